This is an optimization exercise on Yosys and OpenROAD, whose aim is small area, not a production implementation.
RTL that was checked went through simulation tests only; none was proved equivalent to the original.
Runs are listed by start time; runs that overlapped did not see each other's results, and the first one shown may already differ from the original design.
Not every run is shown, and edits may drop behaviour that the tests do not exercise.
The RTL of runs 3 to 5 was laid out without a check of its function.
The clock port is modelled as an ideal driver; clocking choices that lean on that would not hold on a real chip.

<file path="flow/design.v">
`timescale 1ns / 1ps
`timescale 1ns / 1ps 
module top(
    input clk,
    input rst,
    input start,
    output reg tx, 
    input rx,
    output reg [7:0] rxdata,
    output reg rdone
    );
 parameter clk_value = 100_000_000;
 parameter baud = 9600;
 parameter wait_count = clk_value / baud;
 reg bitDone;
 integer count;
 parameter idle = 0, send = 1, check = 2;
 reg [1:0] state;
 always@(posedge clk)
 begin
  if(rst)
    begin
    count   <= 0;
    bitDone <= 1'b0;
    end
  else if(state == idle)
    begin 
    count <= 0;
    end
  else begin
    if(count == wait_count)
       begin
        bitDone <= 1'b1;
        count   <= 0;  
       end
    else
       begin
       count   <= count + 1;
       bitDone <= 1'b0;  
      end    
  end
 end
 reg [9:0] txData;
 integer bitIndex;  
 always@(posedge clk)
 begin
 if(rst)
   begin
   state    <= idle;
   tx       <= 1'b1;
   bitIndex <= 0;
   end
 else
 case(state)
 idle : 
     begin
           tx       <= 1'b1;
           txData   <= 8'h00;
           bitIndex <= 0;
            if(start == 1'b1)
              begin
                txData <= {1'b1,8'h41,1'b0};
                state  <= send;
              end
            else
              begin           
               state <= idle;
              end
     end
  send: begin
           tx       <= txData[bitIndex];
           bitIndex <= bitIndex + 1;
           state    <= check;
  end 
  check: 
  begin
        if(bitDone == 1'b1)
            begin
               if(bitIndex == 10)
                begin
                 state <= idle;
                end
                else
                begin
                state <= send;
                end
            end
  end
 default: state <= idle;
 endcase
 end
 integer rcount;
 integer rindex;
 parameter ridle = 0, rwait = 1, recv = 2, rcheck = 3;
 reg [1:0] rstate;
 always@(posedge clk)
 begin
 if(rst)
   begin
   rstate <= ridle;
   rcount <= 0;
   rindex <= 0;
   rdone  <= 1'b0;
   rxdata <= 8'h00;
   end
 else
 case(rstate)
 ridle : 
     begin
      rdone  <= 1'b0;
      rindex <= 0;
         if(rx == 1'b0)
          begin
           rstate <= recv;
          end
         else
           begin
           rstate <= ridle;
           end
     end
rwait : 
begin
      if(rcount < wait_count / 2)
         begin
          rcount <= rcount + 1;
          rstate <= rwait;
         end
     else
       begin
          rcount <= 0;
          rstate <= recv;
          rxdata <= {rx,rxdata[7:1]}; 
       end
end
recv : 
begin
   if(bitDone == 1'b1)
      begin
       rstate <= rcheck;
      end
  else
     begin
      rstate <= recv;
     end
end
rcheck: 
begin
   if(rindex < 8)
      begin
      rindex <= rindex + 1;
      rstate <= rwait;
      end
    else
      begin
      rstate <= ridle;
      rindex <= 0;
      rdone  <= 1'b1; 
      end
end
default : rstate <= ridle;
 endcase
 end
 endmodule
</file>
<file path="flow/run.sh">
#!/bin/bash
# synth_recipe.tcl (not shown) runs the flow's synth.tcl, then flattens the netlist and writes it again
# the make line also repeats each setting of config.mk as NAME=value (left out here)
make -C /OpenROAD-flow-scripts/flow DESIGN_CONFIG=/design/flow/config.mk WORK_HOME=/design/flow/orfs CLKGATE_MAP_FILE= SYNTH_SCRIPT=/design/flow/synth_recipe.tcl finish
</file>
<file path="flow/config.mk">
export PLATFORM = sky130hd
export DESIGN_NAME = top
export DESIGN_NICKNAME = top
export VERILOG_FILES = /design/flow/design.v
export SDC_FILE = /design/flow/constraint.sdc
export NUM_CORES = 4
export LEC_CHECK = 0
export CAP_MARGIN = 20
export CORE_MARGIN = 2
export CORE_UTILIZATION = 40
export SLEW_MARGIN = 20
</file>
<file path="flow/constraint.sdc">
create_clock -name core_clock -period 10.0 [get_ports {clk}]
set_input_delay 2.0000 -clock core_clock [delete_from_list [all_inputs] [get_ports {clk}]]
set_output_delay 2.0000 -clock core_clock [all_outputs]
set_load 0.01 [all_outputs]
</file>
==> metrics.log, run 1 <==
INFO  metric die_width = 133 um
INFO  metric max_cap_violations = 0
INFO  metric critical_path_arrival = 3.83 ns
INFO  metric inserted_diodes = 0
INFO  metric min_to = count[0]$_SDFF_PP0_
INFO  metric grt_pass1_wl = 23500 um
INFO  metric tot_gr_track_use = 0.162
INFO  metric drt_iter0_markers = 268
INFO  metric postCtsSetupRepairBufs = 0
INFO  metric finalWorstPathRequiredPeriod = 3.52 ns
INFO  metric h-tree-depth = 4
INFO  metric std_cell_rows = 47
INFO  metric detail_route.first_pass.iterations = 4
INFO  metric clock_tree.buffer_depth = 2
INFO  metric cpMaxStageDelayCell = sky130_fd_sc_hd__clkdlybuf4s50_1
INFO  metric cp_slowest_stage_delay = 0.74 ns
INFO  metric timing_hold_violations_final = 0
INFO  metric worst_hold_slack = 0.466 ns
INFO  metric grt_overflow = 0
INFO  metric antenna_found_initial = 0
INFO  metric synth_compound_gate_area_share = 0.0277
INFO  metric synth_most_common_cell = sky130_fd_sc_hd__nor2_1
INFO  metric crit-reg2reg-capture = bitIndex[18]$_SDFFE_PP0P_
INFO  metric worst-path-max-fanout = 17
INFO  metric detailed_place_hpwl = 9080 um
INFO  metric commonest_register_cell_after_synthesis = sky130_fd_sc_hd__dfxtp_1
INFO  metric critical_path_class = input pin to flop
INFO  metric floorplan.core_area = 16400 um2
INFO  metric crit_buf_inv = 3
INFO  metric worst_slew_pin_slew = 0.673 ns
INFO  metric timing.final.setup_violations = 0
INFO  metric dieArea = 17600 um2
INFO  metric synth_enable_flop_cells = 1
INFO  metric fin_setup_tns = 0 ns
INFO  metric wire_per_inst = 13.4 um
INFO  metric synth.avg_cell_area = 8.77 um2
INFO  metric clk-insertion-delay-late = 0.42 ns
INFO  metric dp_cells = 968
INFO  metric synth-xor-area-share = 0.158
INFO  metric cts_hold_repair.buffers = 0
INFO  metric ys_seq_elements = 144
INFO  metric synth_largest_area_cell = sky130_fd_sc_hd__dfxtp_1
INFO  metric worst_slew_margin_rel = 0.548
INFO  metric min_period_over_period = 0.352
INFO  metric via_count_of_the_first_global_routing_pass = 5190
INFO  metric layout.cells.non_filler = 1000
INFO  metric maxClockFrequency = 0.284 GHz
INFO  metric ys_async_sr_fraction = 0
INFO  metric clockRootBuffer = sky130_fd_sc_hd__clkbuf_16
INFO  metric cp-start-kind = input pin
INFO  metric critPathRequiredTime = 10.31 ns
INFO  metric wl = 13400 um
INFO  metric cp_top_family = buffers and inverters
INFO  metric worstSetupEndpointType = flop
INFO  metric synth.net_count = 771
INFO  metric top_cell_types_by_occurrence_after_synthesis = sky130_fd_sc_hd__nor2_1, sky130_fd_sc_hd__dfxtp_1, sky130_fd_sc_hd__xor2_1, sky130_fd_sc_hd__nand2_1, sky130_fd_sc_hd__nand4_1
INFO  metric dpl_worst_slack = 5.99 ns
INFO  metric remaining_drc_errors = 0
INFO  metric synth_sequential_area_ratio = 0.436
INFO  metric drive_above_1_share = 0.0718
INFO  metric holdPathStages = 1
INFO  metric skew = 0.00729 ns
INFO  metric synth_top_area_cells = sky130_fd_sc_hd__dfxtp_1, sky130_fd_sc_hd__xor2_1, sky130_fd_sc_hd__nor2_1
INFO  metric holdCritStartpoint = count[0]$_SDFF_PP0_
INFO  metric netlist-cell-type-count = 51
INFO  metric worstHoldPathType = flop to flop
INFO  metric rsz0062_at_grt = no
INFO  metric timing.rr.start = bitIndex[0]$_SDFFE_PP0P_
INFO  metric cts.sinks = 144
INFO  metric die_height = 133 um
INFO  metric ys_warn_count = 1
INFO  metric place.port_buffers = 13
INFO  metric route.antenna.remaining_nets = 0
INFO  metric nNetsFinal = 781
INFO  metric post_drt_via_cell_ratio = 5.22
INFO  metric smallest_setup_slack_after_layout = 6.48 ns
INFO  metric synthSimpleGateAreaFrac = 0.316
INFO  metric clkTransAtPathRegs = 0.06 ns
INFO  metric regToRegSetupSlack = 7.93 ns
INFO  metric syn_area = 6640 um2
INFO  metric synth_fa_ha_area_frac = 0.0188
INFO  metric gp_congestion = 0.780
INFO  metric cts_tree = yes
INFO  metric grt_max_degree = 33
INFO  metric count_of_cells_along_the_worst_register_to_register_path = 6
INFO  metric crit_path_cell_trace = clkdlybuf4s50_1 -> inv_1 -> o21ai_2 -> buf_4 -> nor2_1
INFO  metric pin_count = 14
INFO  metric initial_utilization = 0.405
INFO  metric maxSlewViolCount = 0
INFO  metric yosys.area.top_type_share = 0.431
INFO  metric tritoncts.num_buffers = 17
INFO  metric vias = 5224
INFO  metric synth_mux_area_frac = 0.0106
INFO  metric layout-area-overhead-vs-synth = 15.3%
INFO  metric outcome = complete, no violations
INFO  metric synth_top_family_by_area = simple AND/OR/NAND/NOR gates
INFO  metric syn-instance-count = 757
INFO  metric cts_repair_resize_count = 0
-- routing by layer --
metal  global-route usage  vias to the layer above  wire length [um]
met2                0.271                       63              6430
met3               0.0421                       16               368
met4               0.0603                        0               165
met5                    0                        -                 0
li1                     -                     2644                 -
met1                0.201                     2501              6390
-- worst register-to-register path, delay by kind of cell, from the launching register on --
family        cells  cell delay [ns]
fa+ha+maj         1             0.18
xor+xnor          1             0.14
simple gates      4             1.22
flops             1             0.43
-- metrics by stage --
step	instance area [um2]	utilization
2_1_floorplan	6640	-
3_3_place_gp	6950	0.424
3_5_place_dp	6960	0.424
4_1_cts	7650	0.466
5_1_grt	7650	0.466
6_report	7650	0.466
-- final cells by class --
| type | count | area [um2] |
|---|---|---|
| repair buffers | 21 | 190 |
| clock buffers | 19 | 464 |
| multi-input cells | 568 | 3540 |
| clock inverters | 13 | 230 |
| well taps | 220 | 275 |
| inverters | 15 | 56.3 |
| flip-flops and latches | 144 | 2890 |
| fillers | 1534 | 8750 |
-- flip-flops by register name, summed over array words and instances, names as in the netlist --
signal,flops
bitDone,1
bitIndex,32
count,32
rcount,32
rdone,1
rindex,32
rstate,2
rxdata,8
state,2
tx,1
txData,1
-- cell usage in the layout, fill, tap and decap left out, types with 2 or more instances in the layout --
cell type,n
sky130_fd_sc_hd__ha_1,10
sky130_fd_sc_hd__clkdlybuf4s50_1,13
sky130_fd_sc_hd__nand3_1,48
sky130_fd_sc_hd__nor4_1,25
sky130_fd_sc_hd__clkbuf_16,18
sky130_fd_sc_hd__bufinv_16,6
sky130_fd_sc_hd__and3b_1,3
sky130_fd_sc_hd__o21ai_2,3
sky130_fd_sc_hd__nor4_4,3
sky130_fd_sc_hd__xor2_1,90
sky130_fd_sc_hd__nor4b_1,5
sky130_fd_sc_hd__and4_1,17
sky130_fd_sc_hd__clkinv_2,2
sky130_fd_sc_hd__mux2i_1,7
sky130_fd_sc_hd__nor2b_1,5
sky130_fd_sc_hd__xnor2_1,30
sky130_fd_sc_hd__o21bai_1,2
sky130_fd_sc_hd__inv_1,15
sky130_fd_sc_hd__nor2_1,146
sky130_fd_sc_hd__buf_4,8
sky130_fd_sc_hd__nand4_1,49
sky130_fd_sc_hd__dfxtp_1,143
sky130_fd_sc_hd__nand2_1,51
sky130_fd_sc_hd__and3_1,19
sky130_fd_sc_hd__o21ai_0,5
sky130_fd_sc_hd__nand4b_1,2
sky130_fd_sc_hd__nand3b_1,2
sky130_fd_sc_hd__and2_1,3
sky130_fd_sc_hd__a211oi_1,2
sky130_fd_sc_hd__clkinvlp_4,3
sky130_fd_sc_hd__nand2b_1,3
sky130_fd_sc_hd__a21oi_1,6
sky130_fd_sc_hd__nor3_1,15
-- worst max-delay path by stage --
stage	from	to	slack [ns]	cells after the start
after floorplan	rst	bitIndex[21]$_SDFFE_PP0P_	7.05	5
after global placement	rst	rcount[8]$_SDFFE_PP0N_	6.09	5
after detailed placement	rst	rcount[21]$_SDFFE_PP0N_	5.99	5
after CTS	rst	rcount[7]$_SDFFE_PP0N_	6.43	5
after global routing	rst	rcount[9]$_SDFFE_PP0N_	6.23	5
final	rst	rcount[7]$_SDFFE_PP0N_	6.48	5
-- cells by family after synthesis --
kind of cell / Yosys count
adder cells (fa/ha/maj): 10
multiplexers: 7
buffers and inverters: 45
AND/OR/NAND/NOR: 404
XOR/XNOR: 120
AO/OA/AOI/OAI: 27
flip-flops: 144
Power of run 1 is not shown: the default activity estimate is doubtful for this run.
==> run 2: changes to the inputs <==
==> flow/design.v (replaced) <==
module top(
    input clk,
    input rst,
    input start,
    output reg tx,
    input rx,
    output [7:0] rxdata,
    output rdone
    );
 localparam [13:0] CI = 14'b01010101010101;    
 localparam [13:0] CR = 14'b01110001000000;    
 localparam [13:0] CT = 14'b10001010000000;    
 localparam [13:0] CM = 14'b01010101111111;    
 reg [13:0] cp;
 wire [13:0] cs = cp ^ CI;
 wire ctc = ((cs & CM) == (CT & CM));
 reg bitDone;
 reg [3:0] b;
 wire idle = (b[3] & b[1] & b[0]);
 reg F;
 always @(*) begin
  case (b)
   4'd1, 4'd7, 4'd9, 4'd11: F = 1'b1;
   default: F = 1'b0;
  endcase
 end
 always @(posedge clk) begin
  if (rst | idle | ctc) cp <= CR ^ CI;
  else cp <= {cs[12:0], cs[13] ^ cs[0]} ^ CI;
  bitDone <= ~rst & ctc;
  if (rst) b <= 4'd11;
  else if (idle) b <= start ? 4'd0 : 4'd11;
  else if (ctc | (b == 4'd10)) b <= b + 1'b1;
  if (rst) tx <= 1'b1;
  else if (!bitDone) tx <= F;
 end
 localparam [12:0] RI = 13'b1010101010101;
 localparam [12:0] RR = 13'b0111001010011;
 localparam [12:0] RT = 13'b0100100000000;
 localparam [12:0] RM = 13'b0111001110111;
 reg [12:0] rp;
 wire [12:0] rs = rp ^ RI;
 wire rtc = ((rs & RM) == (RT & RM));
 reg [3:0] ri;
 reg ph;
 reg [7:0] rxd;
 assign rxdata = rxd;
 wire ridle = (ri == 4'd0) | (ri == 4'd11);
 wire last = (ri == 4'd10);
 assign rdone = (ri == 4'd11);
 wire stay = ph & ~rtc & ~last;
 always @(posedge clk) begin
  if (rst | ~stay) rp <= RR ^ RI;
  else rp <= {rs[11:0], rs[12] ^ rs[0]} ^ RI;
  if (rst) begin ri <= 4'd0; ph <= 1'b0; end
  else if (ridle) begin ri <= rx ? 4'd0 : 4'd1; ph <= 1'b0; end
  else if (~ph) begin if (bitDone) begin ri <= ri + 1'b1; ph <= 1'b1; end end
  else if (last) begin ri <= 4'd11; ph <= 1'b0; end
  else if (rtc) ph <= 1'b0;
  if (rst) rxd <= 8'h00;
  else if (ph & rtc & ~last) rxd <= {rx, rxd[7:1]};
 end
endmodule
==> run 2 against run 1 <==
  * Still clean on timing, DRC and antenna
  * Setup slack lost 0.077 ns
  * Global-route usage shrank 2.0 points
  * Flip-flop and latch count shrank 98
  * Cell count shrank 76%
  * Utilization grew 0.23 points
  * Clock skew shrank 0.0016 ns
  * Die area shrank 72%
  * Critical endpoint is now rdone
==> metrics.log, run 2 <==
INFO  metric min_period_over_period = 0.360 (+0.00769)
INFO  metric critPathLaunch = ri[1]$_SDFFE_PP0P_
INFO  metric top_register = cp
INFO  metric postCtsSetupRepairBufs = 0 (unchanged)
INFO  metric ys_warn_count = 1 (unchanged)
INFO  metric die_width = 70.1 um (-47%)
INFO  metric via_count_of_the_first_global_routing_pass = 1200 (-77%)
INFO  metric finalWorstPathRequiredPeriod = 3.60 ns (+0.0769 ns)
INFO  metric detailed_place_hpwl = 2330 um (-74%)
INFO  metric dieArea = 4910 um2 (-72%)
INFO  metric initial_utilization = 0.407 (+0.00205)
INFO  metric clkTransAtPathRegs = 0.07 ns (about the same)
INFO  metric cts_repair_resize_count = 0 (unchanged)
INFO  metric cp-start-kind = flop
INFO  metric synth_sequential_area_ratio = 0.527 (+0.0916)
INFO  metric yosys.area.top_type_share = 0.527 (+0.0961)
INFO  metric cpMaxStageDelayCell = sky130_fd_sc_hd__clkdlybuf4s50_1
INFO  metric clockRootBuffer = sky130_fd_sc_hd__clkbuf_8
INFO  metric wl = 3190 um (-76%)
INFO  metric ys_seq_elements = 46 (-68%)
INFO  metric worst_slew_margin_rel = 0.487 (-0.0613)
INFO  metric worst-path-max-fanout = 5 (-12)
INFO  metric cts.sinks = 46 (-68%)
INFO  metric cp_slowest_stage_delay = 0.52 ns (-0.22 ns)
INFO  metric netlist-cell-type-count = 37 (-27%)
INFO  metric worst_slew_pin_slew = 0.768 ns (+0.0947 ns)
INFO  metric worstSetupEndpointType = output port
INFO  metric vias = 1255 (-76%)
INFO  metric clock_tree.buffer_depth = 2 (unchanged)
INFO  metric crit_path_cell_trace = ha_1 -> and3b_1 -> clkdlybuf4s50_1
INFO  metric route.antenna.remaining_nets = 0 (unchanged)
INFO  metric nNetsFinal = 203 (-74%)
INFO  metric fin_setup_tns = 0 ns (unchanged)
INFO  metric syn_area = 1750 um2 (-74%)
INFO  metric antenna_found_initial = 0 (unchanged)
INFO  metric detail_route.first_pass.iterations = 4 (unchanged)
INFO  metric largest_register_ffs = 14
INFO  metric grt_max_degree = 26 (-21%)
INFO  metric holdCritStartpoint = rp[7]$_SDFF_PP0_
INFO  metric top_cell_types_by_occurrence_after_synthesis = sky130_fd_sc_hd__dfxtp_1, sky130_fd_sc_hd__nor2_1, sky130_fd_sc_hd__nand2_1, sky130_fd_sc_hd__nand2b_1, sky130_fd_sc_hd__mux2i_1
INFO  metric layout_top_registers = cp x14, rp x13, rxd x8
INFO  metric synth_most_common_cell = sky130_fd_sc_hd__dfxtp_1
INFO  metric tot_gr_track_use = 0.141 (-0.0205)
INFO  metric maxClockFrequency = 0.278 GHz (-2.1%)
INFO  metric synth_top_area_cells = sky130_fd_sc_hd__dfxtp_1, sky130_fd_sc_hd__nor2_1, sky130_fd_sc_hd__mux2i_1
INFO  metric cts_hold_repair.buffers = 0 (unchanged)
INFO  metric min_to = rp[8]$_SDFF_PP1_
INFO  metric critical_path_arrival = 1.60 ns (-2.23 ns)
INFO  metric timing_hold_violations_final = 0 (unchanged)
INFO  metric remaining_drc_errors = 0 (unchanged)
INFO  metric place.port_buffers = 13 (unchanged)
INFO  metric pin_count = 14 (unchanged)
INFO  metric grt_util_met1 = 0.184 (-0.0170)
INFO  metric syn-instance-count = 176 (-77%)
INFO  metric maxSlewViolCount = 0 (unchanged)
INFO  metric drive_above_1_share = 0.0677 (-0.00409)
INFO  metric floorplan.core_area = 4290 um2 (-74%)
INFO  metric synth_largest_area_cell = sky130_fd_sc_hd__dfxtp_1
INFO  metric grt_overflow = 0 (unchanged)
INFO  metric synth.net_count = 186 (-76%)
INFO  metric rsz0062_at_grt = no
INFO  metric drt_iter0_markers = 73 (-73%)
INFO  metric timing.final.setup_violations = 0 (unchanged)
INFO  metric die_height = 70.1 um (-47%)
INFO  metric holdPathStages = 1 (unchanged)
INFO  metric regToRegSetupSlack = 8.39 ns (+0.46 ns)
INFO  metric grt.busiest_layer = met2
INFO  metric std_cell_rows = 24 (-49%)
INFO  metric synth_enable_flop_cells = 0 (-1)
INFO  metric met3_usage = 0.0491 (+0.00692)
INFO  metric ys_async_sr_fraction = 0 (unchanged)
INFO  metric final_cell_mix = sky130_fd_sc_hd__dfxtp_1, sky130_fd_sc_hd__nor2_1, sky130_fd_sc_hd__nand2_1
INFO  metric grtUsageMet2 = 0.215 (-0.0563)
INFO  metric crit_buf_inv = 1 (-2)
INFO  metric wire_per_inst = 13.1 um (-2.2%)
INFO  metric worstHoldPathType = flop to flop
INFO  metric tritoncts.num_buffers = 5 (-12)
INFO  metric detailed_place.area = 1930 um2 (-72%)
INFO  metric crit-reg2reg-capture = rp[9]$_SDFF_PP1_
INFO  metric outcome = complete, no violations
INFO  metric h-tree-depth = 2 (-2)
INFO  metric grt_pass1_wl = 5500 um (-77%)
INFO  metric cp_top_family = buffers and inverters
INFO  metric final_cell_area = 2010 um2 (-74%)
INFO  metric leading_cell_type_in_the_layout_fill_and_taps_excluded = sky130_fd_sc_hd__dfxtp_1
INFO  metric max_cap_violations = 0 (unchanged)
INFO  metric layout-area-overhead-vs-synth = 15.3% (about the same)
INFO  metric inserted_diodes = 0 (unchanged)
INFO  metric timing.rr.start = ri[0]$_SDFFE_PP0P_
INFO  metric count_of_cells_along_the_worst_register_to_register_path = 6 (unchanged)
INFO  metric post_drt_via_cell_ratio = 5.14 (-1.5%)
INFO  metric cts_tree = yes
INFO  metric skew = 0.00573 ns (-0.00156 ns)
INFO  metric critical_path_class = flop to output port
INFO  metric commonest_register_cell_after_synthesis = sky130_fd_sc_hd__dfxtp_1
INFO  metric gp_congestion = 0.756 (-3.2%)
INFO  metric critPathRequiredTime = 8.00 ns (-2.31 ns)
INFO  metric clk-insertion-delay-late = 0.29 ns (-0.13 ns)
INFO  metric synth.avg_cell_area = 9.92 um2 (+13%)
## run 2: cell count changes after synthesis, sizes merged, moves of 21 or more
cell	before	now
nand4	51	4
nand3	48	3
nor4	28	2
dfxtp	143	46
nand2	52	19
xnor2	30	1
buf	21	0
xor2	90	3
nor2	147	26
## run 2: routing by layer
metal,wire (um),part of all wire,vias to the layer above
li1,-,-,636
met3,129,0.040,5
met1,1550,0.49,596
met2,1450,0.46,18
met5,0,0,-
met4,57,0.018,0
## run 2: kinds of logic after synthesis
logic type	Yosys count	share of synthesized area
and+or+nand+nor	80	0.241
adders and majority gates	6	0.0430
xor gates and xnor gates	4	0.0201
muxes	8	0.0458
buffers and inverters	10	0.0215
DFF	46	0.527
AOI/OAI and AO/OA	22	0.101
## run 2: worst max path at each step
stage,to,slack (ns),depth (start not counted)
finish,rdone,6.40,3
floorplan,rdone,7.25,2
CTS,rdone,6.38,3
detailed placement,rp[9]$_SDFF_PP1_,6.22,4
global route,rdone,6.30,3
global placement,rp[12]$_SDFF_PP1_,6.34,4
## run 2: per-stage QoR
| stage | setup WS [ns] | cells | util | hold slack (ns) |
|---|---|---|---|---|
| detailed placement | 6.22 | 238 | 0.450 | 0.359 |
| finish | 6.40 | 244 | 0.469 | 0.375 |
| global placement | 6.34 | 238 | 0.450 | 0.349 |
| floorplan | 7.25 | 176 | - | 0.343 |
| CTS | 6.38 | 244 | 0.469 | 0.380 |
| global route | 6.30 | 244 | 0.469 | 0.398 |
## run 2: worst reg2reg max path, cell delays in order, from the launching register on
cell,delay (ns)
sky130_fd_sc_hd__dfxtp_1,0.40
sky130_fd_sc_hd__inv_1,0.09
sky130_fd_sc_hd__ha_1,0.21
sky130_fd_sc_hd__nand3b_1,0.21
sky130_fd_sc_hd__nand3b_1,0.18
sky130_fd_sc_hd__nor2_1,0.30
sky130_fd_sc_hd__nand2_1,0.10
## run 2: layout make-up
cell class / count / area (um2)
clock buffers: 6 / 82.6
fillers: 412 / 2280
repair buffers: 13 / 130
well taps: 52 / 65.1
flip-flops and latches: 46 / 921
inverters: 7 / 26.3
multi-input cells: 120 / 788
Power of run 2 is not shown: the default activity estimate is doubtful for this run.
==> run 3: changes to the inputs <==
==> flow/design.v (replaced) <==
module top(
    input clk,
    input rst,
    input start,
    output reg tx,
    input rx,
    output [7:0] rxdata,
    output rdone
    );
 localparam [13:0] CI = 14'b01010101010101;    
 localparam [13:0] CT = 14'd5349;
 localparam [13:0] CM = 14'b11111101111101;
 reg [13:0] cp;
 wire [13:0] cs = cp ^ CI;
 wire bitDone = ((cs & CM) == (CT & CM));
 reg [3:0] b;
 wire idle = b[3] & b[1];
 reg F;
 always @(*) begin
  case (b)
   4'd1, 4'd7, 4'd9, 4'd10: F = 1'b1;
   default: F = 1'b0;
  endcase
 end
 always @(posedge clk) begin
  if (rst | idle) cp <= 14'd0 ^ CI;
  else if (bitDone) cp <= 14'd1 ^ CI;
  else cp <= {cs[12:0], ~(cs[13] ^ cs[0])} ^ CI;
  if (rst) b <= 4'd10;
  else if (idle) b <= start ? 4'd0 : 4'd10;
  else if (bitDone) b <= b + 1'b1;
  tx <= rst | F;
 end
 localparam [12:0] RI = 13'b1010101010101;
 localparam [12:0] RR = 13'b0111001010011;
 localparam [12:0] RT = 13'b0100100000000;
 localparam [12:0] RM = 13'b0111001110111;
 reg [12:0] rp;
 wire [12:0] rs = rp ^ RI;
 wire rtc = ((rs & RM) == (RT & RM));
 reg [3:0] ri;
 reg ph;
 reg [7:0] rxd;
 assign rxdata = rxd;
 wire ridle = (ri == 4'd0) | (ri == 4'd11);
 wire last = (ri == 4'd10);
 assign rdone = (ri == 4'd11);
 always @(posedge clk) begin
  if (rst | ~ph) rp <= RR ^ RI;
  else rp <= {rs[11:0], rs[12] ^ rs[0]} ^ RI;
  if (rst) begin ri <= 4'd0; ph <= 1'b0; end
  else if (ridle) begin ri <= rx ? 4'd0 : 4'd1; ph <= 1'b0; end
  else if (~ph) begin if (bitDone) begin ri <= ri + 1'b1; ph <= 1'b1; end end
  else if (last) begin ri <= 4'd11; ph <= 1'b0; end
  else if (rtc) ph <= 1'b0;
  if (rst) rxd <= 8'h00;
  else if (ph & rtc) rxd <= {rx, rxd[7:1]};
 end
endmodule
==> flow/flow/run.sh (new file) <==
#!/bin/bash
# Standard synthesis, then an area re-mapping of its combinational logic
# (flip-flops untouched), then the standard layout with small port buffers
# and a one-level clock tree.
set -euo pipefail
HERE=$PWD
R=$HERE/orfs/results/$FLOW_PLATFORM/top/base
LIB=$FLOW_HOME/platforms/sky130hd/lib/sky130_fd_sc_hd__tt_025C_1v80.lib
bash standard.sh $R/1_2_yosys.v > synth.log 2>&1
cp $R/1_2_yosys.v $HERE/standard_synth.v
DONTUSE=""
for c in $(grep -o "sky130_fd_sc_hd__lpflow_[a-z0-9_]*\|sky130_fd_sc_hd__probe[a-z0-9_]*" $FLOW_HOME/platforms/sky130hd/config.mk); do DONTUSE="$DONTUSE -dont_use $c"; done
LIB=$LIB IN_V=$HERE/standard_synth.v OUT_V=$R/1_2_yosys.v DONTUSE="$DONTUSE" ABC_SCRIPT=$HERE/flow/area.abc \
  yosys -c $HERE/flow/remap.tcl > remap.log 2>&1
export BUFFER_PORTS_ARGS="-buffer_cell sky130_fd_sc_hd__buf_1"
export CTS_ARGS="${CTS_ARGS_OVERRIDE:--sink_clustering_enable -sink_clustering_size 50 -sink_clustering_max_diameter 500 -root_buf sky130_fd_sc_hd__clkbuf_8 -buf_list sky130_fd_sc_hd__clkbuf_8 -dont_use_dummy_load -repair_clock_nets}"
bash standard.sh finish > layout.log 2>&1
==> flow/flow/area.abc (new file) <==
&get -n
&st
&syn2
&dch -f
&nf -R 1000
&put
==> flow/flow/remap.tcl (new file) <==
# Re-map the combinational logic of the standard synthesis netlist for area.
# The flip-flops keep their instances, names and cell types.
yosys -import
set lib $::env(LIB)
set in $::env(IN_V)
set out $::env(OUT_V)
read_liberty -ignore_miss_func $lib
read_verilog $in
hierarchy -top top
# keep every sequential cell as it is
setattr -mod -set keep_hierarchy 1 sky130_fd_sc_hd__df* sky130_fd_sc_hd__edf* sky130_fd_sc_hd__sdf* sky130_fd_sc_hd__dl* sky130_fd_sc_hd__conb_1
flatten
opt_clean
techmap
opt -fast
abc -liberty $lib {*}$::env(DONTUSE) -script $::env(ABC_SCRIPT)
opt_clean -purge
hilomap -singleton -hicell sky130_fd_sc_hd__conb_1 HI -locell sky130_fd_sc_hd__conb_1 LO
splitnets
opt_clean -purge
stat -liberty $lib
select -module top
write_verilog -noattr -nohex -nodec -selected $out
==> flow/standard.sh (new file) <==
#!/bin/bash
# synth_recipe.tcl (not shown) runs the flow's synth.tcl, then flattens the netlist and writes it again
# the make line also repeats each setting of config.mk as NAME=value (left out here)
make -C /OpenROAD-flow-scripts/flow DESIGN_CONFIG=/design/flow/config.mk WORK_HOME=/design/flow/orfs CLKGATE_MAP_FILE= SYNTH_SCRIPT=/design/flow/synth_recipe.tcl "${@:-finish}"
removed: flow/run.sh
==> run 3 against run 2 <==
  * Still clean
  * Design area decreased by 17%
  * First-iteration DRC count is 37% lower
  * Routed wire length decreased by 21%
  * Synthesized cell count decreased by 13%
  * Fmax is 9.0% higher
  * Critical path type unchanged
==> metrics.log, run 3 <==
INFO  metric outcome = complete, no violations
INFO  metric top_register = cp
INFO  metric critPathRequiredTime = 8.00 ns (about the same)
INFO  metric maxClockFrequency = 0.303 GHz (+9.0%)
INFO  metric vias = 1086 (-13%)
INFO  metric worstHoldPathType = flop to flop
INFO  metric detailed_place_hpwl = 1780 um (-24%)
INFO  metric pin_count = 14 (unchanged)
INFO  metric syn-instance-count = 154 (-13%)
INFO  metric place.port_buffers = 13 (unchanged)
INFO  metric clkTransAtPathRegs = 0.08 ns (about the same)
INFO  metric h-tree-depth = 2 (unchanged)
INFO  metric wl = 2520 um (-21%)
INFO  metric dp_cells = 215 (-9.7%)
INFO  metric grt_max_degree = 20 (-23%)
INFO  metric final_core_utilization = 0.462 (-0.00699)
INFO  metric grt_overflow = 0 (unchanged)
INFO  metric postCtsSetupRepairBufs = 0 (unchanged)
INFO  metric initial_utilization = 0.413 (+0.00580)
INFO  metric leading_cell_type_in_the_layout_fill_and_taps_excluded = sky130_fd_sc_hd__dfxtp_1
INFO  metric cpMaxStageDelayCell = sky130_fd_sc_hd__dfxtp_1
INFO  metric layout.cells.non_filler = 220 (-9.8%)
INFO  metric route.antenna.remaining_nets = 0 (unchanged)
INFO  metric critPathLaunch = ri[1]$_SDFFE_PP0P_
INFO  metric die_height = 65.0 um (-7.3%)
INFO  metric via_count_of_the_first_global_routing_pass = 1041 (-13%)
INFO  metric tot_gr_track_use = 0.143 (+0.00191)
INFO  metric worst_hold_slack = 0.362 ns (-0.0131 ns)
INFO  metric cts_repair_resize_count = 0 (unchanged)
INFO  metric clk-insertion-delay-late = 0.29 ns (about the same)
INFO  metric finalWorstPathRequiredPeriod = 3.30 ns (-0.298 ns)
INFO  metric holdCritStartpoint = cp[7]$_SDFF_PP0_
INFO  metric min_period_over_period = 0.330 (-0.0298)
INFO  metric max_cap_violations = 0 (unchanged)
INFO  metric inserted_diodes = 0 (unchanged)
INFO  metric dieArea = 4220 um2 (-14%)
INFO  metric final.fill_count = 349 (-15%)
INFO  metric clockRootBuffer = sky130_fd_sc_hd__clkbuf_8
INFO  metric nNetsFinal = 178 (-12%)
INFO  metric rsz0062_at_grt = no
INFO  metric cts.sinks = 45 (-2.2%)
INFO  metric met2_wirelength = 1220 um (-16%)
INFO  metric syn_area = 1490 um2 (-15%)
INFO  metric cp-start-kind = flop
INFO  metric timing.final.setup_violations = 0 (unchanged)
INFO  metric worst-path-max-fanout = 5 (unchanged)
INFO  metric cts_tree = yes
INFO  metric drt_iter0_markers = 46 (-37%)
INFO  metric final_cell_mix = sky130_fd_sc_hd__dfxtp_1, sky130_fd_sc_hd__nor2_1, sky130_fd_sc_hd__nand2_1
INFO  metric crit_buf_inv = 1 (unchanged)
INFO  metric met3_length = 119 um (-7.8%)
INFO  metric grt_pass1_wl = 4440 um (-19%)
INFO  metric synth.net_count = 158 (-15%)
INFO  metric worst_slew_margin_rel = 0.506 (+0.0197)
INFO  metric skew = 0.0138 ns (+0.00809 ns)
INFO  metric critical_path_class = flop to output port
INFO  metric cp_top_family = simple AND/OR/NAND/NOR gates
INFO  metric fin_setup_tns = 0 ns (unchanged)
INFO  metric maxSlewViolCount = 0 (unchanged)
INFO  metric drive_above_1_share = 0.0291 (-0.0386)
INFO  metric post_drt_via_cell_ratio = 4.94 (-4.0%)
INFO  metric ys_warn_count = 1 (unchanged)
INFO  metric floorplan.core_area = 3610 um2 (-16%)
INFO  metric die_width = 65.0 um (-7.3%)
INFO  metric worst_slew_pin_slew = 0.741 ns (-0.0271 ns)
INFO  metric timing_hold_violations_final = 0 (unchanged)
INFO  metric clock_tree.buffer_depth = 2 (unchanged)
INFO  metric tritoncts.num_buffers = 5 (unchanged)
INFO  metric antenna_found_initial = 0 (unchanged)
INFO  metric routed.top_layer = met4
INFO  metric std_cell_rows = 22 (-8.3%)
INFO  metric crit_path_cell_trace = and3b_1 -> and2_0 -> buf_1
INFO  metric synth.avg_cell_area = 9.66 um2 (-2.7%)
INFO  metric critical_path_arrival = 1.30 ns (-0.30 ns)
INFO  metric layout_top_registers = cp x14, rp x13, rxd x8
INFO  metric cp_slowest_stage_delay = 0.41 ns (-0.11 ns)
INFO  metric largest_register_ffs = 14 (unchanged)
INFO  metric worstSetupEndpointType = output port
INFO  metric gp_congestion = 0.762 (+0.83%)
INFO  metric cts_hold_repair.buffers = 0 (unchanged)
INFO  metric wl_met1 = 1120 um (-28%)
INFO  metric remaining_drc_errors = 0 (unchanged)
INFO  metric detail_route.first_pass.iterations = 4 (unchanged)
INFO  metric layout-area-overhead-vs-synth = 11.9%
INFO  metric timing.rr.start = rp[0]$_SDFF_PP0_
INFO  metric wire_per_inst = 11.5 um (-12%)
## run 3: area by class of cell
class                           count  area [um2]  share of cell area
Sequential cell                    45         901               0.541
Multi-Input combinational cell    106         576               0.346
Clock buffer                        5        68.8              0.0413
Tap cell                           48        60.1              0.0361
Timing Repair Buffer               13        48.8              0.0293
Inverter                            3        11.3             0.00676
## run 3: through the flow
step	cell area [um2]	setup slack (ns)
floorplan	1490	7.19
global placement	1600	6.81
detailed placement	1600	6.70
CTS	1670	6.69
global route	1670	6.59
finish	1670	6.70
## run 3: final timing paths
path / endpoint / depth (start not counted) / slack [ns]
setup / recovery: rdone / 3 / 6.70
hold / removal: cp[8]$_SDFF_PP1_ / 1 / 0.36
setup reg to reg: rxd[1]$_SDFFE_PP0P_ / 5 / 8.21
hold reg to reg: cp[8]$_SDFF_PP1_ / 1 / 0.36
## run 3: routing by layer
metal | vias up | track usage
met3 | 6 | 0.0642
li1 | 556 | -
met5 | - | 0
met1 | 502 | 0.149
met2 | 22 | 0.240
met4 | 0 | 0.0798
## run 3: worst reg2reg max path, stage by stage, from the launching register on
cell and delay, ns:
sky130_fd_sc_hd__dfxtp_1 0.37, sky130_fd_sc_hd__nor4bb_1 0.21, sky130_fd_sc_hd__and4b_1 0.25, sky130_fd_sc_hd__nand4_1 0.46
sky130_fd_sc_hd__mux2i_1 0.31, sky130_fd_sc_hd__nor2_1 0.06
Power of run 3 is not shown: the default activity estimate is doubtful for this run.
==> run 4: changes to the inputs <==
--- a/flow/flow/run.sh
+++ b/flow/flow/run.sh
@@ -1,5 +1,10 @@
 #!/bin/bash
-# Standard synthesis, then an area re-mapping of its combinational logic
-# (flip-flops untouched), then the standard layout with small port buffers
-# and a one-level clock tree.
+# Own layout flow:
+#  1. the standard synthesis (standard.sh, unchanged);
+#  2. an area re-mapping of its combinational logic with ABC (flip-flops keep
+#     their instances, names and cell types);
+#  3. the standard layout, with buf_1 port buffers and a small clock
+#     distribution (port -> one root buffer -> K leaf buffers) instead of
+#     the H-tree; CTS is then left with nothing to do.
+# Each tool's output goes to its own log file here.
 set -euo pipefail
@@ -15,3 +20,7 @@
 export BUFFER_PORTS_ARGS="-buffer_cell sky130_fd_sc_hd__buf_1"
-export CTS_ARGS="${CTS_ARGS_OVERRIDE:--sink_clustering_enable -sink_clustering_size 50 -sink_clustering_max_diameter 500 -root_buf sky130_fd_sc_hd__clkbuf_8 -buf_list sky130_fd_sc_hd__clkbuf_8 -dont_use_dummy_load -repair_clock_nets}"
+export KBUF_ROOT=sky130_fd_sc_hd__clkbuf_2
+export KBUF_CELL=${KBUF_CELL:-sky130_fd_sc_hd__clkbuf_8}
+export KBUF_N=${KBUF_N:-3}
+export PRE_CTS_TCL=$HERE/flow/clock_buffers.tcl
+export CTS_ARGS="-clk_nets clk"
 bash standard.sh finish > layout.log 2>&1
==> flow/flow/clock_buffers.tcl (new file) <==
# Clock distribution: the clock port drives one root clock buffer, which
# drives K leaf clock buffers, each placed at the centre of a cluster of
# flip-flops and driving that cluster.
set block [ord::get_db_block]
set master [[ord::get_db] findMaster $::env(KBUF_CELL)]
set K $::env(KBUF_N)
set rmaster [[ord::get_db] findMaster $::env(KBUF_ROOT)]
set clk [$block findNet clk]
set sinks {}
foreach it [$clk getITerms] {
  if {[$it getIoType] == "INPUT"} {
    set bb [[$it getInst] getBBox]
    lappend sinks [list $it [expr {([$bb xMin] + [$bb xMax]) / 2.0}] [expr {([$bb yMin] + [$bb yMax]) / 2.0}]]
  }
}
# k-means on sink locations, seeded along the x axis
set sorted [lsort -real -index 1 $sinks]
set n [llength $sorted]
set cent {}
for {set k 0} {$k < $K} {incr k} {
  set s [lindex $sorted [expr {int(($k + 0.5) * $n / $K)}]]
  lappend cent [list [lindex $s 1] [lindex $s 2]]
}
for {set iter 0} {$iter < 50} {incr iter} {
  set assign {}
  foreach s $sinks {
    set best 0; set bd 1e30
    for {set k 0} {$k < $K} {incr k} {
      set c [lindex $cent $k]
      set d [expr {abs([lindex $s 1] - [lindex $c 0]) + abs([lindex $s 2] - [lindex $c 1])}]
      if {$d < $bd} {set bd $d; set best $k}
    }
    lappend assign $best
  }
  set new {}
  for {set k 0} {$k < $K} {incr k} {
    set sx 0; set sy 0; set m 0
    foreach s $sinks a $assign { if {$a == $k} { set sx [expr {$sx + [lindex $s 1]}]; set sy [expr {$sy + [lindex $s 2]}]; incr m } }
    if {$m > 0} { lappend new [list [expr {$sx / $m}] [expr {$sy / $m}]] } else { lappend new [lindex $cent $k] }
  }
  set cent $new
}
set root [odb::dbInst_create $block $rmaster clkbuf_root]
set rnet [odb::dbNet_create $block clknet_root]
$rnet setSigType CLOCK
[$root findITerm A] connect $clk
[$root findITerm X] connect $rnet
set rx 0; set ry 0
foreach c $cent { set rx [expr {$rx + [lindex $c 0] / $K}]; set ry [expr {$ry + [lindex $c 1] / $K}] }
$root setLocation [expr {int($rx)}] [expr {int($ry)}]
$root setPlacementStatus PLACED
for {set k 0} {$k < $K} {incr k} {
  set buf [odb::dbInst_create $block $master clkbuf_leaf_$k]
  set net [odb::dbNet_create $block clknet_leaf_$k]
  $net setSigType CLOCK
  set m 0
  foreach s $sinks a $assign {
    if {$a == $k} { set it [lindex $s 0]; $it disconnect; $it connect $net; incr m }
  }
  [$buf findITerm A] connect $rnet
  [$buf findITerm X] connect $net
  set c [lindex $cent $k]
  $buf setLocation [expr {int([lindex $c 0])}] [expr {int([lindex $c 1])}]
  $buf setPlacementStatus PLACED
  puts "clock buffer $k ($::env(KBUF_CELL)) drives $m sinks"
}
==> run 4 against run 3 <==
  * Design area shrank 1.4%
  * Routed wire length shrank 3.4%
  * Still clean on timing, DRC and antenna
  * Clock skew grew 0.0079 ns
  * Sequential share of layout area grew 0.74 points
  * Global-route usage shrank 2.0 points
  * Setup slack lost 0.090 ns
  * Largest cell class unchanged
  * Flip-flop and latch count is the same
  * Highest routed layer unchanged
==> metrics.log, run 4 <==
INFO  metric leading_cell_type_in_the_layout_fill_and_taps_excluded = sky130_fd_sc_hd__dfxtp_1
INFO  metric ys_warn_count = 1 (unchanged)
INFO  metric synth.avg_cell_area = 9.66 um2 (unchanged)
INFO  metric outcome = complete, no violations
INFO  metric dieArea = 4220 um2 (unchanged)
INFO  metric antenna_found_initial = 0 (unchanged)
INFO  metric smallest_setup_slack_after_layout = 6.61 ns (-0.0902 ns)
INFO  metric crit_path_cell_trace = and3b_1 -> and2_0 -> buf_1
INFO  metric timing_hold_violations_final = 0 (unchanged)
INFO  metric remaining_drc_errors = 0 (unchanged)
INFO  metric die_width = 65.0 um (unchanged)
INFO  metric worst_slew_pin_slew = 0.714 ns (-0.0270 ns)
INFO  metric final_core_utilization = 0.456 (-0.00625)
INFO  metric initial_utilization = 0.413 (unchanged)
INFO  metric critPathRequiredTime = 8.00 ns (about the same)
INFO  metric tot_gr_track_use = 0.123 (-0.0199)
INFO  metric worst_slew_margin_rel = 0.524 (+0.0180)
INFO  metric layout-area-overhead-vs-synth = 10.4%
INFO  metric grt_overflow = 0 (unchanged)
INFO  metric largest_register_ffs = 14 (unchanged)
INFO  metric syn_area = 1490 um2 (unchanged)
INFO  metric maxSlewViolCount = 0 (unchanged)
INFO  metric cp-start-kind = flop
INFO  metric skew = 0.0218 ns (+0.00794 ns)
INFO  metric wire_per_inst = 11.1 um (-3.0%)
INFO  metric critical_path_arrival = 1.39 ns (+0.09 ns)
INFO  metric min_period_over_period = 0.339 (+0.00902)
INFO  metric rsz0062_at_grt = no
INFO  metric grt_pass1_wl = 4330 um (-2.5%)
INFO  metric detailed_place_hpwl = 1780 um (unchanged)
INFO  metric critical_path_class = flop to output port
INFO  metric post_drt_via_cell_ratio = 4.90 (-0.75%)
INFO  metric cpMaxStageDelayCell = sky130_fd_sc_hd__dfxtp_1
INFO  metric nNetsFinal = 177 (-0.56%)
INFO  metric worstSetupEndpointType = output port
INFO  metric final_cell_mix = sky130_fd_sc_hd__dfxtp_1, sky130_fd_sc_hd__nor2_1, sky130_fd_sc_hd__nand2_1
INFO  metric timing.final.setup_violations = 0 (unchanged)
INFO  metric detail_route.first_pass.iterations = 4 (unchanged)
INFO  metric gp_congestion = 0.762 (unchanged)
INFO  metric layout.cells.non_filler = 219 (-0.45%)
INFO  metric crit_buf_inv = 1 (unchanged)
INFO  metric route.antenna.remaining_nets = 0 (unchanged)
INFO  metric cp_slowest_stage_delay = 0.42 ns (about the same)
INFO  metric pin_count = 14 (unchanged)
INFO  metric via_count_of_the_first_global_routing_pass = 1007 (-3.3%)
INFO  metric worstHoldPathType = flop to flop
INFO  metric drt_iter0_markers = 54 (+17%)
INFO  metric fin_setup_tns = 0 ns (unchanged)
INFO  metric syn-instance-count = 154 (unchanged)
INFO  metric wl = 2440 um (-3.4%)
INFO  metric drive_above_1_share = 0.0234 (-0.00568)
INFO  metric clk-insertion-delay-late = 0.37 ns (+0.08 ns)
INFO  metric dpl_worst_slack = 6.70 ns (unchanged)
INFO  metric die_height = 65.0 um (unchanged)
INFO  metric vias = 1073 (-1.2%)
INFO  metric clkTransAtPathRegs = 0.10 ns (+0.02 ns)
INFO  metric cts_repair_resize_count = 0 (unchanged)
INFO  metric postCtsSetupRepairBufs = 0 (unchanged)
INFO  metric layout_top_registers = cp x14, rp x13, rxd x8
INFO  metric grt_max_degree = 20 (unchanged)
INFO  metric place.port_buffers = 13 (unchanged)
INFO  metric top_register = cp
INFO  metric synth.net_count = 158 (unchanged)
INFO  metric max_cap_violations = 0 (unchanged)
INFO  metric cts_hold_repair.buffers = 0 (unchanged)
INFO  metric finalWorstPathRequiredPeriod = 3.39 ns (+0.0902 ns)
INFO  metric floorplan.core_area = 3610 um2 (unchanged)
INFO  metric dp_cells = 215 (unchanged)
INFO  metric wl_met1 = 1120 um (about the same)
INFO  metric maxClockFrequency = 0.295 GHz (-2.7%)
INFO  metric inserted_diodes = 0 (unchanged)
INFO  metric worst-path-max-fanout = 5 (unchanged)
INFO  metric routed.top_layer = met4
INFO  metric met2_wirelength = 1150 um (-6.1%)
INFO  metric std_cell_rows = 22 (unchanged)
INFO  metric met3_length = 105 um (-12%)
INFO  metric cp_top_family = simple AND/OR/NAND/NOR gates
==> run 4: changes by cell type in the layout (fill, tap and decap cells not counted), sizes merged <==
cell,previous run,this run
clkbuf,5,4
==> run 4: routing by layer <==
layer / global-route usage / vias up
met5: 0 / -
met4: 0.0266 / 0
met3: 0.0174 / 7
met2: 0.227 / 18
met1: 0.152 / 494
li1: - / 554
==> run 4: worst register-to-register path, stage by stage, from the launching register on <==
cell and delay, ns:
sky130_fd_sc_hd__dfxtp_1 0.37, sky130_fd_sc_hd__nor4bb_1 0.21, sky130_fd_sc_hd__and4b_1 0.25, sky130_fd_sc_hd__nand4_1 0.46
sky130_fd_sc_hd__mux2i_1 0.30, sky130_fd_sc_hd__nor2_1 0.06
==> run 4: layout make-up <==
class	instances	area (um2)
fillers	354	1960
plain buffers	4	46.3
well taps	48	60.1
flip-flops and latches	45	901
inverters	3	11.3
repair buffers	13	48.8
multi-input cells	106	576
==> run 4: final timing paths <==
kind,start,to,slack [ns],depth (start not counted)
min reg2reg,rp[7]$_SDFF_PP0_,rp[8]$_SDFF_PP1_,0.37,1
max reg2reg,rp[0]$_SDFF_PP0_,rxd[7]$_SDFFE_PP0P_,8.21,5
min,rp[7]$_SDFF_PP0_,rp[8]$_SDFF_PP1_,0.37,1
max,ri[1]$_SDFFE_PP0P_,rdone,6.61,3
==> run 4: metrics by stage <==
stage / cell area (um2) / hold WS, ns
after global routing: 1640 / 0.386
final: 1640 / 0.369
after CTS: 1640 / 0.349
after floorplan: 1490 / 0.343
after detailed placement: 1600 / 0.349
after global placement: 1600 / 0.348
Power of run 4 is not shown: the default activity estimate is doubtful for this run.
==> run 5: changes to the inputs <==
--- a/flow/config.mk
+++ b/flow/config.mk
@@ -9,3 +9,4 @@
 export CORE_MARGIN = 2
-export CORE_UTILIZATION = 40
+export CORE_UTILIZATION = 70
+export PLACE_DENSITY = 0.8
 export SLEW_MARGIN = 20
==> run 5 against run 4 <==
  * Hold slack got worse by 0.037 ns
  * Clock skew increased by 0.023 ns
  * Via count increased by 3.3%
  * Critical path depth unchanged
  * Global-route usage increased by 11 points
  * Cell count decreased by 9.6%
  * Sequential share of layout area increased by 0.89 points
  * Flip-flop and latch count unchanged
  * Synthesized area unchanged
  * Die area decreased by 41%
  * Synthesized cell count unchanged
  * Largest cell class unchanged
==> metrics.log, run 5 <==
INFO  metric drive_above_1_share = 0.0234 (unchanged)
INFO  metric multi_input_area = 576 um2 (unchanged)
INFO  metric count_of_cells_along_the_worst_register_to_register_path = 5 (unchanged)
INFO  metric grt_overflow = 0 (unchanged)
INFO  metric gp_congestion = 0.747 (-2.0%)
INFO  metric drt_iter0_markers = 20 (-63%)
INFO  metric detailed_place.area = 1570 um2 (-1.6%)
INFO  metric worst-path-max-fanout = 5 (unchanged)
INFO  metric ys_warn_count = 1 (unchanged)
INFO  metric syn_area = 1490 um2 (unchanged)
INFO  metric largest_register_ffs = 14 (unchanged)
INFO  metric cp_top_family = simple AND/OR/NAND/NOR gates
INFO  metric route.antenna.remaining_nets = 0 (unchanged)
INFO  metric nNetsFinal = 177 (unchanged)
INFO  metric dieArea = 2510 um2 (-41%)
INFO  metric wl = 2660 um (+9.2%)
INFO  metric outcome = complete, no violations
INFO  metric crit-reg2reg-capture = rxd[3]$_SDFFE_PP0P_
INFO  metric skew = 0.0444 ns (+0.0227 ns)
INFO  metric layout-area-overhead-vs-synth = 8.66%
INFO  metric std_cell_rows = 16 (-27%)
INFO  metric cts_repair_resize_count = 0 (unchanged)
INFO  metric critical_path_class = flop to output port
INFO  metric max_cap_violations = 0 (unchanged)
INFO  metric tot_gr_track_use = 0.235 (+0.111)
INFO  metric regArea = 901 um2 (unchanged)
INFO  metric inserted_diodes = 0 (unchanged)
INFO  metric clkTransAtPathRegs = 0.12 ns (+0.02 ns)
INFO  metric detailed_place_hpwl = 1840 um (+3.4%)
INFO  metric via_count_of_the_first_global_routing_pass = 1110 (+10%)
INFO  metric post_drt_via_cell_ratio = 5.60 (+14%)
INFO  metric die_width = 50.1 um (-23%)
INFO  metric final.fill_count = 138 (-61%)
INFO  metric pin_count = 14 (unchanged)
INFO  metric place.port_buffers = 13 (unchanged)
INFO  metric synth.net_count = 158 (unchanged)
INFO  metric initial_utilization = 0.751 (+0.338)
INFO  metric cp_slowest_stage_delay = 0.42 ns (about the same)
INFO  metric worstHoldPathType = flop to flop
INFO  metric top_register = cp
INFO  metric clk-insertion-delay-late = 0.38 ns (about the same)
INFO  metric worst_slew_pin_slew = 0.763 ns (+0.0491 ns)
INFO  metric cp-start-kind = flop
INFO  metric crit_path_cell_trace = and3b_1 -> and2_0 -> buf_1
INFO  metric smallest_setup_slack_after_layout = 6.60 ns (-0.00928 ns)
INFO  metric fin_setup_tns = 0 ns (unchanged)
INFO  metric maxSlewViolCount = 0 (unchanged)
INFO  metric final_cell_area = 1620 um2 (-1.6%)
INFO  metric rsz0062_at_grt = no
INFO  metric antenna_found_initial = 0 (unchanged)
INFO  metric dpl_worst_slack = 6.75 ns (+0.0473 ns)
INFO  metric die_height = 50.1 um (-23%)
INFO  metric worst_slew_margin_rel = 0.492 (-0.0328)
INFO  metric floorplan.core_area = 1980 um2 (-45%)
INFO  metric maxClockFrequency = 0.294 GHz (-0.27%)
INFO  metric holdPathStages = 1 (unchanged)
INFO  metric regToRegSetupSlack = 8.13 ns (-0.08 ns)
INFO  metric crit_buf_inv = 1 (unchanged)
INFO  metric cts_hold_repair.buffers = 0 (unchanged)
INFO  metric critPathLaunch = ri[1]$_SDFFE_PP0P_
INFO  metric min_period_over_period = 0.340 (+0.000928)
INFO  metric wire_per_inst = 13.4 um (+21%)
INFO  metric synth.avg_cell_area = 9.66 um2 (unchanged)
INFO  metric syn-instance-count = 154 (unchanged)
INFO  metric cpMaxStageDelayCell = sky130_fd_sc_hd__dfxtp_1
INFO  metric timing.rr.start = rp[11]$_SDFF_PP1_
INFO  metric detail_route.first_pass.iterations = 4 (unchanged)
INFO  metric timing.critical_path.depth = 3 (unchanged)
INFO  metric critPathRequiredTime = 8.00 ns (about the same)
INFO  metric grt_max_degree = 23 (+15%)
INFO  metric final_cell_mix = sky130_fd_sc_hd__dfxtp_1, sky130_fd_sc_hd__nor2_1, sky130_fd_sc_hd__nand2_1
INFO  metric worstSetupEndpointType = output port
INFO  metric timing.final.setup_violations = 0 (unchanged)
INFO  metric finalWorstPathRequiredPeriod = 3.40 ns (+0.00928 ns)
INFO  metric remaining_drc_errors = 0 (unchanged)
INFO  metric vias = 1108 (+3.3%)
INFO  metric grt_pass1_wl = 4710 um (+8.6%)
INFO  metric holdCritStartpoint = cp[11]$_SDFF_PP0_
INFO  metric critical_path_arrival = 1.40 ns (about the same)
INFO  metric min_to = cp[12]$_SDFF_PP1_
INFO  metric layout_top_registers = cp x14, rp x13, rxd x8
INFO  metric leading_cell_type_in_the_layout_fill_and_taps_excluded = sky130_fd_sc_hd__dfxtp_1
INFO  metric postCtsSetupRepairBufs = 0 (unchanged)
INFO  metric timing_hold_violations_final = 0 (unchanged)
## run 5: area by class of cell
class / count / area share
inverter: 3 / 0.00697
buffer: 4 / 0.0286
tap: 27 / 0.0209
sequential: 45 / 0.557
timing repair buffer: 13 / 0.0302
multi-input combinational: 106 / 0.356
## run 5: per-stage QoR
stage	std cells	utilization	hold WS [ns]
after floorplan	154	-	0.343
after global routing	198	0.816	0.337
after global placement	194	0.792	0.347
after detailed placement	194	0.792	0.348
final	198	0.816	0.331
after CTS	198	0.816	0.349
## run 5: metal layers
| layer | routed length (um) | global-route usage |
|---|---|---|
| met2 | 1320 | 0.412 |
| met4 | 122 | 0.106 |
| met3 | 90 | 0.0273 |
| met5 | 0 | 0 |
| met1 | 1120 | 0.284 |
## run 5: worst max-delay path by stage
| stage | slack (ns) | endpoint |
|---|---|---|
| floorplan | 7.19 | rdone |
| finish | 6.60 | rdone |
| global placement | 6.84 | ri[0]$_SDFFE_PP0P_ |
| global route | 6.47 | rdone |
| CTS | 6.75 | ri[0]$_SDFFE_PP0P_ |
| detailed placement | 6.75 | ri[0]$_SDFFE_PP0P_ |
Power of run 5 is not shown: the default activity estimate is doubtful for this run.
==> run 6: changes to the inputs <==
--- a/flow/design.v
+++ b/flow/design.v
@@ -44,5 +44,5 @@
  assign rxdata = rxd;
- wire ridle = (ri == 4'd0) | (ri == 4'd11);
- wire last = (ri == 4'd10);
- assign rdone = (ri == 4'd11);
+ wire ridle = ri[3] & ri[0];
+ assign rdone = ri[3] & ~ri[1] & ri[0];
+ wire step = ph & (rtc | ri[3]);    
  always @(posedge clk) begin
@@ -50,7 +50,6 @@
   else rp <= {rs[11:0], rs[12] ^ rs[0]} ^ RI;
-  if (rst) begin ri <= 4'd0; ph <= 1'b0; end
-  else if (ridle) begin ri <= rx ? 4'd0 : 4'd1; ph <= 1'b0; end
-  else if (~ph) begin if (bitDone) begin ri <= ri + 1'b1; ph <= 1'b1; end end
-  else if (last) begin ri <= 4'd11; ph <= 1'b0; end
-  else if (rtc) ph <= 1'b0;
+  if (rst) begin ri <= 4'd11; ph <= 1'b0; end
+  else if (ridle) begin ri <= rx ? 4'd11 : 4'd0; ph <= 1'b0; end
+  else if (~ph) ph <= bitDone;
+  else if (step) begin ri <= ri + 1'b1; ph <= 1'b0; end
   if (rst) rxd <= 8'h00;
--- a/flow/config.mk
+++ b/flow/config.mk
@@ -9,4 +9,3 @@
 export CORE_MARGIN = 2
-export CORE_UTILIZATION = 70
-export PLACE_DENSITY = 0.8
+export CORE_UTILIZATION = 40
 export SLEW_MARGIN = 20
==> run 6 against run 5 <==
  * Synthesized cell count down 5.2%
  * Synthesized area shrank 4.1%
  * Global-route usage down 12 points
  * Via count shrank 11%
  * First-iteration DRC count grew 80%
  * Critical endpoint unchanged
==> metrics.log, run 6 <==
INFO  metric outcome = complete, no violations
INFO  metric floorplan.core_area = 3390 um2 (+71%)
INFO  metric die_width = 63.7 um (+27%)
INFO  metric vias = 990 (-11%)
INFO  metric drive_above_1_share = 0.0305 (+0.00710)
INFO  metric die_height = 63.7 um (+27%)
INFO  metric multi_input_area = 514 um2 (-11%)
INFO  metric regToRegSetupSlack = 8.03 ns (-0.10 ns)
INFO  metric syn_area = 1430 um2 (-4.1%)
INFO  metric critical_path_class = flop to output port
INFO  metric gp_congestion = 0.788 (+5.5%)
INFO  metric crit-reg2reg-capture = ri[1]$_SDFFE_PP1P_
INFO  metric critical_path_arrival = 1.23 ns (-0.17 ns)
INFO  metric ys_warn_count = 1 (unchanged)
INFO  metric fin_setup_tns = 0 ns (unchanged)
INFO  metric skew = 0.0387 ns (-0.00569 ns)
INFO  metric grt_pass1_wl = 4050 um (-14%)
INFO  metric clkTransAtPathRegs = 0.11 ns (about the same)
INFO  metric synth.net_count = 150 (-5.1%)
INFO  metric timing.critical_path.to = rdone
INFO  metric initial_utilization = 0.421 (-0.330)
INFO  metric critPathRequiredTime = 8.00 ns (about the same)
INFO  metric place.port_buffers = 13 (unchanged)
INFO  metric layout_top_registers = cp x14, rp x13, rxd x8
INFO  metric worstHoldPathType = flop to flop
INFO  metric final_core_utilization = 0.468 (-0.348)
INFO  metric leading_cell_type_in_the_layout_fill_and_taps_excluded = sky130_fd_sc_hd__dfxtp_1
INFO  metric dieArea = 4060 um2 (+62%)
INFO  metric inserted_diodes = 0 (unchanged)
INFO  metric rsz0062_at_grt = no
INFO  metric cp-start-kind = flop
INFO  metric regArea = 901 um2 (unchanged)
INFO  metric grt_util_met1 = 0.168 (-0.116)
INFO  metric count_of_cells_along_the_worst_register_to_register_path = 8 (+3)
INFO  metric final_cell_mix = sky130_fd_sc_hd__dfxtp_1, sky130_fd_sc_hd__nor2_1, sky130_fd_sc_hd__nand2_1
INFO  metric worst-path-max-fanout = 8 (+3)
INFO  metric synth.avg_cell_area = 9.77 um2 (+1.1%)
INFO  metric post_drt_via_cell_ratio = 4.71 (-16%)
INFO  metric min_period_over_period = 0.323 (-0.0174)
INFO  metric grt.busiest_layer = met2
INFO  metric route.antenna.remaining_nets = 0 (unchanged)
INFO  metric maxSlewViolCount = 0 (unchanged)
INFO  metric clk-insertion-delay-late = 0.35 ns (-0.03 ns)
INFO  metric remaining_drc_errors = 0 (unchanged)
INFO  metric tot_gr_track_use = 0.116 (-0.119)
INFO  metric layout-area-overhead-vs-synth = 11.2%
INFO  metric critPathLaunch = ri[0]$_SDFFE_PP1P_
INFO  metric maxClockFrequency = 0.310 GHz (+5.4%)
INFO  metric grtUsageMet2 = 0.186 (-0.227)
INFO  metric grt_max_degree = 20 (-13%)
INFO  metric drt_iter0_markers = 36 (+80%)
INFO  metric wire_per_inst = 10.7 um (-21%)
INFO  metric cts_repair_resize_count = 0 (unchanged)
INFO  metric nNetsFinal = 170 (-4.0%)
INFO  metric final.fill_count = 339 (+150%)
INFO  metric timing.rr.start = rp[6]$_SDFF_PP0_
INFO  metric largest_register_ffs = 14 (unchanged)
INFO  metric worst_slew_pin_slew = 0.552 ns (-0.211 ns)
INFO  metric worst_slew_margin_rel = 0.632 (+0.141)
INFO  metric antenna_found_initial = 0 (unchanged)
INFO  metric detailed_place_hpwl = 1700 um (-7.7%)
INFO  metric max_cap_violations = 0 (unchanged)
INFO  metric grt_overflow = 0 (unchanged)
INFO  metric cts_hold_repair.buffers = 0 (unchanged)
INFO  metric wl = 2240 um (-16%)
INFO  metric syn-instance-count = 146 (-5.2%)
INFO  metric top_register = cp
INFO  metric via_count_of_the_first_global_routing_pass = 919 (-17%)
INFO  metric finalWorstPathRequiredPeriod = 3.23 ns (-0.174 ns)
INFO  metric timing.final.setup_violations = 0 (unchanged)
INFO  metric worstSetupEndpointType = output port
INFO  metric detail_route.first_pass.iterations = 4 (unchanged)
INFO  metric timing_hold_violations_final = 0 (unchanged)
INFO  metric std_cell_rows = 21 (+5)
INFO  metric postCtsSetupRepairBufs = 0 (unchanged)
INFO  metric met3_usage = 0.0179 (-0.00942)
INFO  metric pin_count = 14 (unchanged)
==> run 6: final cells by class <==
cell class	count	share of cell area
Sequential cell	45	0.568
Multi-Input combinational cell	98	0.324
Tap cell	46	0.0363
Buffer	4	0.0292
Inverter	3	0.00710
Timing Repair Buffer	14	0.0355
==> run 6: how the worst min path moves through the flow <==
stage,from,to,slack (ns),depth (start not counted)
floorplan,cp[1]$_SDFF_PP0_,cp[2]$_SDFF_PP1_,0.34,1
global placement,cp[1]$_SDFF_PP0_,cp[2]$_SDFF_PP1_,0.35,1
detailed placement,cp[1]$_SDFF_PP0_,cp[2]$_SDFF_PP1_,0.35,1
CTS,cp[1]$_SDFF_PP0_,cp[2]$_SDFF_PP1_,0.36,1
global route,rp[8]$_SDFF_PP1_,rp[9]$_SDFF_PP1_,0.40,1
finish,cp[1]$_SDFF_PP0_,cp[2]$_SDFF_PP1_,0.38,1
==> run 6: critical path, stage by stage (launching register included) <==
cell and delay, ns:
sky130_fd_sc_hd__dfxtp_1 0.46, sky130_fd_sc_hd__nand2_1 0.14, sky130_fd_sc_hd__nor2_1 0.12, sky130_fd_sc_hd__buf_1 0.16
==> run 6: stage by stage <==
stage,std cells,hold slack [ns],setup slack (ns),instance area (um2)
floorplan,146,0.343,7.33,1430
global placement,206,0.349,6.82,1540
detailed placement,206,0.349,6.74,1540
CTS,210,0.357,6.74,1590
global route,210,0.400,6.64,1590
finish,210,0.377,6.77,1590
==> run 6: per-layer routing <==
metal / share of wire / vias to the layer above
met5: 0 / -
met4: 0.014 / 0
met3: 0.031 / 4
met2: 0.45 / 7
met1: 0.51 / 446
li1: - / 533
Power of run 6 is not shown: the default activity estimate is doubtful for this run.
==> run 7: changes to the inputs <==
==> flow/flow/area.abc (replaced) <==
&get -n
&st
&deepsyn -T 20
&nf -R 1000
&put
==> run 7 against run 6 <==
  * Synthesized area down 3.9%
  * Critical path depth increased by 5
  * First-iteration DRC count decreased by 47%
  * Largest cell class unchanged
  * Routed wire length is 3.6% lower
  * Critical path type is now input pin to flop
  * Critical endpoint is now ri[2]$_SDFFE_PP0P_
==> metrics.log, run 7 <==
INFO  metric outcome = complete, no violations
INFO  metric worst_slew_margin_rel = 0.367 (-0.265)
INFO  metric crit_buf_inv = 1 (unchanged)
INFO  metric maxClockFrequency = 0.252 GHz (-19%)
INFO  metric crit-reg2reg-capture = ri[2]$_SDFFE_PP0P_
INFO  metric drt_iter0_markers = 19 (-47%)
INFO  metric clkTransAtPathRegs = 0.09 ns (-0.02 ns)
INFO  metric max_cap_violations = 0 (unchanged)
INFO  metric fin_setup_tns = 0 ns (unchanged)
INFO  metric final_cell_mix = sky130_fd_sc_hd__dfxtp_1, sky130_fd_sc_hd__nor2_1, sky130_fd_sc_hd__nand2_1
INFO  metric timing.final.setup_violations = 0 (unchanged)
INFO  metric grt_max_degree = 19 (-5.0%)
INFO  metric via_count_of_the_first_global_routing_pass = 903 (-1.7%)
INFO  metric rsz0062_at_grt = no
INFO  metric critical_path_arrival = 4.21 ns (+2.98 ns)
INFO  metric count_of_cells_along_the_worst_register_to_register_path = 7 (-1)
INFO  metric tot_gr_track_use = 0.116 (about the same)
INFO  metric timing.critical_path.depth = 8 (+5)
INFO  metric grt_overflow = 0 (unchanged)
INFO  metric post_drt_via_cell_ratio = 4.86 (+3.1%)
INFO  metric die_width = 62.5 um (-1.9%)
INFO  metric grt_pass1_wl = 3920 um (-3.2%)
INFO  metric cts_repair_resize_count = 0 (unchanged)
INFO  metric min_period_over_period = 0.397 (+0.0749)
INFO  metric crit_path_cell_trace = buf_1 -> nor2b_1 -> nand2_1 -> nor3_1 -> and3_1 -> and2_0 -> a221oi_1 -> o21a_1
INFO  metric leading_cell_type_in_the_layout_fill_and_taps_excluded = sky130_fd_sc_hd__dfxtp_1
INFO  metric cp-start-kind = input pin
INFO  metric timing_hold_violations_final = 0 (unchanged)
INFO  metric place.port_buffers = 13 (unchanged)
INFO  metric syn_area = 1370 um2 (-3.9%)
INFO  metric postCtsSetupRepairBufs = 0 (unchanged)
INFO  metric worstSetupEndpointType = flop
INFO  metric wire_per_inst = 11.0 um (+3.3%)
INFO  metric pin_count = 14 (unchanged)
INFO  metric die_height = 62.5 um (-1.9%)
INFO  metric detailed_place_hpwl = 1600 um (-5.8%)
INFO  metric worstHoldPathType = flop to flop
INFO  metric final.fill_count = 343 (+1.2%)
INFO  metric nNetsFinal = 156 (-8.2%)
INFO  metric holdCritStartpoint = rp[8]$_SDFF_PP1_
INFO  metric floorplan.core_area = 3310 um2 (-2.3%)
INFO  metric critical_path_class = input pin to flop
INFO  metric cp_top_family = simple AND/OR/NAND/NOR gates
INFO  metric layout_top_registers = cp x14, rp x13, rxd x8
INFO  metric critPathLaunch = rst
INFO  metric largest_register_ffs = 14 (unchanged)
INFO  metric regToRegSetupSlack = 7.52 ns (-0.51 ns)
INFO  metric maxSlewViolCount = 0 (unchanged)
INFO  metric dieArea = 3910 um2 (-3.7%)
INFO  metric remaining_drc_errors = 0 (unchanged)
INFO  metric finalWorstPathRequiredPeriod = 3.97 ns (+0.749 ns)
INFO  metric inserted_diodes = 0 (unchanged)
INFO  metric initial_utilization = 0.414 (-0.00699)
INFO  metric clk-insertion-delay-late = 0.36 ns (about the same)
INFO  metric syn-instance-count = 132 (-9.6%)
INFO  metric drive_above_1_share = 0.0333 (+0.00285)
INFO  metric cpMaxStageDelayCell = sky130_fd_sc_hd__nor3_1
INFO  metric route.antenna.remaining_nets = 0 (unchanged)
INFO  metric detail_route.first_pass.iterations = 4 (unchanged)
INFO  metric synth.avg_cell_area = 10.4 um2 (+6.2%)
INFO  metric skew = 0.0263 ns (-0.0124 ns)
INFO  metric wl = 2160 um (-3.6%)
INFO  metric top_register = cp
INFO  metric antenna_found_initial = 0 (unchanged)
INFO  metric timing.rr.start = ph$_SDFF_PP0_
INFO  metric layout-area-overhead-vs-synth = 11.7%
INFO  metric ys_warn_count = 1 (unchanged)
INFO  metric cts_hold_repair.buffers = 0 (unchanged)
INFO  metric std_cell_rows = 21 (unchanged)
INFO  metric cp_slowest_stage_delay = 0.78 ns (+0.32 ns)
INFO  metric critPathRequiredTime = 10.24 ns (+2.24 ns)
INFO  metric gp_congestion = 0.737 (-6.5%)
INFO  metric synth.net_count = 136 (-9.3%)
INFO  metric min_to = rp[9]$_SDFF_PP1_
INFO  metric holdPathStages = 1 (unchanged)
INFO  metric worst_slew_pin_slew = 0.942 ns (+0.391 ns)
INFO  metric vias = 953 (-3.7%)
INFO  metric worst-path-max-fanout = 10 (+2)
==> run 7: final cells by class <==
type                            instances  area (um2)  share of cell area
Multi-Input combinational cell         84         458               0.299
Timing Repair Buffer                   14        56.3              0.0368
Inverter                                3        11.3             0.00736
Sequential cell                        45         901               0.589
Tap cell                               46        57.6              0.0376
Buffer                                  4        46.3              0.0303
==> run 7: metrics by stage <==
step           instance area (um2)  setup WS (ns)  hold WS [ns]  instances  utilization
2_1_floorplan                 1370           6.28         0.343        132            -
3_3_place_gp                  1480           5.78         0.345        192        0.448
3_5_place_dp                  1480           5.66         0.348        192        0.448
4_1_cts                       1530           5.65         0.351        196        0.462
5_1_grt                       1530           5.67         0.367        196        0.462
6_report                      1530           6.03         0.343        196        0.462
==> run 7: worst register-to-register path, cell delays in order, from the launching register on <==
cell,delay (ns)
sky130_fd_sc_hd__dfxtp_1,0.37
sky130_fd_sc_hd__nor2b_1,0.34
sky130_fd_sc_hd__nand2_1,0.12
sky130_fd_sc_hd__nor3_1,0.78
sky130_fd_sc_hd__and3_1,0.31
sky130_fd_sc_hd__and2_0,0.21
sky130_fd_sc_hd__a221oi_1,0.11
sky130_fd_sc_hd__o21a_1,0.13
==> run 7: how the worst max path moves through the flow <==
stage,end,slack [ns]
global placement,ri[2]$_SDFFE_PP0P_,5.78
detailed placement,ri[2]$_SDFFE_PP0P_,5.66
global route,ri[3]$_SDFFE_PP1P_,5.67
CTS,ri[2]$_SDFFE_PP0P_,5.65
floorplan,ri[2]$_SDFFE_PP0P_,6.28
finish,ri[2]$_SDFFE_PP0P_,6.03
==> run 7: metal layers <==
| metal | routed length, um | global-route usage | part of all wire |
|---|---|---|---|
| met3 | 80 | 0.0162 | 0.037 |
| met2 | 968 | 0.196 | 0.45 |
| met4 | 47 | 0.0194 | 0.022 |
| met5 | 0 | 0 | 0 |
| met1 | 1060 | 0.160 | 0.49 |
Power of run 7 is not shown: the default activity estimate is doubtful for this run.
==> run 8: changes to the inputs <==
--- a/flow/design.v
+++ b/flow/design.v
@@ -17,9 +17,3 @@
  wire idle = b[3] & b[1];
- reg F;
- always @(*) begin
-  case (b)
-   4'd1, 4'd7, 4'd9, 4'd10: F = 1'b1;
-   default: F = 1'b0;
-  endcase
- end
+ wire F = b[3] ? (b[1] | b[0]) : (b[0] & ~(b[1] ^ b[2]));
  always @(posedge clk) begin
@@ -30,3 +24,3 @@
   else if (idle) b <= start ? 4'd0 : 4'd10;
-  else if (bitDone) b <= b + 1'b1;
+  else if (bitDone) b <= {b[3] | (b[2] & b[1] & b[0]), b[2] ^ (b[1] & b[0]), b[1] ^ b[0], ~b[0]};
   tx <= rst | F;
==> run 8 against run 7 <==
  * Synthesized area fell by 0.64%
  * Sequential share of layout area is 0.34 points higher
  * Fmax up 21%
  * Flip-flop and latch count unchanged
  * Design area fell by 0.57%
  * Still clean on timing, DRC and antenna
  * First-iteration DRC count fell by 16%
  * Largest cell class unchanged
==> metrics.log, run 8 <==
INFO  metric final.fill_count = 342 (-0.29%)
INFO  metric crit-reg2reg-capture = b[1]$_SDFFE_PP1P_
INFO  metric met3_usage = 0.0127 (-0.00354)
INFO  metric die_height = 62.3 um (-0.30%)
INFO  metric ys_warn_count = 1 (unchanged)
INFO  metric syn-instance-count = 129 (-2.3%)
INFO  metric final_cell_mix = sky130_fd_sc_hd__dfxtp_1, sky130_fd_sc_hd__nand2_1, sky130_fd_sc_hd__nor2_1
INFO  metric critPathRequiredTime = 10.23 ns (about the same)
INFO  metric regArea = 901 um2 (unchanged)
INFO  metric wl = 2020 um (-6.3%)
INFO  metric postCtsSetupRepairBufs = 0 (unchanged)
INFO  metric synth.avg_cell_area = 10.6 um2 (+1.7%)
INFO  metric clk-insertion-delay-late = 0.33 ns (-0.03 ns)
INFO  metric worstHoldPathType = flop to flop
INFO  metric critical_path_class = input pin to flop
INFO  metric worstSetupEndpointType = flop
INFO  metric maxSlewViolCount = 0 (unchanged)
INFO  metric route.antenna.remaining_nets = 0 (unchanged)
INFO  metric pin_count = 14 (unchanged)
INFO  metric grt.busiest_layer = met2
INFO  metric crit_buf_inv = 2 (+1)
INFO  metric timing.rr.start = cp[3]$_SDFF_PP0_
INFO  metric max_cap_violations = 0 (unchanged)
INFO  metric gp_congestion = 0.707 (-4.1%)
INFO  metric syn_area = 1360 um2 (-0.64%)
INFO  metric post_drt_via_cell_ratio = 4.75 (-2.4%)
INFO  metric timing.final.setup_violations = 0 (unchanged)
INFO  metric worst_slew_margin_rel = 0.642 (+0.275)
INFO  metric tot_gr_track_use = 0.108 (-0.00831)
INFO  metric multi_input_area = 460 um2 (+0.55%)
INFO  metric maxClockFrequency = 0.305 GHz (+21%)
INFO  metric timing.critical_path.to = ri[0]$_SDFFE_PP1P_
INFO  metric std_cell_rows = 21 (unchanged)
INFO  metric vias = 916 (-3.9%)
INFO  metric critPathLaunch = rst
INFO  metric layout-area-overhead-vs-synth = 11.8% (about the same)
INFO  metric cp_top_family = simple AND/OR/NAND/NOR gates
INFO  metric fin_setup_tns = 0 ns (unchanged)
INFO  metric cts_repair_resize_count = 0 (unchanged)
INFO  metric floorplan.core_area = 3310 um2 (unchanged)
INFO  metric leading_cell_type_in_the_layout_fill_and_taps_excluded = sky130_fd_sc_hd__dfxtp_1
INFO  metric count_of_cells_along_the_worst_register_to_register_path = 4 (-3)
INFO  metric detailed_place_hpwl = 1500 um (-6.1%)
INFO  metric outcome = complete, no violations
INFO  metric initial_utilization = 0.411 (-0.00265)
INFO  metric layout_top_registers = cp x14, rp x13, rxd x8
INFO  metric die_width = 62.3 um (-0.30%)
INFO  metric regToRegSetupSlack = 8.22 ns (+0.70 ns)
INFO  metric dp_cells = 189 (-1.6%)
INFO  metric critical_path_arrival = 3.51 ns (-0.70 ns)
INFO  metric rsz0062_at_grt = no
INFO  metric worst-path-max-fanout = 11 (+1)
INFO  metric remaining_drc_errors = 0 (unchanged)
INFO  metric skew = 0.0104 ns (-0.0158 ns)
INFO  metric timing.critical_path.depth = 8 (unchanged)
INFO  metric worst_slew_pin_slew = 0.535 ns (-0.407 ns)
INFO  metric min_period_over_period = 0.328 (-0.0692)
INFO  metric timing_hold_violations_final = 0 (unchanged)
INFO  metric drive_above_1_share = 0.0340 (+0.000680)
INFO  metric synth.net_count = 133 (-2.2%)
INFO  metric cpMaxStageDelayCell = sky130_fd_sc_hd__nor2_1
INFO  metric via_count_of_the_first_global_routing_pass = 883 (-2.2%)
INFO  metric wire_per_inst = 10.5 um (-4.8%)
INFO  metric detail_route.first_pass.iterations = 4 (unchanged)
INFO  metric dieArea = 3890 um2 (-0.61%)
INFO  metric cp_slowest_stage_delay = 0.42 ns (-0.36 ns)
INFO  metric nNetsFinal = 153 (-1.9%)
INFO  metric grt_util_met1 = 0.151 (-0.00955)
INFO  metric finalWorstPathRequiredPeriod = 3.28 ns (-0.692 ns)
INFO  metric grt_overflow = 0 (unchanged)
INFO  metric inserted_diodes = 0 (unchanged)
INFO  metric cts_hold_repair.buffers = 0 (unchanged)
INFO  metric worst_path_most_repeated_cell = sky130_fd_sc_hd__nand2_1
INFO  metric crit_path_cell_trace = buf_1 -> nor2b_1 -> nand2_1 -> nor3_1 -> buf_4 -> nor2_1 -> nand2_1 -> o21a_1
INFO  metric drt_iter0_markers = 16 (-3)
INFO  metric clkTransAtPathRegs = 0.09 ns (about the same)
INFO  metric antenna_found_initial = 0 (unchanged)
INFO  metric top_register = cp
INFO  metric place.port_buffers = 13 (unchanged)
INFO  metric grt_max_degree = 17 (-2)
INFO  metric grtUsageMet2 = 0.182 (-0.0142)
INFO  metric grt_pass1_wl = 3670 um (-6.4%)
INFO  metric largest_register_ffs = 14 (unchanged)
INFO  metric layout.cells.non_filler = 193 (-1.5%)
INFO  metric cp-start-kind = input pin
run 8: worst register-to-register path, delay by kind of cell (launching register included):
family          cells  cell delay [ns]
simple gates        2             0.87
compound gates      1             0.17
mux                 1             0.32
flops               1             0.32
run 8: worst min path at each step:
stage | endpoint | cells past startpoint | slack, ns | from
after floorplan | cp[2]$_SDFF_PP1_ | 1 | 0.34 | cp[1]$_SDFF_PP0_
after global placement | cp[2]$_SDFF_PP1_ | 1 | 0.35 | cp[1]$_SDFF_PP0_
after detailed placement | cp[8]$_SDFF_PP1_ | 1 | 0.35 | cp[7]$_SDFF_PP0_
after CTS | rp[8]$_SDFF_PP1_ | 1 | 0.36 | rp[7]$_SDFF_PP0_
after global routing | cp[6]$_SDFF_PP1_ | 1 | 0.40 | cp[5]$_SDFF_PP0_
final | rp[9]$_SDFF_PP1_ | 1 | 0.37 | rp[8]$_SDFF_PP1_
run 8: cell type report:
cell class / count / share of cell area
plain buffers: 4 / 0.0304
well taps: 46 / 0.0378
repair buffers: 14 / 0.0370
flip-flops and latches: 45 / 0.592
multi-input cells: 84 / 0.303
run 8: per-layer routing:
layer | vias up | wire (um) | part of all wire
met5 | - | 0 | 0
met4 | 0 | 21 | 0.010
met3 | 2 | 52 | 0.026
met2 | 6 | 903 | 0.45
met1 | 429 | 1050 | 0.52
li1 | 479 | - | -
run 8: per-stage QoR:
step	setup slack (ns)	cell area, um2	hold WS [ns]	util
6_report	6.72	1520	0.371	0.460
5_1_grt	6.51	1520	0.397	0.460
4_1_cts	6.35	1520	0.357	0.460
3_5_place_dp	6.35	1480	0.354	0.446
3_3_place_gp	6.47	1480	0.348	0.446
2_1_floorplan	6.39	1360	0.343	-
Power of run 8 is not shown: the default activity estimate is doubtful for this run.
==> run 9: changes to the inputs <==
--- a/flow/flow/run.sh
+++ b/flow/flow/run.sh
@@ -20,3 +20,3 @@
 export BUFFER_PORTS_ARGS="-buffer_cell sky130_fd_sc_hd__buf_1"
-export KBUF_ROOT=sky130_fd_sc_hd__clkbuf_2
+export KBUF_ROOT=sky130_fd_sc_hd__clkbuf_1
 export KBUF_CELL=${KBUF_CELL:-sky130_fd_sc_hd__clkbuf_8}
--- a/flow/config.mk
+++ b/flow/config.mk
@@ -10,2 +10,3 @@
 export CORE_UTILIZATION = 40
+export GPL_TIMING_DRIVEN = 0
 export SLEW_MARGIN = 20
==> run 9 against run 8 <==
  * Critical endpoint is now rxd[7]$_SDFFE_PP0P_
  * Design area shrank 0.25%
  * Flip-flop and latch count is the same
  * Still clean on timing, DRC and antenna
  * Critical path type unchanged
  * Utilization decreased by 0.11 points
==> metrics.log, run 9 <==
INFO  metric smallest_setup_slack_after_layout = 6.44 ns (-0.273 ns)
INFO  metric clk-insertion-delay-late = 0.43 ns (+0.10 ns)
INFO  metric pin_count = 14 (unchanged)
INFO  metric tot_gr_track_use = 0.111 (+0.00340)
INFO  metric postCtsSetupRepairBufs = 0 (unchanged)
INFO  metric route.antenna.remaining_nets = 0 (unchanged)
INFO  metric dieArea = 3890 um2 (unchanged)
INFO  metric cts_repair_resize_count = 0 (unchanged)
INFO  metric die_width = 62.3 um (unchanged)
INFO  metric vias = 916 (unchanged)
INFO  metric critical_path_arrival = 3.88 ns (+0.37 ns)
INFO  metric antenna_found_initial = 0 (unchanged)
INFO  metric synth.net_count = 133 (unchanged)
INFO  metric regToRegSetupSlack = 7.82 ns (-0.40 ns)
INFO  metric drive_above_1_share = 0.0274 (-0.00662)
INFO  metric grt_max_degree = 18 (+1)
INFO  metric cp_top_family = simple AND/OR/NAND/NOR gates
INFO  metric cts_hold_repair.buffers = 0 (unchanged)
INFO  metric fin_setup_tns = 0 ns (unchanged)
INFO  metric outcome = complete, no violations
INFO  metric worst_slew_margin_rel = 0.533 (-0.109)
INFO  metric nNetsFinal = 152 (-0.65%)
INFO  metric crit_path_cell_trace = buf_1 -> nor2b_1 -> nand2_1 -> nor3_2 -> nor2_1 -> a22o_1
INFO  metric final_cell_mix = sky130_fd_sc_hd__dfxtp_1, sky130_fd_sc_hd__nand2_1, sky130_fd_sc_hd__nor2_1
INFO  metric holdCritStartpoint = rp[8]$_SDFF_PP1_
INFO  metric post_drt_via_cell_ratio = 4.77 (+0.52%)
INFO  metric timing.final.setup_violations = 0 (unchanged)
INFO  metric max_cap_violations = 0 (unchanged)
INFO  metric gp_congestion = 0.717 (+1.5%)
INFO  metric worst_slew_pin_slew = 0.697 ns (+0.161 ns)
INFO  metric initial_utilization = 0.411 (unchanged)
INFO  metric final_core_utilization = 0.458 (-0.00113)
INFO  metric holdPathStages = 1 (unchanged)
INFO  metric wl = 2120 um (+4.9%)
INFO  metric worstSetupEndpointType = flop
INFO  metric crit_buf_inv = 1 (-1)
INFO  metric worst-path-max-fanout = 11 (unchanged)
INFO  metric min_to = rp[9]$_SDFF_PP1_
INFO  metric layout-area-overhead-vs-synth = 11.5%
INFO  metric grt_overflow = 0 (unchanged)
INFO  metric top_register = cp
INFO  metric cp-start-kind = input pin
INFO  metric largest_register_ffs = 14 (unchanged)
INFO  metric cpMaxStageDelayCell = sky130_fd_sc_hd__nor3_2
INFO  metric syn_area = 1360 um2 (unchanged)
INFO  metric finalWorstPathRequiredPeriod = 3.56 ns (+0.273 ns)
INFO  metric via_count_of_the_first_global_routing_pass = 856 (-3.1%)
INFO  metric skew = 0.0168 ns (+0.00633 ns)
INFO  metric count_of_cells_along_the_worst_register_to_register_path = 5 (+1)
INFO  metric wire_per_inst = 11.1 um (+5.4%)
INFO  metric timing_hold_violations_final = 0 (unchanged)
INFO  metric critPathRequiredTime = 10.33 ns (+0.10 ns)
INFO  metric grt_pass1_wl = 3800 um (+3.6%)
INFO  metric rsz0062_at_grt = no
INFO  metric clkTransAtPathRegs = 0.10 ns (about the same)
INFO  metric maxSlewViolCount = 0 (unchanged)
INFO  metric synth.avg_cell_area = 10.6 um2 (unchanged)
INFO  metric min_period_over_period = 0.356 (+0.0273)
INFO  metric place.port_buffers = 13 (unchanged)
INFO  metric remaining_drc_errors = 0 (unchanged)
INFO  metric timing.rr.start = ph$_SDFF_PP0_
INFO  metric std_cell_rows = 21 (unchanged)
INFO  metric syn-instance-count = 129 (unchanged)
INFO  metric layout_top_registers = cp x14, rp x13, rxd x8
INFO  metric floorplan.core_area = 3310 um2 (unchanged)
INFO  metric worstHoldPathType = flop to flop
INFO  metric crit-reg2reg-capture = rxd[7]$_SDFFE_PP0P_
INFO  metric cp_slowest_stage_delay = 0.62 ns (+0.20 ns)
INFO  metric drt_iter0_markers = 36 (+20)
INFO  metric ys_warn_count = 1 (unchanged)
INFO  metric leading_cell_type_in_the_layout_fill_and_taps_excluded = sky130_fd_sc_hd__dfxtp_1
INFO  metric maxClockFrequency = 0.281 GHz (-7.7%)
INFO  metric detailed_place_hpwl = 1510 um (+1.0%)
INFO  metric die_height = 62.3 um (unchanged)
INFO  metric critical_path_class = input pin to flop
INFO  metric dpl_worst_slack = 5.67 ns (-0.681 ns)
INFO  metric inserted_diodes = 0 (unchanged)
INFO  metric detail_route.first_pass.iterations = 4 (unchanged)
-- run 9: how the worst max path moves through the flow --
stage               from                   to  depth (start not counted)
finish               rst  rxd[7]$_SDFFE_PP0P_                          6
global route         rst   ri[0]$_SDFFE_PP1P_                          7
CTS                  rst  rxd[0]$_SDFFE_PP0P_                          6
detailed placement   rst  rxd[2]$_SDFFE_PP0P_                          6
global placement     rst  rxd[0]$_SDFFE_PP0P_                          6
floorplan            rst  rxd[0]$_SDFFE_PP0P_                          5
-- run 9: stage by stage --
| step | cells | area (um2) | hold WS [ns] |
|---|---|---|---|
| after global routing | 192 | 1520 | 0.385 |
| final | 192 | 1520 | 0.364 |
| after detailed placement | 188 | 1470 | 0.353 |
| after global placement | 188 | 1470 | 0.346 |
| after floorplan | 129 | 1360 | 0.343 |
| after CTS | 192 | 1510 | 0.354 |
-- run 9: cell type report --
cell class / instances / area [um2]
fillers: 349 / 1790
flip-flops and latches: 45 / 901
multi-input cells: 84 / 465
well taps: 46 / 57.6
repair buffers: 13 / 48.8
plain buffers: 4 / 45.0
-- run 9: routing by layer --
metal | wire length (um) | part of all wire | up-vias | GRT usage
li1 | - | - | 474 | -
met1 | 1080 | 0.51 | 430 | 0.164
met2 | 949 | 0.45 | 10 | 0.178
met3 | 73 | 0.034 | 2 | 0.0163
met4 | 20 | 0.0094 | 0 | 0.0139
met5 | 0 | 0 | - | 0
Power of run 9 is not shown: the default activity estimate is doubtful for this run.
==> run 10: changes to the inputs <==
--- a/flow/design.v
+++ b/flow/design.v
@@ -23,3 +23,6 @@
   if (rst) b <= 4'd10;
-  else if (idle) b <= start ? 4'd0 : 4'd10;
+  else if (idle) begin
+    if (start == 1'b1) b <= 4'd0;    
+    else b <= 4'd10;
+  end
   else if (bitDone) b <= {b[3] | (b[2] & b[1] & b[0]), b[2] ^ (b[1] & b[0]), b[1] ^ b[0], ~b[0]};
@@ -45,3 +48,7 @@
   if (rst) begin ri <= 4'd11; ph <= 1'b0; end
-  else if (ridle) begin ri <= rx ? 4'd11 : 4'd0; ph <= 1'b0; end
+  else if (ridle) begin
+    if (rx == 1'b0) ri <= 4'd0;    
+    else ri <= 4'd11;
+    ph <= 1'b0;
+  end
   else if (~ph) ph <= bitDone;
==> run 10 against run 9 <==
  * Sequential share of layout area shrank 0.44 points
  * Synthesized cell count grew 0.78%
  * Largest cell class unchanged
  * Critical endpoint is now ri[3]$_SDFFE_PP1P_
  * Register-to-register slack lost 0.17 ns
  * Still clean on timing, DRC and antenna
  * Flip-flop and latch count is the same
  * First-iteration DRC count shrank 11%
  * Die area grew 0.79%
  * Hold slack lost 0.015 ns
  * Utilization grew 0.34 points
==> metrics.log, run 10 <==
INFO  metric clkTransAtPathRegs = 0.10 ns (about the same)
INFO  metric cts_hold_repair.buffers = 0 (unchanged)
INFO  metric critPathRequiredTime = 10.38 ns (+0.05 ns)
INFO  metric pin_count = 14 (unchanged)
INFO  metric regToRegSetupSlack = 7.65 ns (-0.17 ns)
INFO  metric syn_area = 1370 um2 (+0.83%)
INFO  metric top_register = cp
INFO  metric critical_path_class = input pin to flop
INFO  metric skew = 0.0194 ns (+0.00267 ns)
INFO  metric wl = 2260 um (+6.6%)
INFO  metric place.port_buffers = 13 (unchanged)
INFO  metric maxClockFrequency = 0.269 GHz (-4.4%)
INFO  metric worstHoldPathType = flop to flop
INFO  metric cp-start-kind = input pin
INFO  metric largest_register_ffs = 14 (unchanged)
INFO  metric syn-instance-count = 130 (+0.78%)
INFO  metric leading_cell_type_in_the_layout_fill_and_taps_excluded = sky130_fd_sc_hd__dfxtp_1
INFO  metric clk-insertion-delay-late = 0.46 ns (+0.03 ns)
INFO  metric drt_iter0_markers = 32 (-11%)
INFO  metric cts_repair_resize_count = 0 (unchanged)
INFO  metric std_cell_rows = 21 (unchanged)
INFO  metric fin_setup_tns = 0 ns (unchanged)
INFO  metric grt_pass1_wl = 4000 um (+5.3%)
INFO  metric timing.rr.start = ph$_SDFF_PP0_
INFO  metric drive_above_1_share = 0.0272 (-0.000186)
INFO  metric final.fill_count = 343 (-1.7%)
INFO  metric synth.net_count = 134 (+0.75%)
INFO  metric layout_top_registers = cp x14, rp x13, rxd x8
INFO  metric count_of_cells_along_the_worst_register_to_register_path = 8 (+3)
INFO  metric wire_per_inst = 11.7 um (+6.0%)
INFO  metric synth.avg_cell_area = 10.6 um2 (about the same)
INFO  metric layout-area-overhead-vs-synth = 11.4% (about the same)
INFO  metric tot_gr_track_use = 0.118 (+0.00715)
INFO  metric via_count_of_the_first_global_routing_pass = 914 (+6.8%)
INFO  metric max_cap_violations = 0 (unchanged)
INFO  metric finalWorstPathRequiredPeriod = 3.72 ns (+0.165 ns)
INFO  metric worst-path-max-fanout = 11 (unchanged)
INFO  metric remaining_drc_errors = 0 (unchanged)
INFO  metric timing.final.setup_violations = 0 (unchanged)
INFO  metric worstSetupEndpointType = flop
INFO  metric detail_route.first_pass.iterations = 4 (unchanged)
INFO  metric gp_congestion = 0.811 (+13%)
INFO  metric grt_overflow = 0 (unchanged)
INFO  metric critical_path_arrival = 4.10 ns (+0.22 ns)
INFO  metric worst_slew_margin_rel = 0.568 (+0.0350)
INFO  metric ys_warn_count = 1 (unchanged)
INFO  metric inserted_diodes = 0 (unchanged)
INFO  metric min_period_over_period = 0.372 (+0.0165)
INFO  metric regArea = 901 um2 (unchanged)
INFO  metric worst_slew_pin_slew = 0.645 ns (-0.0522 ns)
INFO  metric die_height = 62.6 um (+0.39%)
INFO  metric route.antenna.remaining_nets = 0 (unchanged)
INFO  metric antenna_found_initial = 0 (unchanged)
INFO  metric die_width = 62.6 um (+0.39%)
INFO  metric holdPathStages = 1 (unchanged)
INFO  metric crit-reg2reg-capture = ri[3]$_SDFFE_PP1P_
INFO  metric floorplan.core_area = 3310 um2 (unchanged)
INFO  metric vias = 963 (+5.1%)
INFO  metric post_drt_via_cell_ratio = 4.99 (+4.6%)
INFO  metric min_to = rp[8]$_SDFF_PP1_
INFO  metric postCtsSetupRepairBufs = 0 (unchanged)
INFO  metric detailed_place_hpwl = 1630 um (+7.8%)
INFO  metric holdCritStartpoint = rp[7]$_SDFF_PP0_
INFO  metric maxSlewViolCount = 0 (unchanged)
INFO  metric timing_hold_violations_final = 0 (unchanged)
INFO  metric final_cell_mix = sky130_fd_sc_hd__dfxtp_1, sky130_fd_sc_hd__nor2_1, sky130_fd_sc_hd__nand2_1
INFO  metric initial_utilization = 0.415 (+0.00340)
INFO  metric outcome = complete, no violations
INFO  metric multi_input_area = 473 um2 (+1.6%)
INFO  metric dieArea = 3920 um2 (+0.79%)
INFO  metric grt_max_degree = 18 (unchanged)
INFO  metric nNetsFinal = 153 (+0.66%)
INFO  metric rsz0062_at_grt = no
-- run 10: cell count changes in the layout (fill, tap and decap cells not counted), sizes merged, moves of 2 or more --
cell,previous run,this run
nor2,20,23
nor3,1,3
nand2,21,16
a211oi,0,3
o21ai,6,4
nor4b,1,3
-- run 10: per-layer routing --
metal	vias to the layer above	track usage	share of wire
met1	462	0.159	0.47
met4	0	0.0194	0.015
li1	486	-	-
met2	11	0.207	0.47
met3	4	0.0144	0.037
met5	-	0	0
-- run 10: worst max-delay path by stage --
stage	to	slack (ns)	start
3_5_place_dp	ri[3]$_SDFFE_PP1P_	5.49	rst
2_1_floorplan	ri[3]$_SDFFE_PP1P_	6.20	rst
6_report	ri[3]$_SDFFE_PP1P_	6.28	rst
5_1_grt	ri[3]$_SDFFE_PP1P_	6.05	rst
3_3_place_gp	ri[3]$_SDFFE_PP1P_	5.60	rst
4_1_cts	ri[3]$_SDFFE_PP1P_	5.48	rst
-- run 10: critical path, stage by stage --
cell                       delay, ns
sky130_fd_sc_hd__buf_1          0.19
sky130_fd_sc_hd__nor2b_1        0.36
sky130_fd_sc_hd__nand2_1        0.14
sky130_fd_sc_hd__nor3_2         0.57
sky130_fd_sc_hd__nand2_1        0.18
sky130_fd_sc_hd__nor2_1         0.24
sky130_fd_sc_hd__a21oi_1        0.12
sky130_fd_sc_hd__o21bai_1       0.16
sky130_fd_sc_hd__a21oi_1        0.14
-- run 10: layout make-up --
class / count / share of cell area
flip-flops and latches: 45 / 0.589
multi-input cells: 84 / 0.309
well taps: 46 / 0.0376
repair buffers: 13 / 0.0319
plain buffers: 4 / 0.0295
inverters: 1 / 0.00245
-- run 10: stage by stage --
step                setup slack, ns  hold WS, ns  instances  utilization  area [um2]
global route                   6.05        0.367        193        0.462        1530
floorplan                      6.20        0.343        130            -        1370
finish                         6.28        0.350        193        0.462        1530
detailed placement             5.49        0.354        189        0.447        1480
CTS                            5.48        0.354        193        0.460        1520
global placement               5.60        0.346        189        0.447        1480
Power of run 10 is not shown: the default activity estimate is doubtful for this run.

port drivers added, routing unchanged:
The results above use ideal ports. As a check the final layouts listed here were re-extracted and re-timed, cells and wires unchanged.
Step 1 sets driving cells, clkbuf_16 on the clock port and buf_2 on the other inputs (assumed; they add their load-dependent delay and slew).
Step 2 adds t to the input delays and takes it off the output delays; t is the mean of the earliest and latest rising clock arrival at the registers after step 1. Input paths then give back, and output paths get back, about the clock's delay inside the block.
Three values: no drivers, after step 1, after step 2; two values: the first two.
| run | t (ns) | setup WS [ns] | latest minus earliest clock arrival (ns) | worst slew at a driven data input, ns |
|---|---|---|---|---|
| run 1 | 0.462 | 6.479 / 6.480 / 6.018 | 0.009 / 0.009 | 0.04 |
| run 2 | 0.310 | 6.402 / 6.375 / 6.244 | 0.006 / 0.005 | 0.03 |
| run 3 | 0.314 | 6.700 / 6.673 / 6.683 | 0.014 / 0.014 | 0.03 |
| run 4 | 0.385 | 6.610 / 6.587 / 6.703 | 0.023 / 0.022 | 0.03 |
| run 5 | 0.374 | 6.601 / 6.579 / 6.715 | 0.044 / 0.045 | 0.03 |
| run 6 | 0.354 | 6.774 / 6.753 / 6.749 | 0.039 / 0.040 | 0.03 |
| run 7 | 0.372 | 6.026 / 6.028 / 5.656 | 0.027 / 0.027 | 0.03 |
| run 8 | 0.349 | 6.717 / 6.721 / 6.373 | 0.010 / 0.011 | 0.03 |
| run 9 | 0.447 | 6.444 / 6.448 / 6.002 | 0.017 / 0.017 | 0.03 |
| run 10 | 0.478 | 6.279 / 6.283 / 5.805 | 0.020 / 0.020 | 0.03 |
After both steps setup and hold are still met in every run listed. For run 10, which loses most, drivers alone change the setup slack by +0.004 ns; drivers and shift together by -0.474 ns.
